Source: an optimization exercise on an open RTL-to-GDS flow (aim: small area). Production flows keep margins and buffers that such runs may drop. Only simulation tests tie the RTL to the original design; equivalence was not proved. The runs stand in the order in which they began. Some may have run side by side, so a run need not build on the results above it, and the first need not be the original design. Not every run is shown, and edits may drop behaviour that the tests do not exercise. In runs 3 to 11 the design's own scripts or RTL, not TritonCTS, make the clock network. The clock input has no modelled driver; a real chip could not lean on it and would need a root buffer or a full tree. Power figures rest on the tool's default switching activity, not on a simulated workload.

File: design/flow/run.sh
#!/bin/bash
# synth_recipe.tcl (not shown) runs the flow's synth.tcl, then flattens the netlist and writes it again
# the make line also repeats each setting of config.mk as NAME=value (left out here)
make -C /OpenROAD-flow-scripts/flow DESIGN_CONFIG=/design/flow/config.mk WORK_HOME=/design/flow/orfs CLKGATE_MAP_FILE= SYNTH_SCRIPT=/design/flow/synth_recipe.tcl finish
File: design/flow/config.mk
export PLATFORM = sky130hd
export DESIGN_NAME = alu8
export DESIGN_NICKNAME = alu8
export VERILOG_FILES = /design/flow/design.v
export SDC_FILE = /design/flow/constraint.sdc
export NUM_CORES = 8
export LEC_CHECK = 0
export CAP_MARGIN = 20
export CORE_MARGIN = 2
export CORE_UTILIZATION = 40
export SLEW_MARGIN = 20
File: design/flow/constraint.sdc
create_clock -name core_clock -period 5.0 [get_ports {clk}]
set_input_delay 1.0000 -clock core_clock [delete_from_list [all_inputs] [get_ports {clk}]]
set_output_delay 1.0000 -clock core_clock [all_outputs]
set_load 0.01 [all_outputs]
File: design/flow/design.v
module ALU(input [7:0] operand_1,
            input [7:0] operand_2,
            input [3:0] opcode, 
            input z_in,
            input cy_in,
            input sign_in,
            output z_flag,
            output cy_flag,
            output sign_flag,
            output [7:0] alu_out);
  reg z_flag_w;
  reg cy_flag_w;
  reg sign_flag_w;
  reg [8:0] result;
  always @(*) begin
        z_flag_w = z_in;
        cy_flag_w = cy_in;
        sign_flag_w = sign_in;
        result = 9'b000000000;
        case(opcode[3:1])
        3'b100 : begin 
          result[7:0] = operand_1 | operand_2;
                 if(result[7:0] == 8'b00000000)begin
                    z_flag_w = 1'b1;
                end
            end
        3'b101 :begin 
          result[7:0] = operand_1 ^ operand_2;
          if(result[7:0] == 8'b00000000)begin
                    z_flag_w = 1'b1;
                end
            end
          default : result[7:0] = operand_1;
    endcase
    case (opcode[2:0])
            3'b100 :begin
              result = (operand_1 + operand_2);
              cy_flag_w =result[8] ;
            end
            3'b101 :begin
              result[7:0]  = (operand_1 - operand_2);
                 if (operand_1 > operand_2)begin
                    sign_flag_w = 1'b0;
                    z_flag_w = 1'b0;
                    cy_flag_w = 1'b0;
                 end
                 else if(operand_1<operand_2)begin
                   result[7:0] = ~result[7:0];
                   result[7:0] = result[7:0]+1;
                    sign_flag_w = 1'b1;
                    z_flag_w = 1'b0;
                   cy_flag_w = 1'b1;
                 end
                 else begin
                    z_flag_w = 1'b1;
                 end                 
            end
            3'b111 : begin
              result[7:0]  = operand_1;
                if (operand_1 > operand_2)begin
                    cy_flag_w = 1'b0;
                    z_flag_w = 1'b0;
                 end
              else if(operand_2>operand_1)begin
                    cy_flag_w = 1'b1;
                    z_flag_w = 1'b0;
                 end
                 else begin
                    z_flag_w = 1'b1;
                 end  
            end
            3'b110 :begin 
              result[7:0] = operand_1 & operand_2;
              if(result[7:0] == 8'b00000000)begin
                    z_flag_w = 1'b1;
                end
            end
            default : result[7:0] = 8'b01001010;
        endcase
    end
  assign alu_out = result[7:0];
  assign cy_flag = cy_flag_w;
  assign z_flag = z_flag_w;
  assign sign_flag = sign_flag_w;
endmodule
module alu8(input clk,
            input rst,
            input [7:0] operand_1,
            input [7:0] operand_2,
            input [3:0] opcode,
            output reg [7:0] alu_out,
            output reg z_flag,
            output reg cy_flag,
            output reg sign_flag);
  wire [7:0] result;
  wire z_next, cy_next, sign_next;
  ALU a1(operand_1, operand_2, opcode, z_flag, cy_flag, sign_flag,
         z_next, cy_next, sign_next, result);
  always @(posedge clk) begin
    if (rst) begin
      alu_out   <= 8'b00000000;
      z_flag    <= 1'b0;
      cy_flag   <= 1'b0;
      sign_flag <= 1'b0;
    end
    else begin
      alu_out   <= result;
      z_flag    <= z_next;
      cy_flag   <= cy_next;
      sign_flag <= sign_next;
    end
  end
endmodule
==> impl_metrics.csv, run 1 <==
group,metric,value,unit
placed_design,dp_hpwl,3541,microns
die,initial_core_util,0.4173,
pwr,peakVddDrop,0.00007931,V
pwr,p_clk_frac,0.225,
grt,grt_overflow,0,
placed_design,dp_slack,1266,ps
worst_setup_path,critPathMaxFanout,6,
worst_setup_path,critPathCapture,"alu_out[6]",
die,fp.dieW,68.60,microns
clocking,ctsResizeCount,0,
pwr,p_leak,0.8846,nW
hold_path,hold_path_class,"flop to flop",
pwr,power.density,189.3,nW/um^2
synth,synthAdderAreaFrac,0.2114,
synth,syn_nets,270,
timing,worst_slew_pin_slew,776.1,ps
clocking,cts.clk_slew.worst_paths,50,ps
final_layout,fin_area,2051,sq um
synth,ys.flop_type,"dfxtp_1",
worst_setup_path,reg2reg_setup_slack,4150,ps
timing,holdWs,468.2,ps
die,dieArea,4705,sq um
worst_setup_path,setup.worst_path.class,"primary input to flop",
clocking,postCtsHoldBufs,0,
worst_setup_path,endpoint_kind,"flop",
drt,vias,1627,
synth,yosys.area_share.simple,0.2046,
clocking,cts_buffer_depth,2,
worst_setup_path,reg2reg_to,"z_flag",
final_layout,n_antenna_cell,0,
final_layout,nets,298,
die,rows,23,
worst_setup_path,reg2reg_from,"z_flag",
clocking,clock_latency,230,ps
synth,synth-edff-count,0,
synth,synth_compound_area_frac,0.2361,
timing,setup_viol,0,
placed_design,port_buffers,32,
synth,synth_area,1669,sq um
worst_setup_path,critical_path_arrival,3610,ps
drt,via_per_inst,5.460,
synth,avgSynthCellArea,7.552,sq um
placed_design,place_inst,294,
pwr,power_frac_comb,0.527,
timing,finalHoldViolCount,0,
timing,relSlewSlack,0.4810,
final_layout,drive_above_1_share,0.03629,
die,core,4000,sq um
synth,synth_cell_types,48,
pwr,p_total,388.3,uW
pwr,p_sw_frac,0.3722,
final_layout,final_util,0.5127,
drt,drc,0,
final_layout,fillers,402,
timing,fin_crit,3487,ps
drt,ant_nets,0,
worst_setup_path,reg2regPathDepth,3,
synth,synthArstFlopShare,0,
timing,maxClockFrequency,0.2868,GHz
status,status,"complete, no violations",
drt,first_iter_violations,108,
grt,grt_max_degree,18,
timing,fin_crit_sh,0.6973,
worst_setup_path,start_kind,"primary input",
final_layout,multi_input_area,1294,sq um
clocking,h-tree-depth,1,
clocking,cts_setup_buffers,0,
grt,antenna_found_initial,0,
synth,synth_warnings,2,
placed_design,gp_congestion,0.8737,
pwr,p_seq_frac,0.248,
drt,wirelength,4309,microns
die,die_y,68.60,microns
grt,grt_pass1_wl,6975,microns
synth,synthCells,221,
timing,rsz0062_at_grt,"no",
grt,grt_usage,0.1954,
timing,fin_tns_setup,0,ps
synth,synth_xor_area_frac,0.06822,
synth,yosys-mux-area-fraction,0.05472,
synth,synth_top_family_by_area,"compound AO/OA/AOI/OAI gates",
timing,slew_viol_final,0,
timing,fin_worst_skew,0,ps
die,io_pins,33,
final_layout,seqCellArea,220.2,sq um
grt,grt_pass1_vias,1444,
drt,wl_per_cell,14.46,microns
final_layout,layout.cells.non_filler,298,
final_layout,area_delta_synth_final,22.86,%
clocking,clock-root-buffer,"clkbuf_8",
clocking,cts_made_buffers,3,
run,cap_violations,0,
timing,fin_ws,1513,ps
worst_setup_path,cp-startpoint,"operand_1[1]",
pwr,internal_power,243.8,uW
synth,yosysSeqAreaShare,0.1319,
clocking,numClockSinks,11,
clocking,cts_tree,"yes",
drt,firstDrtPassIters,6,
placed_design,post_dp_cell_area,2006,sq um
synth,synth_seq_cells,11,
worst_setup_path,cp.required,5120,ps
pwr,switchingPower,144.5,uW
cells by family after synthesis:
group,after synthesis
flip-flops,11
AND/OR/NAND/NOR,67
multiplexers,9
buffers and inverters,38
AO/OA/AOI/OAI,56
adder cells (fa/ha/maj),27
XOR/XNOR,13
power groups by stage:
stage | combinational [mW] | sequential (mW) | clock, mW
global route | 0.226 | 0.0967 | 0.0945
global placement | 0.204 | 0.0978 | 0
floorplan | 0.137 | 0.101 | 0
CTS | 0.203 | 0.0962 | 0.0885
detailed placement | 0.203 | 0.0980 | 0
finish | 0.205 | 0.0961 | 0.0874
metal layers:
layer / global-route usage / routed length (microns) / vias to the layer above
met5: 0 / 0 / -
met4: 0.07000 / 77 / 0
met3: 0.01623 / 187 / 6
met2: 0.3089 / 1924 / 50
met1: 0.2755 / 2119 / 738
li1: - / - / 833
cell usage after synthesis (all sizes together) (5+ instances only):
library cell  count  share of area
nor3              7          0.021
xnor2             7          0.037
a41oi             5          0.035
mux2i             8          0.048
o21ai             5          0.015
nor2             22          0.049
a21oi            17          0.053
inv              29          0.065
xor2              6          0.031
dfxtp            11           0.13
nand2            10          0.022
clkbuf            6          0.013
ha               25           0.19
layout by cell type (no fill, tap or decap), types with 4 or more instances in the layout:
cell type / count
o21ai_0: 4
xnor2_1: 7
nor3_1: 7
nand2_1: 10
clkdlybuf4s50_1: 32
mux2i_1: 8
nand4_1: 4
nor2b_1: 4
inv_1: 29
a211oi_1: 4
ha_1: 25
dfxtp_1: 11
a21oi_1: 16
xor2_1: 6
nor2_1: 22
o22ai_1: 4
how the worst min path moves through the flow:
stage | from | to | slack, ps | cells after the start
final | sign_flag | sign_flag | 470 | 2
after global routing | sign_flag | sign_flag | 500 | 2
after CTS | sign_flag | sign_flag | 470 | 2
after detailed placement | sign_flag | sign_flag | 470 | 2
after global placement | sign_flag | sign_flag | 460 | 2
after floorplan | sign_flag | sign_flag | 480 | 2
worst max-delay path, stage by stage:
cell	delay, ps
clkdlybuf4s50_1	630
inv_1	80
ha_1	360
or2_1	240
a221oi_1	370
mux2i_1	230
nand2_1	130
a41oi_2	230
nor3_1	80
a221o_1	250
area by class of cell:
| cell class | count | share of cell area |
|---|---|---|
| well taps | 50 | 0.03051 |
| flip-flops and latches | 11 | 0.1074 |
| clock buffers | 4 | 0.02196 |
| repair buffers | 32 | 0.1562 |
| inverters | 29 | 0.05308 |
| multi-input cells | 172 | 0.6309 |
sequential cells by signal, indices dropped and copies added (netlist names):
signal / cells
sign_flag: 1
alu_out: 8
z_flag: 1
cy_flag: 1
==> run 2: changes to the inputs <==
==> design/flow/design.v (replaced) <==
module ALU(input [7:0] operand_1,
           input [7:0] operand_2,
           input [3:0] opcode,
           input z_in,
           input cy_in,
           input sign_in,
           output z_flag,
           output cy_flag,
           output sign_flag,
           output [7:0] alu_out);
  wire [7:0] a = operand_1;
  wire [7:0] b = operand_2;
  wire op0 = opcode[0];
  wire op1 = opcode[1];
  wire op2 = opcode[2];
  wire op3 = opcode[3];
  wire [7:0] x = a ^ b;
  wire [8:0] k;
  wire [8:0] e;
  assign k[0] = 1'b0;
  assign e[0] = 1'b1;
  genvar i;
  generate
    for (i = 0; i < 8; i = i + 1) begin : g
      assign k[i+1] = (x[i] ^ op0) ? k[i] : b[i];
      assign e[i+1] = e[i] & ~x[i];
    end
  endgenerate
  wire eq = e[8];
  wire lt = k[8];              
  wire neg = op0 & lt;
  wire [7:0] arith = x ^ k[7:0] ^ ({8{neg}} & ~e[7:0]);
  wire [7:0] logic_r = a & (b | {8{op0}});
  wire [7:0] r = op1 ? logic_r : arith;
  assign alu_out = op2 ? r : 8'h4A;
  wire andzero = ~|(a & b);
  wire upd_eq = op2 & op0;                  
  wire set_z = (op2 & op1 & ~op0 & andzero) |
               (~op2 & op3 & ~op1 & eq & andzero) |
               (~op2 & op3 & op1 & eq);
  assign z_flag = upd_eq ? eq : (z_in | set_z);
  wire upd_cy = op2 & ((~op1 & ~op0) | (op0 & ~eq));
  assign cy_flag = upd_cy ? lt : cy_in;
  assign sign_flag = (op2 & ~op1 & op0 & ~eq) ? lt : sign_in;
endmodule
module alu8(input clk,
            input rst,
            input [7:0] operand_1,
            input [7:0] operand_2,
            input [3:0] opcode,
            output reg [7:0] alu_out,
            output reg z_flag,
            output reg cy_flag,
            output reg sign_flag);
  wire [7:0] result;
  wire z_next, cy_next, sign_next;
  ALU a1(operand_1, operand_2, opcode, z_flag, cy_flag, sign_flag,
         z_next, cy_next, sign_next, result);
  always @(posedge clk) begin
    if (rst) begin
      alu_out   <= 8'b00000000;
      z_flag    <= 1'b0;
      cy_flag   <= 1'b0;
      sign_flag <= 1'b0;
    end
    else begin
      alu_out   <= result;
      z_flag    <= z_next;
      cy_flag   <= cy_next;
      sign_flag <= sign_next;
    end
  end
endmodule
==> impl_metrics.csv, run 2 <==
group,metric,value,unit
status,status,"complete, no violations",
worst_setup_path,cp.required,5130,ps
run,cap_violations,0,
drt,wl_per_cell,15.55,microns
synth,yosysSeqAreaShare,0.1473,
clocking,clock_latency,250,ps
clocking,h-tree-depth,1,
grt,antenna_found_initial,0,
pwr,internal_power,240.1,uW
drt,via_per_inst,5.886,
clocking,cts_made_buffers,3,
synth,synth_warnings,1,
synth,synth_seq_cells,11,
clocking,cts_tree,"yes",
timing,worst_slew_pin_slew,579.8,ps
drt,drc,0,
worst_setup_path,setup.worst_path.class,"primary input to flop",
synth,synthArstFlopShare,0,
synth,synth-edff-count,0,
clocking,numClockSinks,11,
die,rows,22,
timing,setup_viol,0,
synth,yosys.area_share.simple,0.3264,
timing,fin_crit_sh,0.7050,
pwr,switchingPower,145.8,uW
synth,yosys-top-cells-count,"nor2_1, dfxtp_1, nand2_1, a21oi_1, nand3_1",
clocking,cts_setup_buffers,0,
synth,synth_compound_area_frac,0.3096,
timing,holdWs,496.4,ps
final_layout,largest_register,"alu_out",
timing,fin_tns_setup,0,ps
clocking,postCtsHoldBufs,0,
die,core,3633,sq um
drt,ant_nets,0,
timing,fin_worst_skew,0,ps
die,die_y,65.14,microns
placed_design,post_dp_cell_area,1798,sq um
timing,fin_ws,1475,ps
hold_path,hold_path_class,"flop to flop",
synth,yosys-mux-area-fraction,0.01339,
worst_setup_path,start_kind,"primary input",
placed_design,place_inst,251,
synth,synth_area,1495,sq um
placed_design,dp_hpwl,3092,microns
pwr,p_seq_frac,0.253,
synth,avgSynthCellArea,8.261,sq um
grt,grt_max_degree,15,
pwr,power_frac_comb,0.503,
grt,grt_pass1_wl,6679,microns
final_layout,drive_above_1_share,0.1498,
pwr,power.density,209.2,nW/um^2
timing,relSlewSlack,0.6122,
final_layout,area_delta_synth_final,23.35,%
die,io_pins,33,
drt,vias,1501,
clocking,ctsResizeCount,0,
synth,synth_cell_types,68,
synth,yosysMostFrequentCell,"nor2_1",
synth,synthAdderAreaFrac,0.06695,
timing,fin_crit,3525,ps
synth,yosysTopAreaCell,"dfxtp_1",
drt,wirelength,3966,microns
final_layout,final_cell_mix,"clkdlybuf4s50_1, nor2_1, nand2_1, dfxtp_1",
clocking,cts.clk_slew.worst_paths,60,ps
synth,synth_top_family_by_area,"simple AND/OR/NAND/NOR gates",
synth,synth_xor_area_frac,0.06192,
timing,slew_viol_final,0,
synth,synthTopCellsByArea,"dfxtp_1, ha_1, nor2_1",
placed_design,dp_slack,1212,ps
drt,wl_met1,1952,microns
worst_setup_path,critical_path_arrival,3650,ps
die,fp.dieW,65.14,microns
synth,syn_nets,211,
drt,firstDrtPassIters,4,
pwr,p_total,385.9,uW
grt,grt_overflow,0,
placed_design,gp_congestion,0.8958,
final_layout,n_antenna_cell,0,
pwr,p_leak,0.6623,nW
final_layout,largest_reg_flops,8,
die,dieArea,4243,sq um
drt,first_iter_violations,73,
final_layout,layout_commonest_cell,"clkdlybuf4s50_1",
drt,top_layer,"met4",
final_layout,final_util,0.5076,
clocking,cts_buffer_depth,2,
grt,grt_pass1_vias,1402,
synth,ys.flop_type,"dfxtp_1",
worst_setup_path,endpoint_kind,"flop",
grt,grt_usage,0.1991,
worst_setup_path,critPathMaxFanout,14,
clocking,clock-root-buffer,"clkbuf_8",
pwr,p_sw_frac,0.3778,
pwr,p_clk_frac,0.245,
synth,synth_top_area_frac,0.1473,
timing,finalHoldViolCount,0,
timing,maxClockFrequency,0.2837,GHz
drt,met3_length,142,microns
pwr,peakVddDrop,0.00006986,V
die,initial_core_util,0.4115,
final_layout,layout.cells.non_filler,255,
final_layout,nets,238,
synth,synthCells,181,
drt,dr_wl_met2,1826,microns
placed_design,port_buffers,32,
timing,rsz0062_at_grt,"no",
final_layout,fin_area,1844,sq um
==> run 2: area by class of cell <==
| class | instances | area [sq um] |
|---|---|---|
| inverters | 7 | 26.28 |
| multi-input cells | 152 | 1164 |
| well taps | 48 | 60.06 |
| fillers | 367 | 1789 |
| repair buffers | 33 | 327.8 |
| clock inverters | 1 | 5.005 |
| clock buffers | 3 | 41.29 |
| flip-flops and latches | 11 | 220.2 |
==> run 2: final timing paths <==
kind                                   end         start  cells past startpoint  slack (ps)
worst max-delay path            alu_out[6]  operand_2[2]                      8        1480
worst min-delay path             sign_flag     sign_flag                      2         500
worst max register to register      z_flag        z_flag                      4        4170
worst min register to register   sign_flag     sign_flag                      2         500
==> run 2: worst max-delay path, cell delays in order <==
cell and delay (ps):
clkdlybuf4s50_1 530, ha_1 630, nor3b_2 370, nor4_4 100, a311oi_2 380, o31a_1 340
and4_4 260, nor4_2 40
==> run 2: layer usage <==
| metal | vias up | global-route usage |
|---|---|---|
| met1 | 706 | 0.2819 |
| met2 | 38 | 0.3131 |
| met5 | - | 0 |
| met3 | 4 | 0.01370 |
| met4 | 0 | 0.08333 |
| li1 | 753 | - |
==> run 2: cells by family after synthesis <==
family / count (synthesis)
compound gates: 56
xor+xnor: 9
fa+ha+maj: 8
buf+inv: 18
flops: 11
mux: 2
simple gates: 77
==> run 2: power by group through the flow <==
stage / clock network, mW / registers, mW / logic [mW]
after floorplan: 0 / 0.104 / 0.133
after global placement: 0 / 0.0992 / 0.190
after detailed placement: 0 / 0.0995 / 0.192
after CTS: 0.0958 / 0.0977 / 0.193
after global routing: 0.102 / 0.0984 / 0.211
final: 0.0944 / 0.0976 / 0.194
==> run 3: changes to the inputs <==
==> design/flow/design.v (replaced) <==
module ALU(input [7:0] operand_1,
           input [7:0] operand_2,
           input [3:0] opcode,
           input z_in,
           input cy_in,
           input sign_in,
           input rst,
           output z_flag,
           output cy_flag,
           output sign_flag,
           output [7:0] alu_out);
  wire [7:0] a = operand_1;
  wire [7:0] b = operand_2;
  wire op0 = opcode[0];
  wire op1 = opcode[1];
  wire op2 = opcode[2];
  wire op3 = opcode[3];
  wire sub_f;
  wire sub;
  wire op0b;
  hd_buf_1 u_op0b(.A(op0), .X(op0b));
  hd_mux2_1 u_sub(.A0(op1), .A1(op0), .S(op2), .X(sub_f));
  hd_buf_1 u_subb(.A(sub_f), .X(sub));
  wire g_pr;
  wire g_arith;
  wire g_logic;
  wire ng_k;
  hd_nor2b_1 u_gpr(.A(rst), .B_N(op2), .Y(g_pr));
  hd_nor2b_1 u_ga(.A(op1), .B_N(g_pr), .Y(g_arith));
  hd_and2_1 u_gl(.A(op1), .B(g_pr), .X(g_logic));
  hd_or2_1 u_gk(.A(g_pr), .B(rst), .X(ng_k));
  wire [7:0] d;
  wire [8:0] c;
  wire n0a;
  wire n0b;
  hd_xor2_1 u_d0(.A(a[0]), .B(b[0]), .X(d[0]));
  hd_nand2_1 u_c0a(.A(a[0]), .B(b[0]), .Y(n0a));
  hd_nor2b_1 u_c0b(.A(a[0]), .B_N(b[0]), .Y(n0b));
  hd_mux2i_1 u_c1(.A0(n0a), .A1(n0b), .S(sub_f), .Y(c[1]));
  wire bb1;
  hd_xor2_1 u_bb1(.A(b[1]), .B(sub_f), .X(bb1));
  hd_fa_1 u_fa1(.A(a[1]), .B(bb1), .CIN(c[1]), .COUT(c[2]), .SUM(d[1]));
  wire bb2;
  hd_xor2_1 u_bb2(.A(b[2]), .B(sub), .X(bb2));
  hd_fa_1 u_fa2(.A(a[2]), .B(bb2), .CIN(c[2]), .COUT(c[3]), .SUM(d[2]));
  wire bb3;
  hd_xor2_1 u_bb3(.A(b[3]), .B(sub), .X(bb3));
  hd_fa_1 u_fa3(.A(a[3]), .B(bb3), .CIN(c[3]), .COUT(c[4]), .SUM(d[3]));
  wire bb4;
  hd_xor2_1 u_bb4(.A(b[4]), .B(sub), .X(bb4));
  hd_fa_1 u_fa4(.A(a[4]), .B(bb4), .CIN(c[4]), .COUT(c[5]), .SUM(d[4]));
  wire bb5;
  wire p5;
  hd_xor2_1 u_bb5(.A(b[5]), .B(sub), .X(bb5));
  hd_xor2_1 u_p5(.A(a[5]), .B(bb5), .X(p5));
  hd_mux2i_1 u_k5(.A0(bb5), .A1(c[5]), .S(p5), .Y(c[6]));
  hd_xor2_1 u_s5(.A(p5), .B(c[5]), .X(d[5]));
  wire bb6;
  wire p6;
  hd_xnor2_1 u_bb6(.A(b[6]), .B(sub), .Y(bb6));
  hd_xnor2_1 u_p6(.A(a[6]), .B(bb6), .Y(p6));
  hd_mux2i_1 u_k6(.A0(bb6), .A1(c[6]), .S(p6), .Y(c[7]));
  hd_xnor2_1 u_s6(.A(p6), .B(c[6]), .Y(d[6]));
  wire bb7;
  wire p7;
  hd_xor2_1 u_bb7(.A(b[7]), .B(sub), .X(bb7));
  hd_xor2_1 u_p7(.A(a[7]), .B(bb7), .X(p7));
  hd_mux2i_1 u_k7(.A0(bb7), .A1(c[7]), .S(p7), .Y(c[8]));
  hd_xor2_1 u_s7(.A(p7), .B(c[7]), .X(d[7]));
  wire ncout;
  assign ncout = c[8];                   
  wire no2;
  wire o3;
  wire no4;
  wire o5;
  wire no6;
  wire o7;
  hd_nor2_1 u_o2(.A(d[0]), .B(d[1]), .Y(no2));
  hd_nand2b_1 u_o3(.A_N(d[2]), .B(no2), .Y(o3));
  hd_nor2_1 u_o4(.A(o3), .B(d[3]), .Y(no4));
  hd_nand2b_1 u_o5(.A_N(d[4]), .B(no4), .Y(o5));
  hd_nor2_1 u_o6(.A(o5), .B(d[5]), .Y(no6));
  hd_nand2b_1 u_o7(.A_N(d[6]), .B(no6), .Y(o7));
  wire ca;
  wire za;
  hd_nor2_1 u_ca(.A(ncout), .B(sub), .Y(ca));
  hd_nor3_1 u_za(.A(o7), .B(d[7]), .C(ca), .Y(za));
  wire [7:1] e;
  hd_xor2_1 u_e1(.A(d[1]), .B(d[0]), .X(e[1]));
  hd_xnor2_1 u_e2(.A(d[2]), .B(no2), .Y(e[2]));
  hd_xor2_1 u_e3(.A(d[3]), .B(o3), .X(e[3]));
  hd_xnor2_1 u_e4(.A(d[4]), .B(no4), .Y(e[4]));
  hd_xor2_1 u_e5(.A(d[5]), .B(o5), .X(e[5]));
  hd_xnor2_1 u_e6(.A(d[6]), .B(no6), .Y(e[6]));
  hd_xor2_1 u_e7(.A(d[7]), .B(o7), .X(e[7]));
  wire gs;
  wire g_neg;
  wire g_pos;
  hd_and2_1 u_gs(.A(g_arith), .B(sub), .X(gs));
  hd_and2_1 u_gneg(.A(gs), .B(ncout), .X(g_neg));
  hd_a21boi_0 u_gpos(.A1(gs), .A2(ncout), .B1_N(g_arith), .Y(g_pos));
  wire [7:0] nr;
  wire [7:0] nl;
  hd_nand2_1 u_r0(.A(d[0]), .B(g_arith), .Y(nr[0]));
  hd_a22oi_1 u_r1(.A1(g_pos), .A2(d[1]), .B1(g_neg), .B2(e[1]), .Y(nr[1]));
  hd_a22oi_1 u_r2(.A1(g_pos), .A2(d[2]), .B1(g_neg), .B2(e[2]), .Y(nr[2]));
  hd_a22oi_1 u_r3(.A1(g_pos), .A2(d[3]), .B1(g_neg), .B2(e[3]), .Y(nr[3]));
  hd_a22oi_1 u_r4(.A1(g_pos), .A2(d[4]), .B1(g_neg), .B2(e[4]), .Y(nr[4]));
  hd_a22oi_1 u_r5(.A1(g_pos), .A2(d[5]), .B1(g_neg), .B2(e[5]), .Y(nr[5]));
  hd_a22oi_1 u_r6(.A1(g_pos), .A2(d[6]), .B1(g_neg), .B2(e[6]), .Y(nr[6]));
  hd_a22oi_1 u_r7(.A1(g_pos), .A2(d[7]), .B1(g_neg), .B2(e[7]), .Y(nr[7]));
  hd_o211ai_1 u_l0(.A1(b[0]), .A2(op0b), .B1(a[0]), .C1(g_logic), .Y(nl[0]));
  hd_o211ai_1 u_l1(.A1(b[1]), .A2(op0b), .B1(a[1]), .C1(g_logic), .Y(nl[1]));
  hd_o211ai_1 u_l2(.A1(b[2]), .A2(op0b), .B1(a[2]), .C1(g_logic), .Y(nl[2]));
  hd_o211ai_1 u_l3(.A1(b[3]), .A2(op0b), .B1(a[3]), .C1(g_logic), .Y(nl[3]));
  hd_o211ai_1 u_l4(.A1(b[4]), .A2(op0b), .B1(a[4]), .C1(g_logic), .Y(nl[4]));
  hd_o211ai_1 u_l5(.A1(b[5]), .A2(op0b), .B1(a[5]), .C1(g_logic), .Y(nl[5]));
  hd_o211ai_1 u_l6(.A1(b[6]), .A2(op0b), .B1(a[6]), .C1(g_logic), .Y(nl[6]));
  hd_o211ai_1 u_l7(.A1(b[7]), .A2(op0b), .B1(a[7]), .C1(g_logic), .Y(nl[7]));
  hd_nand2_1 u_y0(.A(nr[0]), .B(nl[0]), .Y(alu_out[0]));
  hd_nand3_1 u_y1(.A(nr[1]), .B(nl[1]), .C(ng_k), .Y(alu_out[1]));
  hd_nand2_1 u_y2(.A(nr[2]), .B(nl[2]), .Y(alu_out[2]));
  hd_nand3_1 u_y3(.A(nr[3]), .B(nl[3]), .C(ng_k), .Y(alu_out[3]));
  hd_nand2_1 u_y4(.A(nr[4]), .B(nl[4]), .Y(alu_out[4]));
  hd_nand2_1 u_y5(.A(nr[5]), .B(nl[5]), .Y(alu_out[5]));
  hd_nand3_1 u_y6(.A(nr[6]), .B(nl[6]), .C(ng_k), .Y(alu_out[6]));
  hd_nand2_1 u_y7(.A(nr[7]), .B(nl[7]), .Y(alu_out[7]));
  wire nz_lo;
  wire nz_hi;
  wire and_zero;
  hd_nand4_1 u_az0(.A(nl[0]), .B(nl[1]), .C(nl[2]), .D(nl[3]), .Y(nz_lo));
  hd_nand4_1 u_az1(.A(nl[4]), .B(nl[5]), .C(nl[6]), .D(nl[7]), .Y(nz_hi));
  hd_nor2_1 u_az(.A(nz_lo), .B(nz_hi), .Y(and_zero));
  wire nsc;
  wire nadd0;
  wire nadd;
  wire upd_cy;
  wire cx;
  wire ncy;
  hd_nand2_1 u_nsc(.A(g_pr), .B(op0b), .Y(nsc));
  hd_nor2_1 u_nadd0(.A(op1), .B(op0b), .Y(nadd0));
  hd_nand2_1 u_nadd(.A(g_pr), .B(nadd0), .Y(nadd));
  hd_o21ai_0 u_updcy(.A1(nsc), .A2(za), .B1(nadd), .Y(upd_cy));
  hd_xnor2_1 u_cx(.A(ncout), .B(op0b), .Y(cx));
  hd_mux2i_1 u_cym(.A0(cy_in), .A1(cx), .S(upd_cy), .Y(ncy));
  hd_nor2_1 u_cy(.A(ncy), .B(rst), .Y(cy_flag));
  wire nsub_op;
  wire upd_s;
  wire ns;
  hd_nand3b_1 u_nsubop(.A_N(op1), .B(g_pr), .C(op0b), .Y(nsub_op));
  hd_nor2_1 u_upds(.A(nsub_op), .B(za), .Y(upd_s));
  hd_mux2i_1 u_sm(.A0(sign_in), .A1(ncout), .S(upd_s), .Y(ns));
  hd_nor2_1 u_s(.A(ns), .B(rst), .Y(sign_flag));
  wire nkz0;
  wire k_z;
  wire nzk;
  wire k_z_keep;
  hd_mux2i_1 u_kz0(.A0(op3), .A1(op0b), .S(g_pr), .Y(nkz0));
  hd_nor2_1 u_kz(.A(nkz0), .B(rst), .Y(k_z));
  hd_a21oi_1 u_nzk(.A1(g_logic), .A2(and_zero), .B1(z_in), .Y(nzk));
  hd_nor3b_1 u_kzk(.A(rst), .B(nzk), .C_N(nsc), .Y(k_z_keep));
  hd_a21o_1 u_z(.A1(za), .A2(k_z), .B1(k_z_keep), .X(z_flag));
endmodule
module hd_a21boi_0(input A1, input A2, input B1_N, output Y);
  assign Y = ~((A1 & A2) | ~B1_N);
endmodule
module hd_a21o_1(input A1, input A2, input B1, output X);
  assign X = (A1 & A2) | B1;
endmodule
module hd_a21oi_1(input A1, input A2, input B1, output Y);
  assign Y = ~((A1 & A2) | B1);
endmodule
module hd_a22oi_1(input A1, input A2, input B1, input B2, output Y);
  assign Y = ~((A1 & A2) | (B1 & B2));
endmodule
module hd_and2_1(input A, input B, output X);
  assign X = A & B;
endmodule
module hd_buf_1(input A, output X);
  assign X = A;
endmodule
module hd_fa_1(input A, input B, input CIN, output COUT, output SUM);
  assign SUM = A ^ B ^ CIN;
  assign COUT = (A & B) | (CIN & (A ^ B));
endmodule
module hd_mux2_1(input A0, input A1, input S, output X);
  assign X = S ? A1 : A0;
endmodule
module hd_mux2i_1(input A0, input A1, input S, output Y);
  assign Y = ~(S ? A1 : A0);
endmodule
module hd_nand2_1(input A, input B, output Y);
  assign Y = ~(A & B);
endmodule
module hd_nand2b_1(input A_N, input B, output Y);
  assign Y = ~(~A_N & B);
endmodule
module hd_nand3_1(input A, input B, input C, output Y);
  assign Y = ~(A & B & C);
endmodule
module hd_nand3b_1(input A_N, input B, input C, output Y);
  assign Y = ~(~A_N & B & C);
endmodule
module hd_nand4_1(input A, input B, input C, input D, output Y);
  assign Y = ~(A & B & C & D);
endmodule
module hd_nor2_1(input A, input B, output Y);
  assign Y = ~(A | B);
endmodule
module hd_nor2b_1(input A, input B_N, output Y);
  assign Y = ~(A | ~B_N);
endmodule
module hd_nor3_1(input A, input B, input C, output Y);
  assign Y = ~(A | B | C);
endmodule
module hd_nor3b_1(input A, input B, input C_N, output Y);
  assign Y = ~(A | B | ~C_N);
endmodule
module hd_o211ai_1(input A1, input A2, input B1, input C1, output Y);
  assign Y = ~((A1 | A2) & B1 & C1);
endmodule
module hd_o21ai_0(input A1, input A2, input B1, output Y);
  assign Y = ~((A1 | A2) & B1);
endmodule
module hd_or2_1(input A, input B, output X);
  assign X = A | B;
endmodule
module hd_xnor2_1(input A, input B, output Y);
  assign Y = ~(A ^ B);
endmodule
module hd_xor2_1(input A, input B, output X);
  assign X = A ^ B;
endmodule
module alu8(input clk,
            input rst,
            input [7:0] operand_1,
            input [7:0] operand_2,
            input [3:0] opcode,
            output reg [7:0] alu_out,
            output reg z_flag,
            output reg cy_flag,
            output reg sign_flag);
  wire [7:0] result;
  wire z_next, cy_next, sign_next;
  ALU a1(operand_1, operand_2, opcode, z_flag, cy_flag, sign_flag, rst,
         z_next, cy_next, sign_next, result);
  always @(posedge clk) begin
    alu_out   <= result;
    z_flag    <= z_next;
    cy_flag   <= cy_next;
    sign_flag <= sign_next;
  end
endmodule
==> design/flow/flow/run.sh (new file) <==
#!/bin/bash
# Own layout flow: the standard ORFS flow (standard.sh) with
#  * our own synthesis script (flow/synth.tcl),
#  * port buffers of the smallest buffer cell (buf_1) instead of ORFS's pick,
#  * one clock buffer for the 11 registers instead of CTS's tree
#    (flow/cts_post.tcl, run at the end of ORFS's CTS step).
# Each tool's output goes to ORFS's own logs under orfs/logs; make's output
# to flow_make.log.
set -euo pipefail
W=$(pwd)
export OWN_FLOW_DIR=$W/flow
export OWN_CLOCK_BUFFER=sky130_fd_sc_hd__clkbuf_8
bash standard.sh \
  SYNTH_SCRIPT=$W/flow/synth.tcl \
  "BUFFER_PORTS_ARGS=-buffer_cell sky130_fd_sc_hd__buf_1" \
  POST_CTS_TCL=$W/flow/cts_post.tcl SKIP_CTS_REPAIR_TIMING=1 SKIP_INCREMENTAL_REPAIR=1 \
  finish > $W/flow_make.log 2>&1
==> design/flow/flow/abc_1.script (new file) <==
strash; dch -f; amap
==> design/flow/flow/abc_2.script (new file) <==
strash; dch; amap
==> design/flow/flow/abc_3.script (new file) <==
strash; balance; rewrite; refactor; balance; rewrite -z; dch -f; amap
==> design/flow/flow/abc_4.script (new file) <==
strash; dch -f; map -a
==> design/flow/flow/cts_post.tcl (new file) <==
# Runs at the end of ORFS's CTS step (POST_CTS_TCL). The design has 11
# registers, so CTS's H-tree (a root buffer, leaf buffers and a dummy load)
# is replaced by one clock buffer that drives every register's clock pin.
set db [ord::get_db]
set block [ord::get_db_block]
set clk_net [[$block findBTerm clk] getNet]
set cell $::env(OWN_CLOCK_BUFFER)

# remove the clock buffers and dummy loads CTS inserted
foreach inst [$block getInsts] {
  set name [$inst getName]
  if { [string match clkbuf_* $name] || [string match clkload* $name] } {
    set nets {}
    foreach it [$inst getITerms] {
      set n [$it getNet]
      if { $n != "NULL" && $n != $clk_net } { lappend nets $n }
    }
    puts "own cts: removing $name ([[$inst getMaster] getName])"
    odb::dbInst_destroy $inst
    foreach n [lsort -unique $nets] {
      if { [llength [$n getITerms]] == 0 && [llength [$n getBTerms]] == 0 } {
        odb::dbNet_destroy $n
      }
    }
  }
}

# the registers' clock pins
set sinks {}
set sx 0
set sy 0
foreach inst [$block getInsts] {
  set m [[$inst getMaster] getName]
  if { [string match sky130_fd_sc_hd__df* $m] } {
    set it [$inst findITerm CLK]
    lappend sinks $it
    set bb [$inst getBBox]
    set sx [expr { $sx + ([$bb xMin] + [$bb xMax]) / 2 }]
    set sy [expr { $sy + ([$bb yMin] + [$bb yMax]) / 2 }]
  }
}
set n [llength $sinks]
puts "own cts: $n registers"

set buf [odb::dbInst_create $block [$db findMaster $cell] clkbuf_regs]
set net [odb::dbNet_create $block clknet_regs]
$net setSigType CLOCK
[$buf findITerm A] connect $clk_net
[$buf findITerm X] connect $net
foreach it $sinks {
  $it disconnect
  $it connect $net
}
$buf setLocation [expr { $sx / $n }] [expr { $sy / $n }]
$buf setPlacementStatus PLACED
detailed_placement
check_placement -verbose
estimate_parasitics -placement
report_clock_skew
report_checks -path_delay min_max
==> design/flow/flow/synth.tcl (new file) <==
# Own synthesis. It follows ORFS's synthesis (synth_recipe.tcl: synth.tcl with
# -nofsm -noshare, then flatten and rename) with two changes:
#  * every instance of a module hd_<cell> in the RTL becomes the standard cell
#    sky130_fd_sc_hd__<cell>, whose function the module describes;
#  * no adder extraction, and ABC maps the remaining logic with area scripts
#    (flow/abc_*.script); the smallest result is kept.
yosys -import
source $::env(SCRIPTS_DIR)/synth_preamble.tcl
read_checkpoint $::env(RESULTS_DIR)/1_1_yosys_canonicalize.rtlil
hierarchy -check -top $::env(DESIGN_NAME)

# hd_<cell> modules -> library cells
foreach m [tee -q -s result.string select -list-mod hd_*] {
  set cell sky130_fd_sc_hd__[string range $m 3 end]
  chtype -map $m $cell
  delete $m
}
hierarchy -check -top $::env(DESIGN_NAME)

synth -nofsm -noshare -flatten -top $::env(DESIGN_NAME) -run :fine
synth -nofsm -noshare -top $::env(DESIGN_NAME) -run fine:
chformal -remove
delete t:\$print
yosys rename -wire
opt -purge
dfflibmap {*}$lib_args {*}$lib_dont_use_args
opt
setundef -zero

# map the rest with each script; keep the smallest
set best ""
set best_area 1e30
foreach script [lsort [glob $::env(OWN_FLOW_DIR)/abc_*.script]] {
  design -push-copy
  abc -script $script {*}$lib_args {*}$lib_dont_use_args
  opt_clean -purge
  tee -q -o $::env(OBJECTS_DIR)/own_stat.txt stat {*}$lib_args
  set fh [open $::env(OBJECTS_DIR)/own_stat.txt]
  set txt [read $fh]
  close $fh
  regexp {Chip area for module [^:]*: ([0-9.]+)} $txt -> area
  puts "OWN: $script area $area"
  if { $area < $best_area } {
    set best_area $area
    set best $script
  }
  design -pop
}
puts "OWN: using $best ($best_area)"
abc -script $best {*}$lib_args {*}$lib_dont_use_args

splitnets
opt_clean -purge
hilomap -singleton -hicell {*}$::env(TIEHI_CELL_AND_PORT) -locell {*}$::env(TIELO_CELL_AND_PORT)
insbuf -buf {*}$::env(MIN_BUF_CELL_AND_PORTS)
tee -o $::env(REPORTS_DIR)/synth_stat.txt stat {*}$lib_args
check -assert -mapped

# left out here: clear keep_hierarchy, flatten, clean up, hide names made inside functions, write 1_2_yosys.v
exec cp $::env(SDC_FILE) $::env(RESULTS_DIR)/1_synth.sdc
==> design/flow/standard.sh (new file) <==
#!/bin/bash
# synth_recipe.tcl (not shown) runs the flow's synth.tcl, then flattens the netlist and writes it again
# the make line also repeats each setting of config.mk as NAME=value (left out here)
make -C /OpenROAD-flow-scripts/flow DESIGN_CONFIG=/design/flow/config.mk WORK_HOME=/design/flow/orfs CLKGATE_MAP_FILE= SYNTH_SCRIPT=/design/flow/synth_recipe.tcl "${@:-finish}"
--- a/design/flow/config.mk
+++ b/design/flow/config.mk
@@ -8,4 +8,5 @@
 export CAP_MARGIN = 20
-export CORE_MARGIN = 2
-export CORE_UTILIZATION = 40
+export CORE_AREA = 2 2 59 59
+export DIE_AREA = 0 0 61 61
+export GPL_TIMING_DRIVEN = 0
 export SLEW_MARGIN = 20
removed: design/flow/run.sh
==> impl_metrics.csv, run 3 <==
group,metric,value,unit
timing,setup_viol,0,
die,rows,20,
timing,worst_slew_pin_slew,825.3,ps
final_layout,layout_commonest_cell,"buf_1",
final_layout,n_antenna_cell,0,
die,dieArea,3721,sq um
final_layout,drive_above_1_share,0.007353,
synth,synth_seq_cells,11,
final_layout,largest_register,"alu_out",
timing,fin_crit,4793,ps
clocking,numClockSinks,11,
timing,fin_worst_skew,0,ps
drt,vias,839,
pwr,peakVddDrop,0.00007992,V
synth,synthArstFlopShare,0,
drt,via_per_inst,4.661,
synth,syn_nets,129,
worst_setup_path,critPathMaxFanout,7,
final_layout,nets,166,
drt,wl_per_cell,12.04,microns
worst_setup_path,setup.worst_path.class,"primary input to flop",
worst_setup_path,critical_path_arrival,4820,ps
final_layout,fillers,356,
pwr,power.density,257.1,nW/um^2
synth,synth_area,900.9,sq um
final_layout,multi_input_area,673.1,sq um
worst_setup_path,reg2reg_setup_slack,4250,ps
placed_design,gp_congestion,0.7953,
hold_path,holdPathEnd,"sign_flag",
worst_setup_path,start_kind,"primary input",
drt,first_iter_violations,14,
timing,fin_tns_setup,0,ps
die,io_pins,33,
synth,synth_warnings,1,
drt,wirelength,2168,microns
status,status,"complete, no violations",
final_layout,largest_reg_flops,8,
drt,ant_nets,0,
timing,relSlewSlack,0.4449,
final_layout,final_cell_mix,"buf_1, xor2_1, dfxtp_1, nor2_1, nand2_1",
synth,synthTopCellsByArea,"dfxtp_1, xor2_1, fa_1",
worst_setup_path,cp-startpoint,"opcode[2]",
timing,maxClockFrequency,0.2087,GHz
die,core,3078,sq um
worst_setup_path,reg2reg_from,"z_flag",
final_layout,seqCellArea,220.2,sq um
synth,yosysMostFrequentCell,"xor2_1",
drt,firstDrtPassIters,2,
drt,drc,0,
grt,grt_pass1_vias,806,
synth,synth_top_area_frac,0.2444,
die,initial_core_util,0.2927,
placed_design,dp_hpwl,1734,microns
clocking,cts.clk_slew.worst_paths,80,ps
worst_setup_path,reg2regPathDepth,3,
worst_setup_path,reg2reg_to,"z_flag",
hold_path,hp-start,"sign_flag",
placed_design,port_buffers,32,
synth,synth-edff-count,0,
clocking,clock_latency,140,ps
die,fp.dieW,61,microns
pwr,p_leak,0.4049,nW
placed_design,dp_slack,5.254,ps
synth,synth_cell_types,24,
grt,grt_pass1_wl,3574,microns
pwr,p_total,280.1,uW
timing,fin_ws,207.3,ps
timing,holdWs,521.4,ps
grt,grt_overflow,0,
synth,avgSynthCellArea,8.746,sq um
synth,ys.flop_type,"dfxtp_1",
synth,yosys-top-cells-count,"xor2_1, dfxtp_1, nor2_1, nand2_1, o211ai_1",
grt,grt_usage,0.1302,
final_layout,area_delta_synth_final,20.97,%
grt,grt_max_degree,14,
die,die_y,61,microns
timing,slew_viol_final,0,
run,cap_violations,0,
worst_setup_path,endpoint_kind,"flop",
synth,synthCells,103,
timing,fin_crit_sh,0.9585,
worst_setup_path,cp.required,5020,ps
synth,yosysSeqAreaShare,0.2444,
timing,finalHoldViolCount,0,
hold_path,hold_path_class,"flop to flop",
grt,antenna_found_initial,0,
hold_path,holdPathStages,2,
synth,yosysTopAreaCell,"dfxtp_1",
-- run 3: area by class of cell --
type | instances | area share
sequential | 11 | 0.2021
multi-input combinational | 90 | 0.6177
buffer | 3 | 0.01952
timing repair buffer | 32 | 0.1102
tap | 44 | 0.05052
-- run 3: kinds of logic (layout without fill, tap and decap cells) --
group	after synthesis	count (layout)	share of synthesized area
adder cells (fa/ha/maj)	4	4	0.08889
multiplexers	8	8	0.09028
AND/OR/NAND/NOR	37	37	0.2014
flip-flops	11	11	0.2444
AO/OA/AOI/OAI	19	19	0.1528
buffers and inverters	2	35	0.008336
XOR/XNOR	22	22	0.2139
-- run 3: per-layer routing --
metal  wire length, microns  global-route usage  vias up
met4                     27             0.03727        0
met5                      0                   0        -
li1                       -                   -      431
met2                   1035              0.2258       19
met3                     81             0.02772        2
met1                   1023              0.1624      387
-- run 3: metrics by stage --
stage,util,cell area [sq um],instances
finish,0.3541,1090,180
global route,0.3541,1090,180
detailed placement,0.3496,1076,179
global placement,0.3496,1076,179
floorplan,-,900.9,103
-- run 3: report_power, final --
part           switching (mW)  internal (mW)
clock                  0.0248         0.0183
combinational          0.0783         0.0601
sequential            0.00243         0.0962
-- run 3: worst max path at each step --
stage,to,slack (ps)
5_1_grt,alu_out[6],-160
2_1_floorplan,cy_flag,550
3_5_place_dp,alu_out[6],5
6_report,alu_out[3],210
3_3_place_gp,alu_out[6],70
-- run 3: critical path, stage by stage --
cell and delay (ps):
buf_1 100, mux2_1 400, xor2_1 180, fa_1 420, fa_1 400, fa_1 400
fa_1 410, mux2i_1 220, mux2i_1 150, mux2i_1 370, a21boi_0 380, a22oi_1 280
nand3_1 90
==> run 4: changes to the inputs <==
--- a/design/flow/design.v
+++ b/design/flow/design.v
@@ -17,3 +17,3 @@
   wire op3 = opcode[3];
-  wire sub_f;
+  wire nsub_f;
   wire sub;
@@ -21,4 +21,4 @@
   hd_buf_1 u_op0b(.A(op0), .X(op0b));
-  hd_mux2_1 u_sub(.A0(op1), .A1(op0), .S(op2), .X(sub_f));
-  hd_buf_1 u_subb(.A(sub_f), .X(sub));
+  hd_mux2i_1 u_sub(.A0(op1), .A1(op0), .S(op2), .Y(nsub_f));
+  hd_inv_2 u_subb(.A(nsub_f), .Y(sub));
   wire g_pr;
@@ -26,3 +26,3 @@
   wire g_logic;
-  wire ng_k;
+  wire g_k;
   hd_nor2b_1 u_gpr(.A(rst), .B_N(op2), .Y(g_pr));
@@ -30,13 +30,11 @@
   hd_and2_1 u_gl(.A(op1), .B(g_pr), .X(g_logic));
-  hd_or2_1 u_gk(.A(g_pr), .B(rst), .X(ng_k));
+  hd_nor2_1 u_gk(.A(op2), .B(rst), .Y(g_k));
   wire [7:0] d;
   wire [8:0] c;
-  wire n0a;
-  wire n0b;
   hd_xor2_1 u_d0(.A(a[0]), .B(b[0]), .X(d[0]));
-  hd_nand2_1 u_c0a(.A(a[0]), .B(b[0]), .Y(n0a));
-  hd_nor2b_1 u_c0b(.A(a[0]), .B_N(b[0]), .Y(n0b));
-  hd_mux2i_1 u_c1(.A0(n0a), .A1(n0b), .S(sub_f), .Y(c[1]));
+  wire na0;
+  hd_inv_1 u_na0(.A(a[0]), .Y(na0));
+  hd_mux2i_1 u_c1(.A0(nsub_f), .A1(na0), .S(b[0]), .Y(c[1]));
   wire bb1;
-  hd_xor2_1 u_bb1(.A(b[1]), .B(sub_f), .X(bb1));
+  hd_xnor2_1 u_bb1(.A(b[1]), .B(nsub_f), .Y(bb1));
   hd_fa_1 u_fa1(.A(a[1]), .B(bb1), .CIN(c[1]), .COUT(c[2]), .SUM(d[1]));
@@ -52,21 +50,18 @@
   wire bb5;
-  wire p5;
   hd_xor2_1 u_bb5(.A(b[5]), .B(sub), .X(bb5));
-  hd_xor2_1 u_p5(.A(a[5]), .B(bb5), .X(p5));
-  hd_mux2i_1 u_k5(.A0(bb5), .A1(c[5]), .S(p5), .Y(c[6]));
-  hd_xor2_1 u_s5(.A(p5), .B(c[5]), .X(d[5]));
+  hd_fa_1 u_fa5(.A(a[5]), .B(bb5), .CIN(c[5]), .COUT(c[6]), .SUM(d[5]));
   wire bb6;
   wire p6;
-  hd_xnor2_1 u_bb6(.A(b[6]), .B(sub), .Y(bb6));
-  hd_xnor2_1 u_p6(.A(a[6]), .B(bb6), .Y(p6));
+  hd_xor2_1 u_bb6(.A(b[6]), .B(sub), .X(bb6));
+  hd_xor2_1 u_p6(.A(a[6]), .B(bb6), .X(p6));
   hd_mux2i_1 u_k6(.A0(bb6), .A1(c[6]), .S(p6), .Y(c[7]));
-  hd_xnor2_1 u_s6(.A(p6), .B(c[6]), .Y(d[6]));
+  hd_xor2_1 u_s6(.A(p6), .B(c[6]), .X(d[6]));
   wire bb7;
   wire p7;
-  hd_xor2_1 u_bb7(.A(b[7]), .B(sub), .X(bb7));
-  hd_xor2_1 u_p7(.A(a[7]), .B(bb7), .X(p7));
+  hd_xnor2_1 u_bb7(.A(b[7]), .B(sub), .Y(bb7));
+  hd_xnor2_1 u_p7(.A(a[7]), .B(bb7), .Y(p7));
   hd_mux2i_1 u_k7(.A0(bb7), .A1(c[7]), .S(p7), .Y(c[8]));
-  hd_xor2_1 u_s7(.A(p7), .B(c[7]), .X(d[7]));
+  hd_xnor2_1 u_s7(.A(p7), .B(c[7]), .Y(d[7]));
   wire ncout;
-  assign ncout = c[8];                   
+  hd_inv_2 u_ncout(.A(c[8]), .Y(ncout));
   wire no2;
@@ -100,3 +95,3 @@
   hd_and2_1 u_gneg(.A(gs), .B(ncout), .X(g_neg));
-  hd_a21boi_0 u_gpos(.A1(gs), .A2(ncout), .B1_N(g_arith), .Y(g_pos));
+  hd_a21boi_1 u_gpos(.A1(gs), .A2(ncout), .B1_N(g_arith), .Y(g_pos));
   wire [7:0] nr;
@@ -104,8 +99,8 @@
   hd_nand2_1 u_r0(.A(d[0]), .B(g_arith), .Y(nr[0]));
-  hd_a22oi_1 u_r1(.A1(g_pos), .A2(d[1]), .B1(g_neg), .B2(e[1]), .Y(nr[1]));
+  hd_a221oi_1 u_r1(.A1(g_pos), .A2(d[1]), .B1(g_neg), .B2(e[1]), .C1(g_k), .Y(nr[1]));
   hd_a22oi_1 u_r2(.A1(g_pos), .A2(d[2]), .B1(g_neg), .B2(e[2]), .Y(nr[2]));
-  hd_a22oi_1 u_r3(.A1(g_pos), .A2(d[3]), .B1(g_neg), .B2(e[3]), .Y(nr[3]));
+  hd_a221oi_1 u_r3(.A1(g_pos), .A2(d[3]), .B1(g_neg), .B2(e[3]), .C1(g_k), .Y(nr[3]));
   hd_a22oi_1 u_r4(.A1(g_pos), .A2(d[4]), .B1(g_neg), .B2(e[4]), .Y(nr[4]));
   hd_a22oi_1 u_r5(.A1(g_pos), .A2(d[5]), .B1(g_neg), .B2(e[5]), .Y(nr[5]));
-  hd_a22oi_1 u_r6(.A1(g_pos), .A2(d[6]), .B1(g_neg), .B2(e[6]), .Y(nr[6]));
+  hd_a221oi_1 u_r6(.A1(g_pos), .A2(d[6]), .B1(g_neg), .B2(e[6]), .C1(g_k), .Y(nr[6]));
   hd_a22oi_1 u_r7(.A1(g_pos), .A2(d[7]), .B1(g_neg), .B2(e[7]), .Y(nr[7]));
@@ -120,8 +115,8 @@
   hd_nand2_1 u_y0(.A(nr[0]), .B(nl[0]), .Y(alu_out[0]));
-  hd_nand3_1 u_y1(.A(nr[1]), .B(nl[1]), .C(ng_k), .Y(alu_out[1]));
+  hd_nand2_1 u_y1(.A(nr[1]), .B(nl[1]), .Y(alu_out[1]));
   hd_nand2_1 u_y2(.A(nr[2]), .B(nl[2]), .Y(alu_out[2]));
-  hd_nand3_1 u_y3(.A(nr[3]), .B(nl[3]), .C(ng_k), .Y(alu_out[3]));
+  hd_nand2_1 u_y3(.A(nr[3]), .B(nl[3]), .Y(alu_out[3]));
   hd_nand2_1 u_y4(.A(nr[4]), .B(nl[4]), .Y(alu_out[4]));
   hd_nand2_1 u_y5(.A(nr[5]), .B(nl[5]), .Y(alu_out[5]));
-  hd_nand3_1 u_y6(.A(nr[6]), .B(nl[6]), .C(ng_k), .Y(alu_out[6]));
+  hd_nand2_1 u_y6(.A(nr[6]), .B(nl[6]), .Y(alu_out[6]));
   hd_nand2_1 u_y7(.A(nr[7]), .B(nl[7]), .Y(alu_out[7]));
@@ -163,3 +158,3 @@
 endmodule
-module hd_a21boi_0(input A1, input A2, input B1_N, output Y);
+module hd_a21boi_1(input A1, input A2, input B1_N, output Y);
   assign Y = ~((A1 & A2) | ~B1_N);
@@ -171,2 +166,5 @@
   assign Y = ~((A1 & A2) | B1);
+endmodule
+module hd_a221oi_1(input A1, input A2, input B1, input B2, input C1, output Y);
+  assign Y = ~((A1 & A2) | (B1 & B2) | C1);
 endmodule
@@ -185,4 +183,7 @@
 endmodule
-module hd_mux2_1(input A0, input A1, input S, output X);
-  assign X = S ? A1 : A0;
+module hd_inv_1(input A, output Y);
+  assign Y = ~A;
+endmodule
+module hd_inv_2(input A, output Y);
+  assign Y = ~A;
 endmodule
@@ -197,5 +198,2 @@
 endmodule
-module hd_nand3_1(input A, input B, input C, output Y);
-  assign Y = ~(A & B & C);
-endmodule
 module hd_nand3b_1(input A_N, input B, input C, output Y);
@@ -223,5 +221,2 @@
   assign Y = ~((A1 | A2) & B1);
-endmodule
-module hd_or2_1(input A, input B, output X);
-  assign X = A | B;
 endmodule
--- a/design/flow/flow/run.sh
+++ b/design/flow/flow/run.sh
@@ -11,3 +11,4 @@
 export OWN_FLOW_DIR=$W/flow
-export OWN_CLOCK_BUFFER=sky130_fd_sc_hd__clkbuf_8
+export OWN_CLOCK_BUFFER=sky130_fd_sc_hd__buf_2
+export OWN_CLOCK_BUFFERS=2
 bash standard.sh \
==> design/flow/flow/cts_post.tcl (replaced) <==
# Runs at the end of ORFS's CTS step (POST_CTS_TCL). The design has only a
# few registers, so CTS's H-tree (a root buffer, leaf buffers and a dummy
# load) is replaced by OWN_CLOCK_BUFFERS buffers of cell OWN_CLOCK_BUFFER,
# each driving the clock pins of a group of nearby registers, all fed
# straight from the clock port.
set db [ord::get_db]
set block [ord::get_db_block]
set clk_net [[$block findBTerm clk] getNet]
set cell $::env(OWN_CLOCK_BUFFER)
set nbuf $::env(OWN_CLOCK_BUFFERS)

# remove the clock buffers and dummy loads CTS inserted
foreach inst [$block getInsts] {
  set name [$inst getName]
  if { [string match clkbuf_* $name] || [string match clkload* $name] } {
    set nets {}
    foreach it [$inst getITerms] {
      set n [$it getNet]
      if { $n != "NULL" && $n != $clk_net } { lappend nets $n }
    }
    puts "own cts: removing $name ([[$inst getMaster] getName])"
    odb::dbInst_destroy $inst
    foreach n [lsort -unique $nets] {
      if { [llength [$n getITerms]] == 0 && [llength [$n getBTerms]] == 0 } {
        odb::dbNet_destroy $n
      }
    }
  }
}

# the registers' clock pins, with their positions
set sinks {}
foreach inst [$block getInsts] {
  set m [[$inst getMaster] getName]
  if { [string match sky130_fd_sc_hd__df* $m] } {
    set bb [$inst getBBox]
    lappend sinks [list [$inst findITerm CLK] \
      [expr { ([$bb xMin] + [$bb xMax]) / 2 }] [expr { ([$bb yMin] + [$bb yMax]) / 2 }]]
  }
}
puts "own cts: [llength $sinks] registers, $nbuf buffers"

# groups of nearly equal size: the registers sorted along the direction in
# which they spread most, cut into OWN_CLOCK_BUFFERS consecutive runs
set xs {}
set ys {}
foreach s $sinks { lappend xs [lindex $s 1]; lappend ys [lindex $s 2] }
set spanx [expr { [tcl::mathfunc::max {*}$xs] - [tcl::mathfunc::min {*}$xs] }]
set spany [expr { [tcl::mathfunc::max {*}$ys] - [tcl::mathfunc::min {*}$ys] }]
set axis [expr { $spanx >= $spany ? 1 : 2 }]
set sorted [lsort -integer -index $axis $sinks]
set n [llength $sorted]
set groups {}
set cent {}
for {set k 0} {$k < $nbuf} {incr k} {
  set lo [expr { ($k * $n) / $nbuf }]
  set hi [expr { (($k + 1) * $n) / $nbuf - 1 }]
  set grp [lrange $sorted $lo $hi]
  set sx 0
  set sy 0
  foreach s $grp { set sx [expr { $sx + [lindex $s 1] }]; set sy [expr { $sy + [lindex $s 2] }] }
  lappend groups $grp
  lappend cent [list [expr { $sx / [llength $grp] }] [expr { $sy / [llength $grp] }]]
}

set k 0
foreach grp $groups c $cent {
  if { [llength $grp] == 0 } continue
  set buf [odb::dbInst_create $block [$db findMaster $cell] clkbuf_regs_$k]
  set net [odb::dbNet_create $block clknet_regs_$k]
  $net setSigType CLOCK
  [$buf findITerm A] connect $clk_net
  [$buf findITerm X] connect $net
  foreach s $grp {
    set it [lindex $s 0]
    $it disconnect
    $it connect $net
  }
  $buf setLocation [lindex $c 0] [lindex $c 1]
  $buf setPlacementStatus PLACED
  puts "own cts: buffer $k drives [llength $grp] registers"
  incr k
}
detailed_placement
check_placement -verbose
estimate_parasitics -placement
report_clock_skew
report_checks -path_delay min_max
==> impl_metrics.csv, run 4 <==
group,metric,value,unit
status,status,"complete, no violations",
drt,vias,826,
final_layout,area_delta_synth_final,20.87,%
synth,ys.flop_type,"dfxtp_1",
pwr,peakVddDrop,0.00006893,V
clocking,cts.clk_slew.worst_paths,90,ps
synth,synth-edff-count,0,
clocking,numClockSinks,11,
pwr,p_leak,0.4126,nW
worst_setup_path,critical-path-top-delay-family,"adder cells",
drt,via_per_inst,4.615,
synth,avgSynthCellArea,8.783,sq um
synth,synthCells,101,
pwr,p_total,264.5,uW
timing,fin_crit_sh,0.9598,
synth,yosys-top-cells-count,"xor2_1, dfxtp_1, nand2_1, nor2_1",
placed_design,gp_congestion,0.8162,
hold_path,hold_path_class,"flop to flop",
pwr,switchingPower,98.78,uW
worst_setup_path,cp_cell_sequence,"buf_1 -> mux2i_1 -> mux2i_1 -> fa_1 -> fa_1 -> fa_1 -> fa_1 -> fa_1 -> mux2i_1 -> mux2i_1 -> inv_2 -> nor2_1 -> nor3_1 -> o21ai_0 -> mux2i_1 -> nor2_1",
final_layout,largest_register,"alu_out",
final_layout,fillers,341,
pwr,internal_power,165.7,uW
pwr,p_seq_frac,0.372,
final_layout,seqCellArea,220.2,sq um
synth,yosysSeqAreaShare,0.2482,
timing,relSlewSlack,0.5892,
drt,first_iter_violations,15,
drt,wirelength,2057,microns
worst_setup_path,endpoint_kind,"flop",
synth,yosysTopAreaCell,"dfxtp_1",
synth,yosysMostFrequentCell,"xor2_1",
synth,synth_top_family_by_area,"XOR/XNOR gates",
final_layout,n_antenna_cell,0,
timing,fin_crit,4799,ps
die,core,3078,sq um
worst_setup_path,critPathMaxFanout,5,
timing,fin_worst_skew,0,ps
synth,synthArstFlopShare,0,
worst_setup_path,critical_path_arrival,4820,ps
final_layout,final_cell_mix,"buf_1, xor2_1, nor2_1, nand2_1, dfxtp_1",
pwr,p_sw_frac,0.3734,
die,die_y,61,microns
worst_setup_path,cp.required,5020,ps
synth,synth_seq_cells,11,
pwr,p_clk_frac,0.126,
drt,ant_nets,0,
synth,synth_warnings,1,
synth,synthAdderAreaFrac,0.1128,
grt,grt_pass1_wl,3291,microns
timing,finalHoldViolCount,0,
synth,yosys-mux-area-fraction,0.07898,
placed_design,dp_slack,6.876,ps
timing,maxClockFrequency,0.2084,GHz
worst_setup_path,critPathBufInv,2,
die,initial_core_util,0.2882,
placed_design,dp_hpwl,1697,microns
drt,drc,0,
worst_setup_path,setup.worst_path.class,"primary input to flop",
synth,synth_area,887.1,sq um
final_layout,multi_input_area,651.9,sq um
worst_setup_path,crit_path_max_incr_delay,420,ps
run,cap_violations,0,
final_layout,largest_reg_flops,8,
synth,synth_compound_area_frac,0.1594,
final_layout,drive_above_1_share,0.02963,
placed_design,post_dp_cell_area,1062,sq um
timing,fin_ws,201.0,ps
die,rows,20,
grt,grt_overflow,0,
synth,synth_top_area_frac,0.2482,
die,fp.dieW,61,microns
synth,synthTopCellsByArea,"dfxtp_1, xor2_1, fa_1",
die,io_pins,33,
timing,worst_slew_pin_slew,616.2,ps
worst_setup_path,start_kind,"primary input",
placed_design,port_buffers,32,
final_layout,layout_commonest_cell,"buf_1",
pwr,power.density,246.7,nW/um^2
final_layout,fin_area,1072,sq um
die,dieArea,3721,sq um
synth,synth_xor_area_frac,0.1975,
clocking,clock_latency,120,ps
timing,slew_viol_final,0,
timing,setup_viol,0,
grt,grt_usage,0.1194,
synth,synth_cell_types,24,
synth,syn_nets,128,
worst_setup_path,critPathSlowestCell,"fa_1",
grt,grt_max_degree,14,
pwr,power_frac_comb,0.502,
drt,firstDrtPassIters,4,
final_layout,nets,166,
grt,grt_pass1_vias,814,
grt,antenna_found_initial,0,
synth,yosys.area_share.simple,0.1862,
drt,wl_per_cell,11.49,microns
run 4: layer usage:
metal | track usage | vias to the layer above | wire length [microns] | part of all wire
met5 | 0 | - | 0 | 0
met2 | 0.2058 | 20 | 1089 | 0.53
li1 | - | 426 | - | -
met3 | 0.03625 | 2 | 108 | 0.053
met1 | 0.1355 | 378 | 843 | 0.41
met4 | 0.05280 | 0 | 15 | 0.0073
run 4: final timing paths:
path | from | endpoint | slack, ps | depth (start not counted)
max | opcode[2] | cy_flag | 200 | 16
min | sign_flag | sign_flag | 530 | 2
max reg2reg | z_flag | z_flag | 4260 | 3
min reg2reg | sign_flag | sign_flag | 530 | 2
run 4: worst register-to-register path: cells and delay by family, from the launching register on:
| family | cells | cell delay [ps] |
|---|---|---|
| simple gates | 1 | 60 |
| compound gates | 2 | 260 |
| flops | 1 | 320 |
run 4: area by class of cell:
cell class              count  area share
plain buffers               3     0.01284
multi-input cells          86      0.6079
flip-flops and latches     11      0.2054
inverters                   3     0.01050
repair buffers             32      0.1120
well taps                  44     0.05134
run 4: kinds of logic (layout without fill, tap and decap cells):
logic type               Yosys count  in the layout
AO/OA/AOI/OAI                     19             19
XOR/XNOR                          20             20
adder cells (fa/ha/maj)            5              5
buffers and inverters              4             38
flip-flops                        11             11
multiplexers                       7              7
AND/OR/NAND/NOR                   35             35
run 4: through the flow:
stage	cells	hold WS [ps]	TNS [ps]	util
final	179	529.1	0	0.3484
after global placement	177	494.5	0	0.3451
after floorplan	101	533.9	0	-
after global routing	179	588.8	-27.23	0.3484
after detailed placement	177	515.8	0	0.3451
run 4: power groups by stage:
stage | registers [mW] | clock network (mW) | logic [mW]
global placement | 0.100 | 0 | 0.129
detailed placement | 0.101 | 0 | 0.133
floorplan | 0.105 | 0 | 0.0963
finish | 0.0985 | 0.0333 | 0.133
global route | 0.0998 | 0.0419 | 0.146
==> run 5: changes to the inputs <==
--- a/design/flow/design.v
+++ b/design/flow/design.v
@@ -82,2 +82,4 @@
   hd_nor3_1 u_za(.A(o7), .B(d[7]), .C(ca), .Y(za));
+  wire zp;
+  hd_nor2_1 u_zp(.A(o7), .B(d[7]), .Y(zp));
   wire [7:1] e;
@@ -128,31 +130,31 @@
   hd_nor2_1 u_az(.A(nz_lo), .B(nz_hi), .Y(and_zero));
+  wire cout = c[8];
   wire nsc;
+  wire scnz;
+  hd_nand2_1 u_nsc(.A(g_pr), .B(op0b), .Y(nsc));
+  hd_nor2_1 u_scnz(.A(zp), .B(nsc), .Y(scnz));
   wire nadd0;
   wire nadd;
-  wire upd_cy;
-  wire cx;
-  wire ncy;
-  hd_nand2_1 u_nsc(.A(g_pr), .B(op0b), .Y(nsc));
+  wire t_add;
+  wire x_cy;
   hd_nor2_1 u_nadd0(.A(op1), .B(op0b), .Y(nadd0));
   hd_nand2_1 u_nadd(.A(g_pr), .B(nadd0), .Y(nadd));
-  hd_o21ai_0 u_updcy(.A1(nsc), .A2(za), .B1(nadd), .Y(upd_cy));
-  hd_xnor2_1 u_cx(.A(ncout), .B(op0b), .Y(cx));
-  hd_mux2i_1 u_cym(.A0(cy_in), .A1(cx), .S(upd_cy), .Y(ncy));
-  hd_nor2_1 u_cy(.A(ncy), .B(rst), .Y(cy_flag));
+  hd_nor2_1 u_tadd(.A(cout), .B(nadd), .Y(t_add));
+  hd_mux2i_1 u_xcy(.A0(cy_in), .A1(ncout), .S(scnz), .Y(x_cy));
+  hd_a211oi_1 u_cy(.A1(nadd), .A2(x_cy), .B1(rst), .C1(t_add), .Y(cy_flag));
   wire nsub_op;
   wire upd_s;
-  wire ns;
+  wire w_s;
   hd_nand3b_1 u_nsubop(.A_N(op1), .B(g_pr), .C(op0b), .Y(nsub_op));
-  hd_nor2_1 u_upds(.A(nsub_op), .B(za), .Y(upd_s));
-  hd_mux2i_1 u_sm(.A0(sign_in), .A1(ncout), .S(upd_s), .Y(ns));
-  hd_nor2_1 u_s(.A(ns), .B(rst), .Y(sign_flag));
-  wire nkz0;
-  wire k_z;
+  hd_nor2_1 u_upds(.A(nsub_op), .B(zp), .Y(upd_s));
+  hd_nor2_1 u_ws(.A(sign_in), .B(upd_s), .Y(w_s));
+  hd_a211oi_1 u_s(.A1(cout), .A2(upd_s), .B1(rst), .C1(w_s), .Y(sign_flag));
+  wire t8b;
   wire nzk;
-  wire k_z_keep;
-  hd_mux2i_1 u_kz0(.A0(op3), .A1(op0b), .S(g_pr), .Y(nkz0));
-  hd_nor2_1 u_kz(.A(nkz0), .B(rst), .Y(k_z));
-  hd_a21oi_1 u_nzk(.A1(g_logic), .A2(and_zero), .B1(z_in), .Y(nzk));
-  hd_nor3b_1 u_kzk(.A(rst), .B(nzk), .C_N(nsc), .Y(k_z_keep));
-  hd_a21o_1 u_z(.A1(za), .A2(k_z), .B1(k_z_keep), .X(z_flag));
+  hd_and3_1 u_t8b(.A(g_k), .B(op3), .C(za), .X(t8b));
+  hd_a211oi_1 u_nzk(.A1(g_logic), .A2(and_zero), .B1(z_in), .C1(t8b), .Y(nzk));
+  hd_a211oi_1 u_z(.A1(nsc), .A2(nzk), .B1(rst), .C1(scnz), .Y(z_flag));
+endmodule
+module hd_a211oi_1(input A1, input A2, input B1, input C1, output Y);
+  assign Y = ~((A1 & A2) | B1 | C1);
 endmodule
@@ -161,8 +163,2 @@
 endmodule
-module hd_a21o_1(input A1, input A2, input B1, output X);
-  assign X = (A1 & A2) | B1;
-endmodule
-module hd_a21oi_1(input A1, input A2, input B1, output Y);
-  assign Y = ~((A1 & A2) | B1);
-endmodule
 module hd_a221oi_1(input A1, input A2, input B1, input B2, input C1, output Y);
@@ -175,2 +171,5 @@
   assign X = A & B;
+endmodule
+module hd_and3_1(input A, input B, input C, output X);
+  assign X = A & B & C;
 endmodule
@@ -213,10 +212,4 @@
 endmodule
-module hd_nor3b_1(input A, input B, input C_N, output Y);
-  assign Y = ~(A | B | ~C_N);
-endmodule
 module hd_o211ai_1(input A1, input A2, input B1, input C1, output Y);
   assign Y = ~((A1 | A2) & B1 & C1);
-endmodule
-module hd_o21ai_0(input A1, input A2, input B1, output Y);
-  assign Y = ~((A1 | A2) & B1);
 endmodule
--- a/design/flow/flow/run.sh
+++ b/design/flow/flow/run.sh
@@ -4,3 +4,3 @@
 #  * port buffers of the smallest buffer cell (buf_1) instead of ORFS's pick,
-#  * one clock buffer for the 11 registers instead of CTS's tree
+#  * two clock buffers for the 11 registers instead of CTS's tree
 #    (flow/cts_post.tcl, run at the end of ORFS's CTS step).
==> impl_metrics.csv, run 5 <==
group,metric,value,unit
die,core,3078,sq um
status,status,"complete, no violations",
synth,synthArstFlopShare,0,
die,fp.dieW,61,microns
final_layout,area_delta_synth_final,21.20,%
placed_design,dp_hpwl,1724,microns
die,die_y,61,microns
final_layout,fin_area,1059,sq um
synth,avgSynthCellArea,8.733,sq um
synth,synth-edff-count,0,
worst_setup_path,critPathMaxFanout,4,
die,io_pins,33,
final_layout,drive_above_1_share,0.02985,
drt,wirelength,1995,microns
placed_design,port_buffers,32,
timing,maxClockFrequency,0.2072,GHz
worst_setup_path,start_kind,"primary input",
run,cap_violations,0,
synth,syn_nets,127,
timing,worst_slew_pin_slew,529.7,ps
timing,setup_viol,0,
timing,slew_viol_final,0,
pwr,peakVddDrop,0.00006581,V
synth,synth_cell_types,22,
synth,synthCells,100,
grt,antenna_found_initial,0,
drt,vias,864,
synth,synth_warnings,1,
pwr,p_total,259.6,uW
synth,synthTopCellsByArea,"dfxtp_1, xor2_1, fa_1",
drt,firstDrtPassIters,4,
final_layout,final_cell_mix,"buf_1, nor2_1, xor2_1, nand2_1, dfxtp_1",
grt,grt_max_degree,12,
clocking,numClockSinks,11,
pwr,power.density,245.3,nW/um^2
timing,fin_crit_sh,0.9651,
drt,wl_per_cell,11.21,microns
drt,first_iter_violations,14,
final_layout,final_util,0.3439,
die,rows,20,
die,initial_core_util,0.2837,
timing,fin_worst_skew,0,ps
pwr,p_leak,0.4038,nW
final_layout,largest_register,"alu_out",
timing,relSlewSlack,0.6461,
worst_setup_path,cp.required,5040,ps
worst_setup_path,critical_path_arrival,4870,ps
clocking,cts.clk_slew.worst_paths,90,ps
grt,grt_overflow,0,
synth,yosysSeqAreaShare,0.2521,
final_layout,n_antenna_cell,0,
synth,synth_area,873.3,sq um
drt,drc,0,
synth,yosys-top-cells-count,"nor2_1, xor2_1, dfxtp_1, nand2_1, o211ai_1",
placed_design,post_dp_cell_area,1049,sq um
grt,grt_pass1_wl,3394,microns
timing,finalHoldViolCount,0,
placed_design,gp_congestion,0.8324,
timing,fin_crit,4825,ps
hold_path,hold_path_class,"flop to flop",
drt,via_per_inst,4.854,
clocking,clock_latency,130,ps
drt,ant_nets,0,
synth,synth_seq_cells,11,
grt,grt_pass1_vias,802,
synth,synth_top_area_frac,0.2521,
worst_setup_path,setup.worst_path.class,"primary input to flop",
grt,grt_usage,0.1196,
final_layout,layout_commonest_cell,"buf_1",
final_layout,nets,165,
worst_setup_path,endpoint_kind,"flop",
final_layout,largest_reg_flops,8,
die,dieArea,3721,sq um
synth,yosysTopAreaCell,"dfxtp_1",
synth,ys.flop_type,"dfxtp_1",
==> run 5: changes by cell type after synthesis, sizes merged <==
cell,delta
nor3b,-1
a21oi,-1
o21ai,-1
and3,+1
a21o,-1
a211oi,+4
nor2,+1
xnor2,-1
mux2i,-2
==> run 5: metrics by stage <==
step	hold slack [ps]	worst slack, ps	std cells	TNS (ps)
5_1_grt	537.3	-171.7	178	-621.1
3_3_place_gp	483.7	72.43	176	0
2_1_floorplan	511.2	567.5	100	0
3_5_place_dp	487.3	12.56	176	0
6_report	500.0	174.5	178	0
==> run 5: report_power, final <==
group / internal [mW] / leakage, nW / switching, mW
logic: 0.0562 / 0.305 / 0.0744
clock network: 0.0114 / 0.00787 / 0.0189
registers: 0.0963 / 0.0907 / 0.00235
total: 0.164 / 0.404 / 0.0957
==> run 5: area by class of cell <==
| class | instances | area (sq um) |
|---|---|---|
| Fill cell | 344 | 2019 |
| Inverter | 3 | 11.26 |
| Sequential cell | 11 | 220.2 |
| Multi-Input combinational cell | 85 | 638.1 |
| Timing Repair Buffer | 32 | 120.1 |
| Buffer | 3 | 13.76 |
| Tap cell | 44 | 55.05 |
==> run 5: path summary, 6_finish.rpt <==
path / from / to / slack, ps / cells past startpoint
worst max-delay path: opcode[2] / z_flag / 170 / 16
worst min register to register: sign_flag / sign_flag / 500 / 2
worst min-delay path: sign_flag / sign_flag / 500 / 2
worst max register to register: z_flag / z_flag / 4240 / 2
==> run 5: critical path, cell delays in order <==
cell	delay [ps]
buf_1	130
mux2i_1	390
mux2i_1	160
fa_1	400
fa_1	380
fa_1	390
fa_1	400
fa_1	420
mux2i_1	240
mux2i_1	180
inv_2	110
nor2_1	50
nor3_1	130
and3_1	170
a211oi_1	40
a211oi_1	260
==> run 5: per-layer routing <==
metal	global-route usage	wire, microns
met1	0.1584	891
met5	0	0
met2	0.2089	945
met3	0.01279	150
met4	0.02795	7
==> run 5: cell families after synthesis <==
logic type                 count (synthesis)  synth area share
and+or+nand+nor                           36            0.1920
AOI/OAI and AO/OA                         20            0.1762
xor gates and xnor gates                  19            0.1905
DFF                                       11            0.2521
muxes                                      5           0.05731
adders and majority gates                  5            0.1146
buffers and inverters                      4           0.01719
==> run 6: changes to the inputs <==
--- a/design/flow/design.v
+++ b/design/flow/design.v
@@ -21,3 +21,3 @@
   hd_buf_1 u_op0b(.A(op0), .X(op0b));
-  hd_mux2i_1 u_sub(.A0(op1), .A1(op0), .S(op2), .Y(nsub_f));
+  hd_a21oi_1 u_sub(.A1(op0), .A2(op2), .B1(op1), .Y(nsub_f));
   hd_inv_2 u_subb(.A(nsub_f), .Y(sub));
@@ -163,2 +163,5 @@
 endmodule
+module hd_a21oi_1(input A1, input A2, input B1, output Y);
+  assign Y = ~((A1 & A2) | B1);
+endmodule
 module hd_a221oi_1(input A1, input A2, input B1, input B2, input C1, output Y);
==> impl_metrics.csv, run 6 <==
group,metric,value,unit
status,status,"complete, no violations",
final_layout,layout.cells.non_filler,178,
final_layout,nets,165,
pwr,p_leak,0.3967,nW
final_layout,final_cell_mix,"buf_1, nor2_1, xor2_1, nand2_1, dfxtp_1",
synth,yosysTopAreaCell,"dfxtp_1",
worst_setup_path,reg2reg_setup_slack,4270,ps
grt,grt_pass1_vias,829,
drt,via_per_inst,4.618,
die,die_y,61,microns
synth,avgSynthCellArea,8.683,sq um
drt,ant_nets,0,
final_layout,largest_register,"alu_out",
grt,grt_overflow,0,
drt,wl_met1,968,microns
die,io_pins,33,
clocking,cts.clk_slew.worst_paths,90,ps
synth,synthTopCellsByArea,"dfxtp_1, xor2_1, fa_1",
synth,synthArstFlopShare,0,
drt,dr_wl_met2,917,microns
placed_design,port_buffers,32,
placed_design,place_inst,176,
worst_setup_path,start_kind,"primary input",
final_layout,area_delta_synth_final,21.33,%
clocking,numClockSinks,11,
timing,fin_tns_setup,0,ps
die,dieArea,3721,sq um
drt,top_layer,"met3",
timing,setup_viol,0,
worst_setup_path,reg2reg_from,"z_flag",
worst_setup_path,cp.required,5020,ps
grt,antenna_found_initial,0,
final_layout,drive_above_1_share,0.02985,
die,initial_core_util,0.2821,
synth,synth-edff-count,0,
run,cap_violations,0,
worst_setup_path,reg2regPathDepth,2,
hold_path,holdPathEnd,"sign_flag",
synth,yosysSeqAreaShare,0.2536,
synth,synth_cell_types,23,
timing,holdWs,543.1,ps
hold_path,hp-start,"sign_flag",
synth,yosys.area_share.simple,0.1931,
synth,synth_seq_cells,11,
hold_path,hold_path_class,"flop to flop",
worst_setup_path,critical_path_arrival,4750,ps
drt,wl_per_cell,11.37,microns
final_layout,n_antenna_cell,0,
synth,yosys-top-cells-count,"nor2_1, xor2_1, dfxtp_1, nand2_1, o211ai_1",
synth,synth_top_family_by_area,"simple AND/OR/NAND/NOR gates",
final_layout,fin_area,1054,sq um
die,core,3078,sq um
placed_design,dp_hpwl,1696,microns
synth,syn_nets,127,
synth,ys.flop_type,"dfxtp_1",
pwr,power.density,240.2,nW/um^2
final_layout,layout_commonest_cell,"buf_1",
timing,fin_crit_sh,0.9456,
timing,fin_worst_skew,0,ps
pwr,peakVddDrop,0.00006635,V
final_layout,largest_reg_flops,8,
synth,synth_warnings,1,
placed_design,gp_congestion,0.8200,
synth,synthAdderAreaFrac,0.1153,
drt,vias,822,
drt,drc,0,
synth,synthCells,100,
pwr,p_total,253.1,uW
grt,grt_max_degree,12,
synth,synth_area,868.3,sq um
grt,grt_usage,0.1207,
synth,synth_xor_area_frac,0.1916,
worst_setup_path,setup.worst_path.class,"primary input to flop",
worst_setup_path,endpoint_kind,"flop",
drt,firstDrtPassIters,4,
die,fp.dieW,61,microns
grt,grt_pass1_wl,3429,microns
placed_design,post_dp_cell_area,1044,sq um
timing,fin_crit,4728,ps
timing,slew_viol_final,0,
synth,yosys-mux-area-fraction,0.04611,
timing,maxClockFrequency,0.2115,GHz
timing,worst_slew_pin_slew,537.9,ps
drt,first_iter_violations,18,
hold_path,holdPathStages,2,
clocking,clock_latency,130,ps
drt,met3_length,137,microns
synth,synth_top_area_frac,0.2536,
timing,finalHoldViolCount,0,
worst_setup_path,critPathMaxFanout,5,
synth,synth_compound_area_frac,0.1830,
die,rows,20,
timing,relSlewSlack,0.6414,
drt,wirelength,2023,microns
worst_setup_path,reg2reg_to,"z_flag",
==> run 6: changes by cell type after synthesis, sizes merged <==
cell   before  now
mux2i       5    4
a21oi       0    1
==> run 6: routing by layer <==
metal | GRT usage | vias to the layer above
li1 | - | 421
met5 | 0 | -
met1 | 0.1626 | 368
met4 | 0.03727 | 0
met3 | 0.01493 | 0
met2 | 0.2012 | 33
==> run 6: cells by family (layout without fill, tap and decap cells) <==
group           Yosys count  count (layout)
compound gates           21              21
xor+xnor                 19              19
fa+ha+maj                 5               5
buf+inv                   4              38
flops                    11              11
mux                       4               4
simple gates             36              36
==> run 6: worst max-delay path: stages <==
cell      delay [ps]
buf_1            120
a21oi_1          340
xnor2_1          150
fa_1             420
fa_1             390
fa_1             390
fa_1             400
fa_1             420
mux2i_1          240
xnor2_1          240
nor2_1           120
nor2_1           200
mux2i_1          230
a211oi_1          90
==> run 6: final cells by class <==
class,instances,area (sq um)
Fill cell,343,2024
Inverter,3,11.26
Buffer,3,13.76
Timing Repair Buffer,32,120.1
Tap cell,44,55.05
Multi-Input combinational cell,85,633.1
Sequential cell,11,220.2
==> run 6: report_power, final <==
group,switching [mW],internal [mW]
clock network,0.0196,0.0114
logic,0.0707,0.0529
registers,0.00212,0.0963
total,0.0924,0.161
==> run 6: worst max path at each step <==
stage                    from    endpoint  slack, ps  cells after the start
global route        opcode[2]      z_flag        -90                     16
global placement    opcode[1]  alu_out[3]        180                     14
detailed placement  opcode[1]  alu_out[6]        110                     14
floorplan           opcode[2]      z_flag        610                     15
finish              opcode[1]     cy_flag        270                     14
==> run 6: metrics by stage <==
| stage | setup WS, ps | utilization |
|---|---|---|
| after floorplan | 611.3 | - |
| after global placement | 176.7 | 0.3390 |
| after detailed placement | 110.2 | 0.3390 |
| after global routing | -89.98 | 0.3423 |
| final | 271.9 | 0.3423 |
==> run 7: changes to the inputs <==
--- a/design/flow/design.v
+++ b/design/flow/design.v
@@ -65,2 +65,4 @@
   wire ncout;
+  wire cout;
+  assign cout = c[8];                    
   hd_inv_2 u_ncout(.A(c[8]), .Y(ncout));
@@ -92,8 +94,8 @@
   hd_xor2_1 u_e7(.A(d[7]), .B(o7), .X(e[7]));
-  wire gs;
+  wire ngs;
   wire g_neg;
   wire g_pos;
-  hd_and2_1 u_gs(.A(g_arith), .B(sub), .X(gs));
-  hd_and2_1 u_gneg(.A(gs), .B(ncout), .X(g_neg));
-  hd_a21boi_1 u_gpos(.A1(gs), .A2(ncout), .B1_N(g_arith), .Y(g_pos));
+  hd_nand2_1 u_ngs(.A(g_arith), .B(op0b), .Y(ngs));
+  hd_nor2_1 u_gneg(.A(ngs), .B(cout), .Y(g_neg));
+  hd_o21a_1 u_gpos(.A1(ngs), .A2(cout), .B1(g_arith), .X(g_pos));
   wire [7:0] nr;
@@ -130,3 +132,2 @@
   hd_nor2_1 u_az(.A(nz_lo), .B(nz_hi), .Y(and_zero));
-  wire cout = c[8];
   wire nsc;
@@ -135,3 +136,2 @@
   hd_nor2_1 u_scnz(.A(zp), .B(nsc), .Y(scnz));
-  wire nadd0;
   wire nadd;
@@ -139,4 +139,3 @@
   wire x_cy;
-  hd_nor2_1 u_nadd0(.A(op1), .B(op0b), .Y(nadd0));
-  hd_nand2_1 u_nadd(.A(g_pr), .B(nadd0), .Y(nadd));
+  hd_nand2b_1 u_nadd(.A_N(op0b), .B(g_arith), .Y(nadd));
   hd_nor2_1 u_tadd(.A(cout), .B(nadd), .Y(t_add));
@@ -144,7 +143,5 @@
   hd_a211oi_1 u_cy(.A1(nadd), .A2(x_cy), .B1(rst), .C1(t_add), .Y(cy_flag));
-  wire nsub_op;
   wire upd_s;
   wire w_s;
-  hd_nand3b_1 u_nsubop(.A_N(op1), .B(g_pr), .C(op0b), .Y(nsub_op));
-  hd_nor2_1 u_upds(.A(nsub_op), .B(zp), .Y(upd_s));
+  hd_nor2_1 u_upds(.A(ngs), .B(zp), .Y(upd_s));
   hd_nor2_1 u_ws(.A(sign_in), .B(upd_s), .Y(w_s));
@@ -160,5 +157,2 @@
 endmodule
-module hd_a21boi_1(input A1, input A2, input B1_N, output Y);
-  assign Y = ~((A1 & A2) | ~B1_N);
-endmodule
 module hd_a21oi_1(input A1, input A2, input B1, output Y);
@@ -200,5 +194,2 @@
 endmodule
-module hd_nand3b_1(input A_N, input B, input C, output Y);
-  assign Y = ~(~A_N & B & C);
-endmodule
 module hd_nand4_1(input A, input B, input C, input D, output Y);
@@ -217,2 +208,5 @@
   assign Y = ~((A1 | A2) & B1 & C1);
+endmodule
+module hd_o21a_1(input A1, input A2, input B1, output X);
+  assign X = (A1 | A2) & B1;
 endmodule
==> impl_metrics.csv, run 7 <==
group,metric,value,unit
timing,slew_viol_final,0,
final_layout,multi_input_area,619.3,sq um
synth,synth_seq_cells,11,
grt,grt_max_degree,12,
die,dieArea,3721,sq um
drt,vias,823,
pwr,peakVddDrop,0.00007841,V
worst_setup_path,setup.worst_path.class,"primary input to flop",
synth,yosysTopAreaCell,"dfxtp_1",
final_layout,layout_commonest_cell,"buf_1",
worst_setup_path,reg2reg_setup_slack,4260,ps
pwr,power.density,247.3,nW/um^2
synth,synth-edff-count,0,
drt,via_per_inst,4.676,
drt,ant_nets,0,
synth,yosys-mux-area-fraction,0.04685,
synth,yosysSeqAreaShare,0.2577,
worst_setup_path,endpoint_kind,"flop",
synth,yosys.area_share.simple,0.1801,
synth,synthAdderAreaFrac,0.1171,
final_layout,fin_area,1040,sq um
hold_path,hold_path_class,"flop to flop",
final_layout,largest_reg_flops,8,
clocking,cts.clk_slew.worst_paths,100,ps
drt,first_iter_violations,22,
placed_design,dp_hpwl,1728,microns
drt,firstDrtPassIters,3,
timing,finalHoldViolCount,0,
timing,setup_viol,0,
synth,synth_top_family_by_area,"XOR/XNOR gates",
die,die_y,61,microns
pwr,power_frac_comb,0.476,
placed_design,post_dp_cell_area,1030,sq um
final_layout,largest_register,"alu_out",
status,status,"complete, no violations",
final_layout,final_cell_mix,"buf_1, nor2_1, xor2_1, nand2_1, dfxtp_1",
clocking,clock_latency,130,ps
synth,synth_warnings,1,
final_layout,drive_above_1_share,0.03030,
timing,fin_crit,4703,ps
worst_setup_path,critical_path_arrival,4730,ps
synth,avgSynthCellArea,8.720,sq um
final_layout,fillers,340,
die,core,3078,sq um
die,fp.dieW,61,microns
synth,ys.flop_type,"dfxtp_1",
final_layout,final_util,0.3378,
synth,synthTopCellsByArea,"dfxtp_1, xor2_1, fa_1",
pwr,p_clk_frac,0.141,
hold_path,holdPathEnd,"sign_flag",
timing,fin_tns_setup,0,ps
timing,fin_crit_sh,0.9406,
worst_setup_path,reg2regPathDepth,2,
final_layout,nets,163,
synth,synthArstFlopShare,0,
hold_path,hp-start,"sign_flag",
synth,syn_nets,125,
grt,grt_overflow,0,
die,initial_core_util,0.2776,
placed_design,gp_congestion,0.7752,
die,rows,20,
grt,grt_pass1_wl,3284,microns
pwr,p_seq_frac,0.383,
synth,synth_compound_area_frac,0.1859,
worst_setup_path,reg2reg_from,"cy_flag",
worst_setup_path,start_kind,"primary input",
final_layout,layout.cells.non_filler,176,
final_layout,seqCellArea,220.2,sq um
run,cap_violations,0,
pwr,p_sw_frac,0.3790,
timing,maxClockFrequency,0.2126,GHz
synth,synth_top_area_frac,0.2577,
die,io_pins,33,
timing,worst_slew_pin_slew,474.5,ps
drt,drc,0,
pwr,switchingPower,97.46,uW
timing,relSlewSlack,0.6746,
grt,grt_usage,0.1173,
worst_setup_path,cp.required,5020,ps
final_layout,area_delta_synth_final,21.67,%
synth,yosys-top-cells-count,"nor2_1, xor2_1, dfxtp_1, nand2_1, o211ai_1",
grt,antenna_found_initial,0,
drt,wirelength,2032,microns
pwr,internal_power,159.7,uW
synth,synth_xor_area_frac,0.1947,
drt,wl_per_cell,11.55,microns
placed_design,place_inst,174,
synth,synth_cell_types,22,
final_layout,n_antenna_cell,0,
pwr,p_leak,0.3898,nW
clocking,numClockSinks,11,
synth,synthCells,98,
timing,fin_worst_skew,0,ps
worst_setup_path,reg2reg_to,"cy_flag",
placed_design,port_buffers,32,
worst_setup_path,critPathMaxFanout,7,
grt,grt_pass1_vias,770,
hold_path,holdPathStages,2,
synth,synth_area,854.6,sq um
[run 7: changes by cell type after synthesis]
cell      before  now
and2_1         3    1
nand3b_1       1    0
o21a_1         0    1
nand2b_1       3    4
a21boi_1       1    0
[run 7: worst max path at each step]
stage	slack, ps	endpoint	cells past startpoint	start
after floorplan	590	z_flag	15	opcode[2]
after global placement	130	alu_out[6]	13	opcode[2]
after global routing	50	alu_out[1]	13	opcode[2]
final	300	alu_out[6]	13	opcode[2]
after detailed placement	80	alu_out[6]	13	opcode[2]
[run 7: through the flow]
stage	hold slack [ps]	power, mW	setup WS, ps
final	494.0	0.2571	297.1
after global routing	548.1	0.2777	49.05
after detailed placement	487.4	0.2239	75.14
after global placement	483.7	0.2198	129.5
after floorplan	511.2	0.1920	589.6
[run 7: cell type report]
cell class / instances / area share
buffer: 3 / 0.01324
multi-input combinational: 83 / 0.5957
sequential: 11 / 0.2118
inverter: 3 / 0.01083
timing repair buffer: 32 / 0.1155
tap: 44 / 0.05295
[run 7: critical path, cell delays in order]
cell and delay (ps):
buf_1 100, a21oi_1 310, xnor2_1 140, fa_1 420, fa_1 390, fa_1 390, fa_1 390, fa_1 410
mux2i_1 250, mux2i_1 230, o21a_1 320, a221oi_1 290, nand2_1 80
[run 7: kinds of logic after synthesis]
group | after synthesis
multiplexers | 4
adder cells (fa/ha/maj) | 5
buffers and inverters | 4
flip-flops | 11
AO/OA/AOI/OAI | 21
AND/OR/NAND/NOR | 34
XOR/XNOR | 19
[run 7: routing by layer]
| layer | up-vias | routed length [microns] | GRT usage |
|---|---|---|---|
| li1 | 420 | - | - |
| met1 | 379 | 981 | 0.1554 |
| met2 | 22 | 937 | 0.2012 |
| met3 | 2 | 92 | 0.01706 |
| met4 | 0 | 21 | 0.02795 |
| met5 | - | 0 | 0 |
[run 7: power groups by stage]
stage	logic, mW	registers [mW]	clock network, mW
final	0.122	0.0984	0.0364
after global routing	0.139	0.0992	0.0392
after detailed placement	0.123	0.101	0
after global placement	0.120	0.100	0
after floorplan	0.0872	0.105	0
==> run 8: changes to the inputs <==
--- a/design/flow/design.v
+++ b/design/flow/design.v
@@ -87,9 +87,9 @@
   wire [7:1] e;
-  hd_xor2_1 u_e1(.A(d[1]), .B(d[0]), .X(e[1]));
+  hd_a21oi_1 u_e1(.A1(d[1]), .A2(d[0]), .B1(no2), .Y(e[1]));
   hd_xnor2_1 u_e2(.A(d[2]), .B(no2), .Y(e[2]));
-  hd_xor2_1 u_e3(.A(d[3]), .B(o3), .X(e[3]));
+  hd_a21oi_1 u_e3(.A1(d[3]), .A2(o3), .B1(no4), .Y(e[3]));
   hd_xnor2_1 u_e4(.A(d[4]), .B(no4), .Y(e[4]));
-  hd_xor2_1 u_e5(.A(d[5]), .B(o5), .X(e[5]));
+  hd_a21oi_1 u_e5(.A1(d[5]), .A2(o5), .B1(no6), .Y(e[5]));
   hd_xnor2_1 u_e6(.A(d[6]), .B(no6), .Y(e[6]));
-  hd_xor2_1 u_e7(.A(d[7]), .B(o7), .X(e[7]));
+  hd_a21oi_1 u_e7(.A1(d[7]), .A2(o7), .B1(zp), .Y(e[7]));
   wire ngs;
@@ -131,3 +131,3 @@
   hd_nand4_1 u_az1(.A(nl[4]), .B(nl[5]), .C(nl[6]), .D(nl[7]), .Y(nz_hi));
-  hd_nor2_1 u_az(.A(nz_lo), .B(nz_hi), .Y(and_zero));
+  hd_nor3b_1 u_az(.A(nz_lo), .B(nz_hi), .C_N(g_logic), .Y(and_zero));
   wire nsc;
@@ -148,6 +148,4 @@
   hd_a211oi_1 u_s(.A1(cout), .A2(upd_s), .B1(rst), .C1(w_s), .Y(sign_flag));
-  wire t8b;
   wire nzk;
-  hd_and3_1 u_t8b(.A(g_k), .B(op3), .C(za), .X(t8b));
-  hd_a211oi_1 u_nzk(.A1(g_logic), .A2(and_zero), .B1(z_in), .C1(t8b), .Y(nzk));
+  hd_a311oi_1 u_nzk(.A1(g_k), .A2(op3), .A3(za), .B1(z_in), .C1(and_zero), .Y(nzk));
   hd_a211oi_1 u_z(.A1(nsc), .A2(nzk), .B1(rst), .C1(scnz), .Y(z_flag));
@@ -166,7 +164,7 @@
 endmodule
+module hd_a311oi_1(input A1, input A2, input A3, input B1, input C1, output Y);
+  assign Y = ~((A1 & A2 & A3) | B1 | C1);
+endmodule
 module hd_and2_1(input A, input B, output X);
   assign X = A & B;
-endmodule
-module hd_and3_1(input A, input B, input C, output X);
-  assign X = A & B & C;
 endmodule
@@ -205,2 +203,5 @@
   assign Y = ~(A | B | C);
+endmodule
+module hd_nor3b_1(input A, input B, input C_N, output Y);
+  assign Y = ~(A | B | ~C_N);
 endmodule
==> impl_metrics.csv, run 8 <==
group,metric,value,unit
status,status,"complete, no violations",
timing,fin_crit,4780,ps
pwr,p_leak,0.3768,nW
final_layout,area_delta_synth_final,22.09,%
drt,ant_nets,0,
timing,slew_viol_final,0,
die,rows,20,
die,initial_core_util,0.2724,
final_layout,drive_above_1_share,0.03053,
final_layout,final_cell_mix,"buf_1, nor2_1, nand2_1, dfxtp_1",
drt,first_iter_violations,21,
clocking,clock_latency,130,ps
synth,synth_top_area_frac,0.2627,
pwr,peakVddDrop,0.00006272,V
die,core,3078,sq um
grt,grt_max_degree,12,
placed_design,gp_congestion,0.8626,
synth,synth_seq_cells,11,
drt,wirelength,2023,microns
drt,wl_per_cell,11.56,microns
timing,worst_slew_pin_slew,507.9,ps
synth,synth_area,838.3,sq um
pwr,power.density,243.5,nW/um^2
timing,fin_tns_setup,0,ps
grt,grt_overflow,0,
die,die_y,61,microns
final_layout,largest_reg_flops,8,
synth,synth_top_family_by_area,"compound AO/OA/AOI/OAI gates",
synth,synthArstFlopShare,0,
worst_setup_path,cp.required,5010,ps
synth,avgSynthCellArea,8.642,sq um
placed_design,port_buffers,32,
synth,yosysTopAreaCell,"dfxtp_1",
grt,use_met1,0.1451,
final_layout,nets,162,
synth,synth_compound_area_frac,0.2149,
drt,vias,813,
synth,yosys-top-cells-count,"dfxtp_1, nand2_1, nor2_1, o211ai_1, xor2_1",
timing,fin_crit_sh,0.9559,
synth,synthCells,97,
grt,grt_util_met3,0.002132,
synth,synth_warnings,1,
final_layout,largest_register,"alu_out",
worst_setup_path,critPathMaxFanout,7,
placed_design,dp_hpwl,1699,microns
synth,synthAdderAreaFrac,0.1194,
die,fp.dieW,61,microns
grt,grt_pass1_wl,3036,microns
placed_design,post_dp_cell_area,1013,sq um
final_layout,layout_commonest_cell,"buf_1",
timing,finalHoldViolCount,0,
hold_path,hold_path_class,"flop to flop",
grt,grt_usage,0.1055,
timing,holdWs,505.1,ps
grt,antenna_found_initial,0,
drt,via_per_inst,4.646,
clocking,cts.clk_slew.worst_paths,90,ps
synth,synth-edff-count,0,
synth,yosys.area_share.simple,0.1806,
timing,setup_viol,0,
pwr,p_total,249.3,uW
timing,relSlewSlack,0.6614,
worst_setup_path,endpoint_kind,"flop",
drt,drc,0,
synth,yosysSeqAreaShare,0.2627,
clocking,numClockSinks,11,
synth,yosys-mux-area-fraction,0.04776,
worst_setup_path,setup.worst_path.class,"primary input to flop",
die,dieArea,3721,sq um
synth,ys.flop_type,"dfxtp_1",
run,cap_violations,0,
synth,synth_xor_area_frac,0.1567,
timing,fin_worst_skew,0,ps
grt,busiest_layer,"met2",
final_layout,n_antenna_cell,0,
die,io_pins,33,
grt,use_met2,0.1828,
synth,synth_cell_types,23,
drt,firstDrtPassIters,4,
synth,syn_nets,124,
final_layout,final_util,0.3325,
synth,synthTopCellsByArea,"dfxtp_1, fa_1, xor2_1",
worst_setup_path,start_kind,"primary input",
final_layout,fin_area,1023,sq um
timing,maxClockFrequency,0.2092,GHz
grt,grt_pass1_vias,750,
worst_setup_path,critical_path_arrival,4790,ps
-- run 8: changes by cell type after synthesis --
cell | previous run | this run
a311oi_1 | 0 | 1
a211oi_1 | 4 | 3
and3_1 | 1 | 0
nor2_1 | 12 | 11
a21oi_1 | 1 | 5
nor3b_1 | 0 | 1
xor2_1 | 12 | 8
-- run 8: report_power, final --
group | internal, mW | total [mW] | leakage [nW] | switching (mW)
registers | 0.0959 | 0.0981 | 0.0907 | 0.00216
logic | 0.0504 | 0.119 | 0.278 | 0.0682
clock network | 0.0114 | 0.0326 | 0.00787 | 0.0212
-- run 8: final timing paths --
path                                start    endpoint  slack, ps  cells after the start
worst max-delay path            opcode[2]  alu_out[6]        220                     13
worst min-delay path            sign_flag   sign_flag        510                      2
worst max register to register     z_flag      z_flag       4230                      2
worst min register to register  sign_flag   sign_flag        510                      2
-- run 8: per-stage QoR --
stage          std cells  setup slack [ps]
2_1_floorplan         97             595.2
3_3_place_gp         173             166.5
3_5_place_dp         173             45.84
5_1_grt              175            -46.96
6_report             175             220.4
-- run 8: cell families (layout without fill, tap and decap cells) --
family          after synthesis  count (layout)
buf+inv                       4              38
fa+ha+maj                     5               5
compound gates               25              25
simple gates                 33              33
mux                           4               4
flops                        11              11
xor+xnor                     15              15
-- run 8: area by class of cell --
class                      count  area (sq um)
fill                         362          2054
multi-input combinational     82         603.1
sequential                    11         220.2
timing repair buffer          32         120.1
tap                           44         55.05
buffer                         3         13.76
inverter                       3         11.26
-- run 8: worst max-delay path, stage by stage --
cell and delay (ps):
buf_1 100, a21oi_1 330, xnor2_1 140, fa_1 420
fa_1 390, fa_1 400, fa_1 400, fa_1 420
mux2i_1 240, mux2i_1 220, o21a_1 300, a221oi_1 310
nand2_1 110
-- run 8: per-layer routing --
metal	wire length (microns)	part of all wire	vias to the layer above
met5	0	0	-
met4	0	0	0
met3	113	0.056	0
met2	923	0.46	26
met1	986	0.49	368
li1	-	-	419
==> run 9: changes to the inputs <==
--- a/design/flow/design.v
+++ b/design/flow/design.v
@@ -31,2 +31,4 @@
   hd_nor2_1 u_gk(.A(op2), .B(rst), .Y(g_k));
+  wire ng_k;
+  hd_inv_1 u_ngk(.A(g_k), .Y(ng_k));
   wire [7:0] d;
@@ -53,17 +55,14 @@
   wire bb6;
-  wire p6;
   hd_xor2_1 u_bb6(.A(b[6]), .B(sub), .X(bb6));
-  hd_xor2_1 u_p6(.A(a[6]), .B(bb6), .X(p6));
-  hd_mux2i_1 u_k6(.A0(bb6), .A1(c[6]), .S(p6), .Y(c[7]));
-  hd_xor2_1 u_s6(.A(p6), .B(c[6]), .X(d[6]));
+  hd_fa_1 u_fa6(.A(a[6]), .B(bb6), .CIN(c[6]), .COUT(c[7]), .SUM(d[6]));
   wire bb7;
   wire p7;
-  hd_xnor2_1 u_bb7(.A(b[7]), .B(sub), .Y(bb7));
-  hd_xnor2_1 u_p7(.A(a[7]), .B(bb7), .Y(p7));
+  hd_xor2_1 u_bb7(.A(b[7]), .B(sub), .X(bb7));
+  hd_xor2_1 u_p7(.A(a[7]), .B(bb7), .X(p7));
   hd_mux2i_1 u_k7(.A0(bb7), .A1(c[7]), .S(p7), .Y(c[8]));
-  hd_xnor2_1 u_s7(.A(p7), .B(c[7]), .Y(d[7]));
+  hd_xor2_1 u_s7(.A(p7), .B(c[7]), .X(d[7]));
   wire ncout;
   wire cout;
-  assign cout = c[8];                    
-  hd_inv_2 u_ncout(.A(c[8]), .Y(ncout));
+  assign ncout = c[8];                   
+  hd_inv_2 u_cout(.A(ncout), .Y(cout));
   wire no2;
@@ -103,8 +102,8 @@
   hd_nand2_1 u_r0(.A(d[0]), .B(g_arith), .Y(nr[0]));
-  hd_a221oi_1 u_r1(.A1(g_pos), .A2(d[1]), .B1(g_neg), .B2(e[1]), .C1(g_k), .Y(nr[1]));
+  hd_a22oi_1 u_r1(.A1(g_pos), .A2(d[1]), .B1(g_neg), .B2(e[1]), .Y(nr[1]));
   hd_a22oi_1 u_r2(.A1(g_pos), .A2(d[2]), .B1(g_neg), .B2(e[2]), .Y(nr[2]));
-  hd_a221oi_1 u_r3(.A1(g_pos), .A2(d[3]), .B1(g_neg), .B2(e[3]), .C1(g_k), .Y(nr[3]));
+  hd_a22oi_1 u_r3(.A1(g_pos), .A2(d[3]), .B1(g_neg), .B2(e[3]), .Y(nr[3]));
   hd_a22oi_1 u_r4(.A1(g_pos), .A2(d[4]), .B1(g_neg), .B2(e[4]), .Y(nr[4]));
   hd_a22oi_1 u_r5(.A1(g_pos), .A2(d[5]), .B1(g_neg), .B2(e[5]), .Y(nr[5]));
-  hd_a221oi_1 u_r6(.A1(g_pos), .A2(d[6]), .B1(g_neg), .B2(e[6]), .C1(g_k), .Y(nr[6]));
+  hd_a22oi_1 u_r6(.A1(g_pos), .A2(d[6]), .B1(g_neg), .B2(e[6]), .Y(nr[6]));
   hd_a22oi_1 u_r7(.A1(g_pos), .A2(d[7]), .B1(g_neg), .B2(e[7]), .Y(nr[7]));
@@ -119,8 +118,8 @@
   hd_nand2_1 u_y0(.A(nr[0]), .B(nl[0]), .Y(alu_out[0]));
-  hd_nand2_1 u_y1(.A(nr[1]), .B(nl[1]), .Y(alu_out[1]));
+  hd_nand3_1 u_y1(.A(nr[1]), .B(nl[1]), .C(ng_k), .Y(alu_out[1]));
   hd_nand2_1 u_y2(.A(nr[2]), .B(nl[2]), .Y(alu_out[2]));
-  hd_nand2_1 u_y3(.A(nr[3]), .B(nl[3]), .Y(alu_out[3]));
+  hd_nand3_1 u_y3(.A(nr[3]), .B(nl[3]), .C(ng_k), .Y(alu_out[3]));
   hd_nand2_1 u_y4(.A(nr[4]), .B(nl[4]), .Y(alu_out[4]));
   hd_nand2_1 u_y5(.A(nr[5]), .B(nl[5]), .Y(alu_out[5]));
-  hd_nand2_1 u_y6(.A(nr[6]), .B(nl[6]), .Y(alu_out[6]));
+  hd_nand3_1 u_y6(.A(nr[6]), .B(nl[6]), .C(ng_k), .Y(alu_out[6]));
   hd_nand2_1 u_y7(.A(nr[7]), .B(nl[7]), .Y(alu_out[7]));
@@ -158,5 +157,2 @@
 endmodule
-module hd_a221oi_1(input A1, input A2, input B1, input B2, input C1, output Y);
-  assign Y = ~((A1 & A2) | (B1 & B2) | C1);
-endmodule
 module hd_a22oi_1(input A1, input A2, input B1, input B2, output Y);
@@ -191,2 +187,5 @@
   assign Y = ~(~A_N & B);
+endmodule
+module hd_nand3_1(input A, input B, input C, output Y);
+  assign Y = ~(A & B & C);
 endmodule
==> impl_metrics.csv, run 9 <==
group,metric,value,unit
status,status,"complete, no violations",
hold_path,holdPathEnd,"sign_flag",
timing,setup_viol,0,
clocking,cts.clk_slew.worst_paths,100,ps
die,die_y,61,microns
timing,relSlewSlack,0.6470,
drt,vias,806,
grt,grt_usage,0.1165,
timing,fin_crit_sh,0.9814,
synth,synth_cell_types,23,
pwr,internal_power,154.9,uW
timing,fin_tns_setup,0,ps
worst_setup_path,crit_path_max_incr_delay,420,ps
timing,fin_worst_skew,0,ps
hold_path,hold_path_class,"flop to flop",
placed_design,dp_hpwl,1665,microns
drt,wirelength,2094,microns
worst_setup_path,critical_path_arrival,4980,ps
synth,synthArstFlopShare,0,
worst_setup_path,reg2regPathDepth,2,
synth,ys.flop_type,"dfxtp_1",
drt,firstDrtPassIters,4,
pwr,switchingPower,90.44,uW
worst_setup_path,setup.worst_path.class,"primary input to flop",
placed_design,gp_congestion,0.7703,
pwr,p_seq_frac,0.399,
worst_setup_path,cp.required,5080,ps
final_layout,fin_area,1020,sq um
synth,yosys-top-cells-count,"dfxtp_1, nor2_1, xor2_1, nand2_1, o211ai_1",
worst_setup_path,critPathBufInv,2,
worst_setup_path,reg2reg_setup_slack,4220,ps
hold_path,hp-start,"sign_flag",
final_layout,fillers,331,
drt,first_iter_violations,17,
synth,synth_top_area_frac,0.2639,
synth,synth_area,834.6,sq um
synth,synth_seq_cells,11,
die,fp.dieW,61,microns
synth,yosysSeqAreaShare,0.2639,
worst_setup_path,start_kind,"primary input",
pwr,peakVddDrop,0.00005765,V
worst_setup_path,reg2reg_from,"z_flag",
timing,maxClockFrequency,0.2038,GHz
grt,grt_pass1_wl,3270,microns
drt,drc,0,
synth,avgSynthCellArea,8.693,sq um
final_layout,largest_register,"alu_out",
hold_path,holdPathStages,2,
worst_setup_path,critPathMaxFanout,7,
die,core,3078,sq um
synth,synth_warnings,1,
pwr,p_leak,0.3750,nW
grt,grt_max_degree,12,
pwr,power_frac_comb,0.456,
grt,grt_overflow,0,
synth,syn_nets,124,
worst_setup_path,endpoint_kind,"flop",
grt,grt_pass1_vias,793,
drt,wl_per_cell,12.03,microns
synth,synthTopCellsByArea,"dfxtp_1, fa_1, xor2_1",
timing,slew_viol_final,0,
timing,worst_slew_pin_slew,529.4,ps
worst_setup_path,critical-path-top-delay-family,"adder cells",
die,io_pins,33,
final_layout,largest_reg_flops,8,
worst_setup_path,cpMostUsedCell,"fa_1",
final_layout,n_antenna_cell,0,
run,cap_violations,0,
grt,antenna_found_initial,0,
final_layout,drive_above_1_share,0.03077,
die,rows,20,
synth,yosysTopAreaCell,"dfxtp_1",
pwr,p_sw_frac,0.3687,
placed_design,port_buffers,32,
worst_setup_path,cp-startpoint,"opcode[2]",
final_layout,area_delta_synth_final,22.19,%
die,dieArea,3721,sq um
clocking,numClockSinks,11,
timing,finalHoldViolCount,0,
worst_setup_path,critPathSlowestCell,"fa_1",
pwr,power.density,240.6,nW/um^2
worst_setup_path,cp_cell_sequence,"buf_1 -> a21oi_1 -> xnor2_1 -> fa_1 -> fa_1 -> fa_1 -> fa_1 -> fa_1 -> fa_1 -> mux2i_1 -> inv_2 -> nor2_1 -> a22oi_1 -> nand3_1",
final_layout,nets,162,
pwr,p_clk_frac,0.145,
synth,synthCells,96,
final_layout,final_cell_mix,"buf_1, nor2_1, dfxtp_1, xor2_1",
placed_design,post_dp_cell_area,1010,sq um
worst_setup_path,reg2reg_to,"z_flag",
clocking,clock_latency,130,ps
die,initial_core_util,0.2711,
timing,fin_crit,4907,ps
drt,ant_nets,0,
synth,synth-edff-count,0,
final_layout,layout_commonest_cell,"buf_1",
drt,via_per_inst,4.632,
-- run 9: how the worst max path moves through the flow --
stage	end	cells after the start
finish	alu_out[3]	14
global route	alu_out[3]	14
detailed placement	alu_out[3]	14
global placement	alu_out[3]	14
floorplan	cy_flag	13
-- run 9: power by group through the flow --
| stage | Sequential, mW | Clock (mW) | Combinational (mW) |
|---|---|---|---|
| global route | 0.0987 | 0.0395 | 0.127 |
| finish | 0.0979 | 0.0355 | 0.112 |
| floorplan | 0.105 | 0 | 0.0778 |
| detailed placement | 0.100 | 0 | 0.112 |
| global placement | 0.0999 | 0 | 0.109 |
-- run 9: tightest hold or removal path, cell delays in order (launching register included) --
cell	delay (ps)
dfxtp_1	320
nor2_1	90
a211oi_1	40
-- run 9: area by class of cell --
| cell class | count | area, sq um | area share |
|---|---|---|---|
| Tap cell | 44 | 55.05 | 0.05399 |
| Multi-Input combinational cell | 80 | 595.6 | 0.5840 |
| Timing Repair Buffer | 32 | 120.1 | 0.1178 |
| Inverter | 4 | 15.01 | 0.01472 |
| Buffer | 3 | 13.76 | 0.01350 |
| Sequential cell | 11 | 220.2 | 0.2160 |
-- run 9: logic make-up (layout without fill, tap and decap cells) --
| kind of cell | after synthesis | after routing | synth area share |
|---|---|---|---|
| and+or+nand+nor | 33 | 33 | 0.1859 |
| AOI/OAI and AO/OA | 25 | 25 | 0.2114 |
| xor gates and xnor gates | 13 | 13 | 0.1364 |
| DFF | 11 | 11 | 0.2639 |
| adders and majority gates | 6 | 6 | 0.1439 |
| buffers and inverters | 5 | 39 | 0.02249 |
| muxes | 3 | 3 | 0.03598 |
-- run 9: per-stage QoR --
| step | worst slack, ps | util | power, mW | hold WS, ps | std cells |
|---|---|---|---|---|---|
| finish | 92.87 | 0.3313 | 0.2453 | 495.9 | 174 |
| detailed placement | -58.91 | 0.3280 | 0.2117 | 489.1 | 172 |
| floorplan | 378.4 | - | 0.1823 | 511.2 | 96 |
| global route | -166.9 | 0.3313 | 0.2651 | 568.8 | 174 |
| global placement | -95.79 | 0.3280 | 0.2092 | 487.4 | 172 |
-- run 9: routing by layer --
layer  wire length [microns]  GRT usage  vias up
li1                        -          -      411
met1                     937     0.1440      379
met2                    1072     0.2120       16
met3                      85    0.01706        0
met4                       0    0.02795        0
met5                       0          0        -
==> run 10: changes to the inputs <==
--- a/design/flow/flow/run.sh
+++ b/design/flow/flow/run.sh
@@ -4,3 +4,3 @@
 #  * port buffers of the smallest buffer cell (buf_1) instead of ORFS's pick,
-#  * two clock buffers for the 11 registers instead of CTS's tree
+#  * one clock buffer for the 11 registers instead of CTS's tree
 #    (flow/cts_post.tcl, run at the end of ORFS's CTS step).
@@ -11,4 +11,4 @@
 export OWN_FLOW_DIR=$W/flow
-export OWN_CLOCK_BUFFER=sky130_fd_sc_hd__buf_2
-export OWN_CLOCK_BUFFERS=2
+export OWN_CLOCK_BUFFER=sky130_fd_sc_hd__buf_4
+export OWN_CLOCK_BUFFERS=1
 bash standard.sh \
==> impl_metrics.csv, run 10 <==
group,metric,value,unit
status,status,"complete, no violations",
worst_setup_path,endpoint_kind,"flop",
drt,first_iter_violations,33,
pwr,peakVddDrop,0.00008974,V
final_layout,area_delta_synth_final,21.89,%
worst_setup_path,start_kind,"primary input",
die,initial_core_util,0.2711,
synth,synthCells,96,
final_layout,layout_commonest_cell,"buf_1",
grt,grt_usage,0.1130,
final_layout,n_antenna_cell,0,
timing,maxClockFrequency,0.2040,GHz
grt,grt_overflow,0,
placed_design,port_buffers,32,
timing,slew_viol_final,0,
run,cap_violations,0,
synth,syn_nets,124,
grt,busiest_layer,"met2",
hold_path,hold_path_class,"flop to flop",
drt,firstDrtPassIters,4,
die,io_pins,33,
worst_setup_path,critPathMaxFanout,7,
final_layout,largest_reg_flops,8,
drt,wl_per_cell,11.95,microns
drt,vias,832,
worst_setup_path,critical_path_arrival,4990,ps
synth,synth_seq_cells,11,
placed_design,dp_hpwl,1665,microns
grt,grt_pass1_vias,791,
timing,relSlewSlack,0.6641,
timing,setup_viol,0,
final_layout,final_cell_mix,"buf_1, nor2_1, dfxtp_1, xor2_1",
timing,fin_worst_skew,0,ps
timing,fin_ws,98.84,ps
synth,synth_warnings,1,
clocking,numClockSinks,11,
synth,synthTopCellsByArea,"dfxtp_1, fa_1, xor2_1",
die,rows,20,
grt,grt_pass1_wl,3263,microns
synth,yosysSeqAreaShare,0.2639,
grt,antenna_found_initial,0,
timing,fin_crit,4901,ps
synth,synth_area,834.6,sq um
synth,ys.flop_type,"dfxtp_1",
synth,synthArstFlopShare,0,
synth,synth_cell_types,23,
drt,wirelength,2068,microns
placed_design,dp_slack,-58.91,ps
synth,synth-edff-count,0,
grt,use_met2,0.2151,
synth,yosys-top-cells-count,"dfxtp_1, nor2_1, xor2_1, nand2_1, o211ai_1",
die,fp.dieW,61,microns
die,die_y,61,microns
die,dieArea,3721,sq um
pwr,power.density,240.0,nW/um^2
timing,finalHoldViolCount,0,
final_layout,drive_above_1_share,0.02326,
timing,fin_crit_sh,0.9802,
synth,synth_top_area_frac,0.2639,
worst_setup_path,setup.worst_path.class,"primary input to flop",
drt,drc,0,
timing,worst_slew_pin_slew,502.0,ps
synth,avgSynthCellArea,8.693,sq um
final_layout,nets,161,
grt,grt_util_met3,0.01066,
synth,yosysTopAreaCell,"dfxtp_1",
drt,ant_nets,0,
worst_setup_path,cp.required,5090,ps
timing,fin_tns_setup,0,ps
grt,grt_max_degree,12,
clocking,cts.clk_slew.worst_paths,110,ps
drt,via_per_inst,4.809,
pwr,p_leak,0.3719,nW
grt,use_met1,0.1427,
timing,holdWs,497.4,ps
die,core,3078,sq um
final_layout,largest_register,"alu_out",
placed_design,gp_congestion,0.7703,
clocking,clock_latency,140,ps
-- run 10: cell counts after synthesis --
No cell type changed its count.
-- run 10: layer usage --
metal / wire, microns / share of wire
met1: 873 / 0.42
met2: 1036 / 0.50
met3: 142 / 0.069
met4: 16 / 0.0077
met5: 0 / 0
-- run 10: metrics by stage --
stage          instances  utilization  area, sq um  power [mW]
2_1_floorplan         96            -        834.6      0.1823
6_report             173       0.3305         1017      0.2441
3_3_place_gp         172       0.3280         1010      0.2092
3_5_place_dp         172       0.3280         1010      0.2117
5_1_grt              173       0.3305         1017      0.2642
-- run 10: path summary, 6_finish.rpt --
path	slack, ps	cells after the start	startpoint	end
worst max-delay path	100	14	opcode[2]	alu_out[3]
worst min-delay path	500	2	sign_flag	sign_flag
worst max register to register	4230	2	z_flag	z_flag
worst min register to register	500	2	sign_flag	sign_flag
-- run 10: critical path, stage by stage --
cell and delay [ps]:
buf_1 100, a21oi_1 310, xnor2_1 150, fa_1 420, fa_1 380, fa_1 390
fa_1 390, fa_1 390, fa_1 410, mux2i_1 310, inv_2 90, nor2_1 410
a22oi_1 130, nand3_1 110
-- run 10: logic make-up (layout without fill, tap and decap cells) --
| family | Yosys count | count (layout) | share of synthesized area |
|---|---|---|---|
| AND/OR/NAND/NOR | 33 | 33 | 0.1859 |
| XOR/XNOR | 13 | 13 | 0.1364 |
| buffers and inverters | 5 | 38 | 0.02249 |
| AO/OA/AOI/OAI | 25 | 25 | 0.2114 |
| flip-flops | 11 | 11 | 0.2639 |
| multiplexers | 3 | 3 | 0.03598 |
| adder cells (fa/ha/maj) | 6 | 6 | 0.1439 |
-- run 10: cell type report --
class	count	area, sq um
plain buffers	2	11.26
fillers	331	2061
well taps	44	55.05
repair buffers	32	120.1
multi-input cells	80	595.6
flip-flops and latches	11	220.2
inverters	4	15.01
-- run 10: report_power, final --
part	total (mW)	internal [mW]	switching, mW
registers	0.0979	0.0958	0.00213
clock network	0.0344	0.0106	0.0238
logic	0.112	0.0477	0.0641
==> run 11: changes to the inputs <==
--- a/design/flow/design.v
+++ b/design/flow/design.v
@@ -36,5 +36,5 @@
   hd_xor2_1 u_d0(.A(a[0]), .B(b[0]), .X(d[0]));
-  wire na0;
-  hd_inv_1 u_na0(.A(a[0]), .Y(na0));
-  hd_mux2i_1 u_c1(.A0(nsub_f), .A1(na0), .S(b[0]), .Y(c[1]));
+  wire n0;
+  hd_nand2_1 u_n0(.A(a[0]), .B(b[0]), .Y(n0));
+  hd_o21ai_1 u_c1(.A1(b[0]), .A2(nsub_f), .B1(n0), .Y(c[1]));
   wire bb1;
@@ -97,3 +97,3 @@
   hd_nand2_1 u_ngs(.A(g_arith), .B(op0b), .Y(ngs));
-  hd_nor2_1 u_gneg(.A(ngs), .B(cout), .Y(g_neg));
+  hd_nor2_2 u_gneg(.A(ngs), .B(cout), .Y(g_neg));
   hd_o21a_1 u_gpos(.A1(ngs), .A2(cout), .B1(g_arith), .X(g_pos));
@@ -197,2 +197,5 @@
 endmodule
+module hd_nor2_2(input A, input B, output Y);
+  assign Y = ~(A | B);
+endmodule
 module hd_nor2b_1(input A, input B_N, output Y);
@@ -211,2 +214,5 @@
   assign X = (A1 | A2) & B1;
+endmodule
+module hd_o21ai_1(input A1, input A2, input B1, output Y);
+  assign Y = ~((A1 | A2) & B1);
 endmodule
==> impl_metrics.csv, run 11 <==
group,metric,value,unit
status,status,"complete, no violations",
worst_setup_path,setup.worst_path.class,"primary input to flop",
pwr,p_total,245.6,uW
placed_design,dp_slack,-116.9,ps
grt,grt_pass1_wl,3249,microns
timing,slew_viol_final,0,
timing,fin_tns_setup,0,ps
timing,fin_crit,4935,ps
grt,grt_max_degree,12,
final_layout,drive_above_1_share,0.03101,
pwr,switchingPower,91.43,uW
final_layout,nets,161,
final_layout,largest_reg_flops,8,
worst_setup_path,critPathMaxFanout,7,
drt,vias,809,
timing,relSlewSlack,0.6679,
timing,fin_crit_sh,0.9870,
die,rows,20,
worst_setup_path,start_kind,"primary input",
drt,dr_wl_met2,1059,microns
pwr,power_frac_comb,0.459,
hold_path,hold_path_class,"flop to flop",
die,initial_core_util,0.2703,
hold_path,holdPathStages,2,
synth,synth_seq_cells,11,
final_layout,fillers,340,
final_layout,final_cell_mix,"buf_1, dfxtp_1, nor2_1, xor2_1, nand2_1",
synth,synth-edff-count,0,
drt,ant_nets,0,
drt,wirelength,2036,microns
synth,avgSynthCellArea,8.667,sq um
synth,synthTopCellsByArea,"dfxtp_1, fa_1, xor2_1",
synth,synthCells,96,
grt,grt_pass1_vias,749,
run,cap_violations,0,
clocking,numClockSinks,11,
worst_setup_path,endpoint_kind,"flop",
drt,firstDrtPassIters,4,
final_layout,n_antenna_cell,0,
drt,met3_length,111,microns
synth,syn_nets,124,
timing,holdWs,508.4,ps
timing,maxClockFrequency,0.2026,GHz
final_layout,largest_register,"alu_out",
timing,worst_slew_pin_slew,498.1,ps
clocking,cts.clk_slew.worst_paths,110,ps
timing,fin_ws,65.22,ps
pwr,p_sw_frac,0.3723,
final_layout,area_delta_synth_final,21.95,%
synth,synthArstFlopShare,0,
drt,wl_met1,865,microns
die,die_y,61,microns
pwr,peakVddDrop,0.00007764,V
drt,drc,0,
synth,synth_cell_types,25,
synth,synth_top_area_frac,0.2647,
timing,fin_worst_skew,0,ps
timing,finalHoldViolCount,0,
die,dieArea,3721,sq um
synth,yosys-top-cells-count,"dfxtp_1, nor2_1, nand2_1, xor2_1, o211ai_1",
synth,yosysTopAreaCell,"dfxtp_1",
placed_design,port_buffers,32,
pwr,p_leak,0.3645,nW
synth,synth_warnings,1,
timing,setup_viol,0,
placed_design,dp_hpwl,1727,microns
final_layout,layout_commonest_cell,"buf_1",
synth,yosysSeqAreaShare,0.2647,
pwr,internal_power,154.2,uW
clocking,clock_latency,150,ps
worst_setup_path,critical_path_arrival,4970,ps
drt,wl_per_cell,11.77,microns
synth,ys.flop_type,"dfxtp_1",
final_layout,multi_input_area,596.8,sq um
drt,top_layer,"met3",
grt,grt_overflow,0,
pwr,p_clk_frac,0.143,
drt,first_iter_violations,28,
worst_setup_path,reg2regPathDepth,2,
worst_setup_path,cp.required,5030,ps
die,core,3078,sq um
die,fp.dieW,61,microns
pwr,p_seq_frac,0.399,
final_layout,seqCellArea,220.2,sq um
grt,antenna_found_initial,0,
die,io_pins,33,
drt,via_per_inst,4.676,
placed_design,gp_congestion,0.8219,
synth,synth_area,832.0,sq um
synth,yosysMostFrequentCell,"dfxtp_1",
grt,grt_usage,0.1124,
pwr,power.density,242.0,nW/um^2
[run 11: logic make-up after synthesis]
logic type | after synthesis | share of synthesized area
xor+xnor | 13 | 0.1368
mux | 2 | 0.02406
compound gates | 26 | 0.2180
buf+inv | 4 | 0.01804
simple gates | 34 | 0.1940
flops | 11 | 0.2647
fa+ha+maj | 6 | 0.1444
[run 11: metal layers]
layer	track usage	vias to the layer above
li1	-	413
met4	0	0
met5	0	-
met2	0.2120	29
met3	0.01919	0
met1	0.1419	367
[run 11: path summary, 6_finish.rpt]
path	start	end	slack, ps
setup / recovery	opcode[2]	alu_out[3]	70
hold / removal	sign_flag	sign_flag	510
setup reg to reg	z_flag	z_flag	4220
hold reg to reg	sign_flag	sign_flag	510
[run 11: critical path, cell delays in order]
cell and delay (ps):
buf_1 100, a21oi_1 350, xnor2_1 150, fa_1 410, fa_1 400, fa_1 390, fa_1 390, fa_1 390
fa_1 420, mux2i_1 280, inv_2 110, o21a_1 270, a22oi_1 190, nand3_1 110
[run 11: area by class of cell]
cell class / count / area share
buffer: 2 / 0.01110
timing repair buffer: 32 / 0.1184
multi-input combinational: 81 / 0.5882
sequential: 11 / 0.2170
inverter: 3 / 0.01110
tap: 44 / 0.05425
[run 11: power by group through the flow]
stage	Sequential [mW]	Clock (mW)	Combinational, mW
2_1_floorplan	0.105	0	0.0780
3_3_place_gp	0.0998	0	0.110
3_5_place_dp	0.100	0	0.113
5_1_grt	0.0990	0.0396	0.128
6_report	0.0979	0.0350	0.113
[run 11: metrics by stage]
stage,instance area [sq um],instances,utilization
2_1_floorplan,832.0,96,-
3_3_place_gp,1007,172,0.3272
3_5_place_dp,1007,172,0.3272
5_1_grt,1015,173,0.3297
6_report,1015,173,0.3297

-- static timing again, ports no longer ideal --
The flow's constraints put no driver on any port. The routed layouts listed below were extracted and timed again, unchanged, in two steps. Step 1, drivers: a clkbuf_16 drives clk and a buf_2 each remaining input, both assumed. Step 2 adds t to the input delays and takes it off the output delays; t is the mean of the earliest and latest rising clock arrival at the registers after step 1. Input paths then give back, and output paths get back, about the clock's delay inside the block. Three values: no drivers, after step 1, after step 2; two values: the first two.
| run | t, ns | setup slack, ns | worst register clock-pin slew, ns |
|---|---|---|---|
| run 1 | 0.255 | 1.513 / 1.515 / 1.260 | 0.05 / 0.05 |
| run 2 | 0.267 | 1.475 / 1.477 / 1.211 | 0.06 / 0.06 |
| run 3 | 0.164 | 0.207 / 0.206 / 0.042 | 0.08 / 0.08 |
| run 4 | 0.152 | 0.201 / 0.207 / 0.055 | 0.09 / 0.09 |
| run 5 | 0.138 | 0.175 / 0.162 / 0.024 | 0.09 / 0.09 |
| run 6 | 0.140 | 0.272 / 0.271 / 0.132 | 0.09 / 0.09 |
| run 7 | 0.157 | 0.297 / 0.299 / 0.142 | 0.10 / 0.10 |
| run 8 | 0.144 | 0.220 / 0.219 / 0.075 | 0.09 / 0.09 |
| run 9 | 0.154 | 0.093 / 0.096 / -0.058 | 0.10 / 0.10 |
| run 10 | 0.165 | 0.099 / 0.098 / -0.067 | 0.11 / 0.11 |
| run 11 | 0.164 | 0.065 / 0.057 / -0.107 | 0.11 / 0.11 |
Met with ideal ports but missed after step 2: setup timing in run 9, run 10 and run 11. For run 2, which loses most, drivers alone change the setup slack by +0.002 ns; drivers and shift together by -0.264 ns.
